From an optimization exercise on the open Yosys and OpenROAD flow, aimed at a short achievable clock period and few clock cycles; shortcuts taken in it are not production practice. Function was checked by simulation only, so behaviour that the tests miss may differ from the original. Order is by start time. A run may have started before the one above it ended, and the first run may already hold edits. Some runs may be left out. An edit can pass the tests and still lose a function that they never use. The clock cells of run 10 come from the design's own scripts or RTL, not from TritonCTS. The flow treats the clock pin as an ideal source. Dropping or thinning the clock tree relies on that and would not hold on a real chip. Power figures rest on the tool's default switching activity, not on a simulated workload.

<file path="flow/config.mk">
export PLATFORM = sky130hd
export DESIGN_NAME = cpu
export DESIGN_NICKNAME = cpu
export VERILOG_FILES = /design/flow/design.v
export SDC_FILE = /design/flow/constraint.sdc
export NUM_CORES = 4
export LEC_CHECK = 0
export CAP_MARGIN = 20
export CORE_MARGIN = 2
export CORE_UTILIZATION = 40
export SLEW_MARGIN = 20
</file>
<file path="flow/constraint.sdc">
create_clock -name core_clock -period 7.0 [get_ports {clk}]
set_input_delay 1.4000 -clock core_clock [delete_from_list [all_inputs] [get_ports {clk}]]
set_output_delay 1.4000 -clock core_clock [all_outputs]
set_load 0.01 [all_outputs]
</file>
<file path="flow/design.v">
module cpu(clk,reset,s,load,in,out,N,V,Z,w);
  input clk, reset, s, load;
  input [15:0] in;
  output [15:0] out;
  output N, V, Z, w;
  wire [15:0] instruction_out;
  wire loada,loadb,loads,loadc,write,asel,bsel;
  wire [2:0] status;
  wire [1:0] op, ALUop, shift, vsel;
  wire [2:0] opcode, readnum, writenum, nsel;  
  wire [15:0] sximm5, sximm8; 
  wire [15:0] mdata = 16'b0;
  wire [7:0] PC = 8'b0;
  vDFFE #(16) instruct_reg(clk, load , in, instruction_out);  
  instruct_decoder decoder(   .instruction_out(instruction_out),
			        .nsel(nsel),
				.opcode(opcode),
				.op(op),
				.ALUop(ALUop),
				.sximm5(sximm5),
				.sximm8(sximm8),
				.shift(shift),
				.readnum(readnum),
				.writenum(writenum)
  );
  FSM state_machine(    .clk(clk),
			.reset(reset),
			.s(s),
			.w(w),
			.opcode(opcode),
			.op(op),
			.nsel(nsel),
			.loada(loada),
			.loadb(loadb),
			.loadc(loadc),
			.loads(loads),
			.vsel(vsel),
			.write(write),
			.asel(asel),
			.bsel(bsel)
  );
  datapath DP(          .clk(clk),
			.readnum(readnum),
			.writenum(writenum),
			.write(write),
			.vsel(vsel),
			.loada(loada),
			.loadb(loadb),
			.loadc(loadc),
			.loads(loads),
			.shift(shift),
			.ALUop(ALUop),
			.asel(asel),
			.bsel(bsel),
			.mdata(mdata),
			.status(status),
			.C(out),
			.sximm8(sximm8),
			.sximm5(sximm5),
			.PC(PC)
  );	
  assign N = status[0];
  assign V = status[1]; 
  assign Z = status[2];  
endmodule
module instruct_decoder( instruction_out, 
			 nsel, 
			 opcode,
			 op,
			 ALUop, 
			 sximm5, 
			 sximm8, 
			 shift,
			 readnum,
			 writenum );
  input [15:0] instruction_out;
  input [2:0] nsel;
  output [2:0] opcode;
  output reg [2:0] readnum, writenum;
  output [1:0] shift, ALUop, op;
  output [15:0] sximm5, sximm8;
  wire [2:0] Rn, Rd, Rm;
  wire [4:0] imm5;
  wire [7:0] imm8;
  setval retval(instruction_out,opcode,op,ALUop,imm5,imm8,shift,Rn,Rd,Rm);
  assign sximm5 = imm5[4] ? {11'b11111111111,imm5}:{11'b00000000000,imm5}; 
  assign sximm8 = imm8[7] ? {8'b11111111,imm8}:{8'b00000000,imm8};
  always @(*) 
    case(nsel)
      3'b001: {readnum,writenum} = {Rn,Rn};  
      3'b010: {readnum,writenum} = {Rd,Rd};  
      3'b100: {readnum,writenum} = {Rm,Rm};  
      default: {readnum,writenum} = 6'bx;  
    endcase
endmodule
module setval(instruction_out,opcode,op,ALUop,imm5,imm8,shift,Rn,Rd,Rm);
  input [15:0] instruction_out;
  output reg [2:0] opcode,Rn,Rd,Rm;
  output reg [1:0] op, ALUop, shift;
  output reg [4:0] imm5;
  output reg [7:0] imm8;
  always @(*) begin 
    casex(instruction_out)
	{5'b11010,11'bx}: {opcode,op,ALUop,Rn,imm8,imm5,Rd,shift,Rm} = {instruction_out[15:13],2'b10,2'b0,instruction_out[10:8],instruction_out[7:0],
						5'b0,3'b0,2'b0,3'b0}; 
	{8'b11000000,8'bx}: {opcode,op,ALUop,Rn,imm8,imm5,Rd,shift,Rm} = {instruction_out[15:13],2'b0,2'b0,3'b0,8'b0,5'b0, instruction_out[7:5],
						instruction_out[4:3],instruction_out[2:0]}; 
	{5'b10100,11'bx}: {opcode,op,ALUop,Rn,imm8,imm5,Rd,shift,Rm} = {instruction_out[15:13],2'b0,2'b0,instruction_out[10:8],
						8'b0,5'b0,instruction_out[7:5],instruction_out[4:3],instruction_out[2:0]}; 
	{5'b10101,11'bx}: {opcode,op,ALUop,Rn,imm8,imm5,Rd,shift,Rm} = {instruction_out[15:13],2'b01,2'b01,instruction_out[10:8],
						8'b0,5'b0,3'b0, instruction_out[4:3], instruction_out[2:0]}; 
 	{5'b10110,11'bx}: {opcode,op,ALUop,Rn,imm8,imm5,Rd,shift,Rm} = {instruction_out[15:13],2'b10,2'b10,instruction_out[10:8],
						8'b0,5'b0,instruction_out[7:5],instruction_out[4:3],instruction_out[2:0]}; 
	{5'b10111,11'bx}: {opcode,op,ALUop,Rn,imm8,imm5,Rd,shift,Rm} = {instruction_out[15:13],2'b11,2'b11,3'b0,
						8'b0,5'b0,instruction_out[7:5],instruction_out[4:3],instruction_out[2:0]}; 
	default: {opcode,op,ALUop,Rn,imm8,imm5,Rd,shift,Rm} = {3'bx,2'bx,2'bx,3'bx,8'bx,5'bx,3'bx,2'bx,3'bx};  
    endcase
end
endmodule
module datapath(clk, readnum, vsel, loada, loadb, shift, asel, bsel,
		ALUop, loadc, loads, writenum, write, mdata, 
		status, C, sximm8, PC, sximm5);
  input clk, loada, loadb, loadc, loads, asel, bsel, write;
  input [1:0] vsel;
  input [1:0] shift, ALUop; 
  input [2:0] writenum, readnum;  
  input [15:0] mdata, sximm8, sximm5;
  input [7:0] PC;
  output wire [2:0] status;
  output wire [15:0] C;
  reg [15:0] data_in;
  wire [15:0] muxa, muxb, aout, bout, bout_shift, data_out, ALUout;
  wire [2:0] status_out;
  always @(*)
    case(vsel)
      2'b00: data_in = C;
      2'b01: data_in = {8'b0,PC};
      2'b10: data_in = sximm8;
      2'b11: data_in = mdata;
    endcase
  regfile REGFILE( .clk(clk), 
           		.write(write),
			.writenum(writenum),
			.readnum(readnum),
			.data_in(data_in),
			.data_out(data_out)
  );
  vDFFE #(16) reg_a(clk, loada, data_out, aout);
  vDFFE #(16) reg_b(clk, loadb, data_out, bout); 
  vDFFE #(16) reg_c(clk, loadc, ALUout, C);
  vDFFE #(3) status_block(.clk(clk), .en(loads), .in(status_out), .out(status));
  shifter shift_b(shift, bout, bout_shift);
  assign muxa = asel ? 16'b0:aout;
  assign muxb = bsel ? sximm5:bout_shift;
  alu ALU( .ALUop(ALUop), .Ain(muxa), .Bin(muxb), .out(ALUout), .status(status_out));
endmodule 
module regfile(clk,write,writenum,readnum,data_in,data_out);
  input clk,write;
  input [2:0] writenum, readnum;
  input [15:0] data_in;
  output [15:0] data_out;
  wire [7:0] readout, writeout;
  wire [15:0] R7, R6, R5, R4, R3, R2, R1, R0;
  dec #(3,8) read_num(readnum, readout);
  dec #(3,8) write_num(writenum, writeout);
  vDFFE #(16) write_reg0(clk, (write & writeout[0]), data_in, R0);
  vDFFE #(16) write_reg1(clk, (write & writeout[1]), data_in, R1);
  vDFFE #(16) write_reg2(clk, (write & writeout[2]), data_in, R2);
  vDFFE #(16) write_reg3(clk, (write & writeout[3]), data_in, R3);
  vDFFE #(16) write_reg4(clk, (write & writeout[4]), data_in, R4);
  vDFFE #(16) write_reg5(clk, (write & writeout[5]), data_in, R5);
  vDFFE #(16) write_reg6(clk, (write & writeout[6]), data_in, R6);
  vDFFE #(16) write_reg7(clk, (write & writeout[7]), data_in, R7);
  mux8 #(16) read_mux(R7, R6, R5, R4, R3, R2, R1, R0, readout, data_out);
endmodule
module dec(a,b);
  parameter n = 2;
  parameter m = 4;
  input [n-1:0] a;
  output [m-1:0] b;
  wire[m-1:0] b = 1<<a;
endmodule 
module vDFFE(clk,en,in,out);
  parameter n = 3;
  input clk, en;
  input [n-1:0] in;
  output reg [n-1:0] out;
  wire [n-1:0] nextout;
  assign nextout = en ? in:out;
  always @(posedge clk)
    out <= nextout;
  endmodule 
module mux8(r7, r6, r5, r4, r3, r2, r1, r0, s, b);
  parameter k = 1;
  input [k-1:0] r7, r6, r5, r4, r3, r2, r1, r0;
  input [7:0] s;
  output [k-1:0] b;
  wire [k-1:0] b = ({k{s[0]}} & r0) |
		   ({k{s[1]}} & r1) |    
		   ({k{s[2]}} & r2) |
		   ({k{s[3]}} & r3) | 
		   ({k{s[4]}} & r4) |
		   ({k{s[5]}} & r5) |
		   ({k{s[6]}} & r6) |
		   ({k{s[7]}} & r7) ;
endmodule
module shifter(shift,bin,out);
input [15:0] bin;
input [1:0] shift;
output reg [15:0] out;  
  always @(*) begin
    case(shift) 
      2'b01: out = bin << 1;  
      2'b10: out = bin >> 1;  
      2'b11: out = $signed(bin) >>> 1;  
      default: out = bin;  
    endcase 
  end 
endmodule 
module alu(ALUop,Ain,Bin,out,status);
  input [1:0] ALUop; 
  input [15:0] Ain, Bin;
  output reg [15:0] out;
  output [2:0] status;
  wire ovf;
  wire [15:0] sout;
  Addsub #(16) a(Ain, Bin, 1'b1, sout, ovf);
  assign status[2] = ((out == 16'b0) ? 1'b1:1'b0);  
  assign status[1] = ovf;  
  assign status[0] = out[15];  
  always @(*) begin
    case (ALUop)
      2'b00: out = Ain + Bin;
      2'b01: out = Ain - Bin; 
      2'b10: out = Ain & Bin;
      2'b11: out = ~Bin;
      default: out = 16'bx;
    endcase	
  end
endmodule
module Addsub(a,b,sub,s,ovf);
  parameter n = 8;
  input [n-1:0] a, b;  
  input sub ;  
  output [n-1:0] s;
  output ovf;   
  wire c1, c2;
  assign ovf = c1 ^ c2;  
  Adder1 #(n-1) ai(a[n-2:0],b[n-2:0]^{n-1{sub}},sub,c1,s[n-2:0]);
  Adder1 #(1) as(a[n-1],b[n-1]^sub,c1,c2,s[n-1]);
endmodule 
module Adder1(a,b,cin,cout,s);
  parameter n = 8;
  input [n-1:0] a, b;
  input cin ;
  output [n-1:0] s;
  output cout;
  assign {cout, s} = a + b + cin;
endmodule
module FSM(clk, reset, s, w, opcode, op, nsel,loada,loadb,loadc,vsel,write,loads,asel,bsel);
  input clk, reset, s;
  input [2:0] opcode;
  input [1:0] op;
  output w;
  output reg [2:0] nsel;
  output reg loada,loadb,loadc,loads,write,asel,bsel;
  output reg [1:0] vsel;
  wire [2:0] state;
  reg load_s;
  reg [2:0] next_state;
  assign w = load_s ? 1'b0:1'b1;  
  assign state =  reset ? 3'b000:next_state;
  always @(posedge clk) begin
    casex({reset,w,s,opcode,op,state})
	11'b1xxxxxxxxxx: {load_s, nsel, next_state,loada,loadb,loadc,vsel,write,loads,asel,bsel} 
				<= {1'b0,3'b000,3'b000,1'b0,1'b0,1'b0,2'b00,1'b0,1'b0,1'b0,1'b0};  
	{8'bx10xxxxx,3'b000}: {load_s,nsel,next_state,loada,loadb,loadc,vsel,write,loads,asel,bsel}
				<= {1'b0,3'b000,3'b000,1'b0,1'b0,1'b0,2'b00,1'b0,1'b0,1'b0,1'b0};  
	{8'bx1111010,3'b000}: {load_s, nsel, next_state,loada,loadb,loadc,vsel,write,loads,asel,bsel} 
				<= {1'b1,3'b001,3'b001,1'b0,1'b0,1'b0,2'b10,1'b1,1'b0,1'b0,1'b0};  
	{8'b00x11010,3'b001}: {load_s, nsel, next_state,loada,loadb,loadc,vsel,write,loads,asel,bsel} 
				<= {1'b0,3'b000,3'b000,1'b0,1'b0,1'b0,2'b00,1'b0,1'b0,1'b0,1'b0};  
        {8'b01111000,3'b000}: {load_s, nsel, next_state,loada,loadb,loadc,vsel,write,loads,asel,bsel} 
				<= {1'b1,3'b100,3'b001,1'b0,1'b1,1'b0,2'b10,1'b0,1'b0,1'b0,1'b0};  
	{8'b00x11000,3'b001}: {load_s,nsel,next_state,loada,loadb,loadc,vsel,write,loads,asel,bsel}
				<= {1'b1,3'b000,3'b010,1'b0,1'b0,1'b1,2'b00,1'b0,1'b0,1'b1,1'b0};  
	{8'b00x11000,3'b010}: {load_s,nsel,next_state,loada,loadb,loadc,vsel,write,loads,asel,bsel}
				<= {1'b1,3'b010,3'b011,1'b0,1'b0,1'b0,2'b00,1'b1,1'b0,1'b0,1'b0};  
	{8'b00x11000,3'b011}: {load_s,nsel,next_state,loada,loadb,loadc,vsel,write,loads,asel,bsel}
				<= {1'b0,3'b000,3'b000,1'b0,1'b0,1'b0,2'b00,1'b0,1'b0,1'b0,1'b0};  
	{8'b01110100,3'b000}: {load_s,nsel,next_state,loada,loadb,loadc,vsel,write,loads,asel,bsel}
				<= {1'b1,3'b001,3'b001,1'b1,1'b0,1'b0,2'b10,1'b0,1'b0,1'b0,1'b0};  
	{8'b00x10100,3'b001}: {load_s,nsel,next_state,loada,loadb,loadc,vsel,write,loads,asel,bsel}
				<= {1'b1,3'b100,3'b010,1'b0,1'b1,1'b0,2'b10,1'b0,1'b0,1'b0,1'b0};  
	{8'b00x10100,3'b010}: {load_s,nsel,next_state,loada,loadb,loadc,vsel,write,loads,asel,bsel}
				<= {1'b1,3'b000,3'b011,1'b0,1'b0,1'b1,2'b00,1'b0,1'b0,1'b0,1'b0};  
	{8'b00x10100,3'b011}: {load_s,nsel,next_state,loada,loadb,loadc,vsel,write,loads,asel,bsel}
				<= {1'b1,3'b010,3'b100,1'b0,1'b0,1'b0,2'b00,1'b1,1'b0,1'b0,1'b0};  
	{8'b00x10100,3'b100}: {load_s,nsel,next_state,loada,loadb,loadc,vsel,write,loads,asel,bsel}
				<= {1'b0,3'b000,3'b000,1'b0,1'b0,1'b0,2'b00,1'b0,1'b0,1'b0,1'b0};  
	{8'b01110101,3'b000}: {load_s,nsel,next_state,loada,loadb,loadc,vsel,write,loads,asel,bsel}
				<= {1'b1,3'b001,3'b001,1'b1,1'b0,1'b0,2'b10,1'b0,1'b0,1'b0,1'b0};  
	{8'b00x10101,3'b001}: {load_s,nsel,next_state,loada,loadb,loadc,vsel,write,loads,asel,bsel}
				<= {1'b1,3'b100,3'b010,1'b0,1'b1,1'b0,2'b10,1'b0,1'b0,1'b0,1'b0};  
	{8'b00x10101,3'b010}: {load_s,nsel,next_state,loada,loadb,loadc,vsel,write,loads,asel,bsel}
				<= {1'b1,3'b000,3'b011,1'b0,1'b0,1'b0,2'b00,1'b0,1'b1,1'b0,1'b0};  
   	{8'b00x10101,3'b011}: {load_s,nsel,next_state,loada,loadb,loadc,vsel,write,loads,asel,bsel}
				<= {1'b0,3'b000,3'b000,1'b0,1'b0,1'b0,2'b00,1'b0,1'b0,1'b0,1'b0};  
	{8'b01110110,3'b000}: {load_s,nsel,next_state,loada,loadb,loadc,vsel,write,loads,asel,bsel}
				<= {1'b1,3'b001,3'b001,1'b1,1'b0,1'b0,2'b10,1'b0,1'b0,1'b0,1'b0};  
	{8'b00x10110,3'b001}: {load_s,nsel,next_state,loada,loadb,loadc,vsel,write,loads,asel,bsel}
				<= {1'b1,3'b100,3'b010,1'b0,1'b1,1'b0,2'b10,1'b0,1'b0,1'b0,1'b0};  
	{8'b00x10110,3'b010}: {load_s,nsel,next_state,loada,loadb,loadc,vsel,write,loads,asel,bsel}
				<= {1'b1,3'b000,3'b011,1'b0,1'b0,1'b1,2'b00,1'b0,1'b0,1'b0,1'b0};  
	{8'b00x10110,3'b011}: {load_s,nsel,next_state,loada,loadb,loadc,vsel,write,loads,asel,bsel}
				<= {1'b1,3'b010,3'b100,1'b0,1'b0,1'b0,2'b00,1'b1,1'b0,1'b0,1'b0};  
	{8'b00x10110,3'b100}: {load_s,nsel,next_state,loada,loadb,loadc,vsel,write,loads,asel,bsel}
				<= {1'b0,3'b000,3'b000,1'b0,1'b0,1'b0,2'b00,1'b0,1'b0,1'b0,1'b0};  
	{8'b01110111,3'b000}: {load_s,nsel,next_state,loada,loadb,loadc,vsel,write,loads,asel,bsel}
				<= {1'b1,3'b100,3'b001,1'b0,1'b1,1'b0,2'b10,1'b0,1'b0,1'b1,1'b0};  
	{8'b00x10111,3'b001}: {load_s,nsel,next_state,loada,loadb,loadc,vsel,write,loads,asel,bsel}
				<= {1'b1,3'b000,3'b010,1'b0,1'b0,1'b1,2'b00,1'b0,1'b0,1'b1,1'b0};  
	{8'b00x10111,3'b010}: {load_s,nsel,next_state,loada,loadb,loadc,vsel,write,loads,asel,bsel}
				<= {1'b1,3'b010,3'b011,1'b0,1'b0,1'b0,2'b00,1'b1,1'b0,1'b0,1'b0};  
	{8'b00x10111,3'b011}: {load_s,nsel,next_state,loada,loadb,loadc,vsel,write,loads,asel,bsel}
				<= {1'b0,3'b000,3'b000,1'b0,1'b0,1'b0,2'b00,1'b0,1'b0,1'b0,1'b0};  
	default: {load_s,nsel,next_state,loada,loadb,loadc,vsel,write,loads,asel,bsel}
				<= {1'b0,3'b000,3'b000,1'b0,1'b0,1'b0,2'b00,1'b0,1'b0,1'b0,1'b0};  
   endcase
  end
endmodule 
</file>
<file path="flow/run.sh">
#!/bin/bash
# synth_recipe.tcl (not shown) runs the flow's synth.tcl, then flattens the netlist and writes it again
# the make line also repeats each setting of config.mk as NAME=value (left out here)
make -C /OpenROAD-flow-scripts/flow DESIGN_CONFIG=/design/flow/config.mk WORK_HOME=/design/flow/orfs CLKGATE_MAP_FILE= SYNTH_SCRIPT=/design/flow/synth_recipe.tcl finish
</file>
==> results.yml, run 1 <==
run_status:
  status: "complete, no violations"
power_and_ir_drop:
  power.leakage_uw: 0.00428
  power.total_uw: 2950
  swShare: 0.238
  netSwitchingPower_uw: 703
  internal_power_uw: 2250
  irDropWorstVdd_uv: 211
  p_per_area_mw_per_mm2: 246
  seqPwrFrac: 0.472
  clkPwrFrac: 0.421
  pwr-share-comb: 0.107
floorplan:
  initial_core_util: 0.406
  io_pins: 40
  die_w_um: 166
  core_area_mm2: 0.0259
  std_cell_rows: 59
  die_y_um: 166
  dieArea_mm2: 0.0276
worst_setup_path:
  cp-startpoint: "instruct_reg.out[4]"
  crit_required_ns: 7.34
  setup.worst_path.end_class: "register"
  r2r_setup_slack_ns: 1.42
  reg2reg_to: "DP.status_block.out[2]"
  crit_arrival_ns: 5.92
  start_kind: "register"
  r2r-start: "instruct_reg.out[4]"
  criticalPathCategory: "register to register"
  rr_worst_depth: 17
  crit_path_end: "DP.status_block.out[2]"
  critPathMaxFanout: 34
global_route:
  grt_start_max_net_pins: 35
  antenna_found_initial: 0
  grt_first_pass_wirelength_um: 42000
  grt_pass1_vias: 7068
  grt_usage: 0.197
  grt-ovfl-total: 0
timing:
  slew_violations: 0
  slew_headroom: 0.291
  setup_violations: 0
  tightestPinTransition_ns: 1.05
  layout_min_cycle_time_ns: 5.58
  setup_ws_ns: 1.42
  skew_ns: 0.0100
  rsz0062_at_grt: "false"
  timing.fmax_ghz: 0.179
  tns_ns: 0
  period_share: 0.798
  hold_violations: 0
yosys:
  synth_area_leaders: "edfxtp_1, ha_1, o21ai_0, dfxtp_1, a22oi_1"
  avgSynthCellArea_um2: 11.9
  ys.flop_type: "edfxtp_1"
  yosys.area.top_type: "edfxtp_1"
  yosys_warnings: 8
  yosys.cell_types.count: 76
  postSynthCellCount: 881
  postSynth.asyncResetShare: 0
  synth_top_area_share: 0.557
  ys_ff_latch: 208
  synth_edf_count: 195
  synth_area_mm2: 0.0105
  ys_seq_area_frac: 0.582
cells_and_area:
  areaGrowthSynthToFinish_pct: 14.4
  drive_gt1_frac: 0.0795
  antenna_cells: 0
  n_fill_cell: 2375
  final-instance-count-excl-fill: 1266
  nNetsFinal: 981
placed_design:
  dp_cells: 1224
  place.gp.congestion: 0.865
  post-place-ws_ns: 1.51
  dp_hpwl_um: 19600
  io_buffers: 39
cts:
  cts_buffers: 23
  cts-htree-levels: 1
  cts_sinks: 208
  cts_resized: 0
  post_cts_buffers: 0
  root_buffer: "clkbuf_16"
  clk_latency_ns: 0.52
  clk_pin_slew_ns: 0.06
  cts_max_path_buffers: 3
  cts_tree: "built"
  hold_buffers: 0
drt:
  drt-total-wl_um: 27400
  drtIter0Drc: 695
  vias: 7198
  drtPass1Iterations: 5
  route.detailed.drc: 0
  antenna_left: 0
  wl_per_cell_um: 21.7
  viasPerCell: 5.69
flow_run:
  maxCapViolations: 0
hold_path:
  hold_path_startpoint: "state_machine.next_state[0]"
  min-delay-path-class: "register to register"
  hold_path_depth: 2
-- cells in the mapped netlist (all sizes together), types with 20 or more instances --
library cell / number
inv: 49
nand3: 28
nor2: 51
ha: 46
xnor2: 20
o21ai: 58
a21oi: 46
nor2b: 29
edfxtp: 195
a22oi: 31
clkbuf: 26
nand2: 54
-- layout by cell type, fill, tap and decap left out, types with 13 or more instances in the layout --
cell	netlist	final
edfxtp_1	195	195
clkdlybuf4s50_1	0	39
mux2i_1	18	18
nor2b_1	29	29
nand3_1	28	28
inv_1	49	49
nand2_1	54	54
xnor2_1	19	19
nor2_1	51	51
ha_1	46	46
dfxtp_1	13	13
clkbuf_16	0	23
and3_1	14	14
a22oi_1	31	31
a21oi_1	46	46
o21ai_0	55	55
-- worst min path at each step --
stage,end,slack [ns]
after floorplan,state_machine.next_state[2],0.45
after detailed placement,state_machine.next_state[2],0.49
after global routing,DP.status_block.out[1],0.54
after global placement,state_machine.next_state[2],0.49
final,state_machine.next_state[2],0.51
after CTS,state_machine.next_state[2],0.50
-- final cells by class --
class,instances,area [µm²],area share
Clock buffer,23,576,0.0479
Clock inverter,19,208,0.0173
Inverter,49,184,0.0153
Multi-Input combinational cell,585,4070,0.338
Sequential cell,208,6120,0.509
Tap cell,335,419,0.0349
Timing Repair Buffer,47,450,0.0375
-- critical path, stage by stage (launching register included) --
cell	delay [ns]
edfxtp_1	1.04
inv_1	0.32
nor2_1	0.42
a22oi_1	0.20
ha_1	0.33
nand2_1	0.06
o21ai_0	0.17
fa_1	0.49
nor2b_1	0.14
o21ai_0	0.13
nor2b_1	0.18
xnor2_1	0.15
a2111oi_0	0.41
o221ai_1	0.20
nand4bb_1	0.27
nor4_1	0.47
nand4b_1	0.16
a211oi_1	0.26
-- through the flow --
step | cell area [µm²] | hold slack (ns) | utilization
after global routing | 12000 | 0.536 | 0.464
after detailed placement | 11200 | 0.489 | 0.434
final | 12000 | 0.510 | 0.464
after global placement | 11200 | 0.486 | 0.434
after CTS | 12000 | 0.498 | 0.464
after floorplan | 10500 | 0.453 | -
-- metal layers --
metal  track usage  wire (µm)  vias to the layer above
met2         0.323      12800                      202
met4        0.0522        728                        0
met1         0.277      12500                     3538
met3        0.0245       1300                       47
li1              -          -                     3411
met5             0          0                        -
-- registers in the layout (all words and copies together), names as in the netlist, 2 cells and up --
signal,cells
DP.REGFILE.write_reg4.out,16
DP.status_block.out,3
instruct_reg.out,16
DP.reg_b.out,16
DP.REGFILE.write_reg3.out,16
DP.reg_c.out,16
DP.REGFILE.write_reg2.out,16
DP.REGFILE.write_reg1.out,16
state_machine.next_state,3
state_machine.nsel,2
DP.REGFILE.write_reg5.out,16
DP.REGFILE.write_reg0.out,16
DP.REGFILE.write_reg6.out,16
DP.REGFILE.write_reg7.out,16
DP.reg_a.out,16
-- power groups by stage --
stage / clock network [µW] / registers (µW) / logic (µW)
finish: 1240 / 1390 / 317
CTS: 1260 / 1390 / 316
global route: 1310 / 1390 / 350
global placement: 0 / 1420 / 312
detailed placement: 0 / 1420 / 315
floorplan: 0 / 1410 / 227
-- logic make-up after synthesis --
group | synth area share
compound gates | 0.160
xor+xnor | 0.0216
fa+ha+maj | 0.0567
buf+inv | 0.0323
flops | 0.582
mux | 0.0236
simple gates | 0.124
Testbench counts, summed over its fixed seeds: cycles 61,093.
==> run 2: changes to the inputs <==
==> flow/design.v (replaced) <==
module cpu(clk,reset,s,load,in,out,N,V,Z,w);
  input clk, reset, s, load;
  input [15:0] in;
  output [15:0] out;
  output N, V, Z, w;
  reg [7:0] asel;    
  reg [7:0] bsel0;   
  reg [7:0] bsel1;   
  reg [7:0] bselr;   
  reg [7:0] bsel15;  
  reg [7:0] wsel;    
  reg       o_movi, o_mov, o_add, o_cmp, o_and, o_mvn, o_wc;
  reg [7:0] imm;
  reg [127:0] R;     
  reg [15:0] C;
  reg        Nr, Vr, Zr, wr;
  wire [4:0] opc = in[15:11];
  wire [2:0] rn = in[10:8], rd = in[7:5], rm = in[2:0];
  wire [1:0] sh = in[4:3];
  wire d_movi = opc == 5'b11010;
  wire d_mov  = opc == 5'b11000;
  wire d_add  = opc == 5'b10100;
  wire d_cmp  = opc == 5'b10101;
  wire d_and  = opc == 5'b10110;
  wire d_mvn  = opc == 5'b10111;
  wire d_wrd  = d_mov | d_add | d_and | d_mvn;
  integer j;
  always @(posedge clk) begin
    if (load) begin
      for (j = 0; j < 8; j = j + 1) begin
        asel[j]   <= rn == j;
        bsel0[j]  <= rm == j && sh == 2'b00;
        bsel1[j]  <= rm == j && sh == 2'b01;
        bselr[j]  <= rm == j && sh[1];
        bsel15[j] <= rm == j && (sh == 2'b00 || sh == 2'b11);
        wsel[j]   <= (d_movi && rn == j) || (d_wrd && rd == j);
      end
      o_movi <= d_movi;
      o_mov  <= d_mov;
      o_add  <= d_add;
      o_cmp  <= d_cmp;
      o_and  <= d_and;
      o_mvn  <= d_mvn;
      o_wc   <= d_wrd;
      imm    <= in[7:0];
    end
  end
  reg [15:0] A, B;
  integer k;
  always @(*) begin
    A = 16'b0;
    B = 16'b0;
    for (k = 0; k < 8; k = k + 1) begin
      A = A | ({16{asel[k]}} & R[16*k +: 16]);
      B = B | ({16{bsel1[k]}} & {R[16*k +: 15], 1'b0})
            | ({16{bselr[k]}} & {1'b0, R[16*k+1 +: 15]})
            | ({bsel15[k], {15{bsel0[k]}}} & R[16*k +: 16]);
    end
  end
  wire [15:0] sum  = A + B;
  wire [15:0] diff = A - B;
  wire [15:0] res  = ({16{o_add}} & sum)
                   | ({16{o_and}} & (A & B))
                   | ({16{o_mov}} & B)
                   | ({16{o_mvn}} & ~B)
                   | ({16{o_movi}} & {{8{imm[7]}}, imm});
  integer i;
  always @(posedge clk) begin
    for (i = 0; i < 8; i = i + 1)
      if (s && wsel[i]) R[16*i +: 16] <= res;
    if (s && o_wc) C <= res;
    if (s && o_cmp) begin
      Nr <= diff[15];
      Vr <= (A[15] ^ B[15]) & (diff[15] ^ A[15]);
      Zr <= A == B;
    end
    if (reset) wr <= 1'b1;
  end
  assign out = C;
  assign N = Nr;
  assign V = Vr;
  assign Z = Zr;
  assign w = wr;
endmodule
==> results.yml, run 2 <==
run_status:
  status: "complete, no violations"
cells_and_area:
  final_common_cell: "a22oi_1"
  n_fill_cell: 2468
  reg_top3: "R: 128 flops, C: 16 flops"
  largest_register_ffs: 128
  regMostFlops: "R"
  antenna_cells: 0
  areaGrowthSynthToFinish_pct: 13.8
  nNetsFinal: 987
  final_cell_mix: "a22oi_1, edfxtp_1, nand4_1"
  multi_input_area_mm2: 0.00433
  drive_gt1_frac: 0.0683
  seqCellArea_mm2: 0.00631
yosys:
  synth_edf_count: 210
  postSynthCellCount: 906
  ys_seq_area_frac: 0.576
  yosys_warnings: 1
  yosys.area.top_type: "edfxtp_1"
  postSynth.asyncResetShare: 0
  ys.flop_type: "edfxtp_1"
  synth_area_mm2: 0.0109
  ys_ff_latch: 210
  synth.most_common_cell: "a22oi_1"
  synthTopCellsByCount: "a22oi_1, edfxtp_1, nand4_1"
  yosys.cell_types.count: 53
  synth_top_area_share: 0.576
  synth_area_leaders: "edfxtp_1, a22oi_1, ha_1, nand4_1, clkbuf_1"
  avgSynthCellArea_um2: 12.1
drt:
  drtPass1Iterations: 12
  viasPerCell: 7.19
  vias: 9286
  drt-total-wl_um: 39300
  wl_per_cell_um: 30.4
  route.detailed.drc: 0
  antenna_left: 0
  drtIter0Drc: 1931
worst_setup_path:
  start_kind: "register"
  criticalPathCategory: "register to register"
  crit_path_max_incr_delay_ns: 0.75
  critPathMaxFanout: 15
  crit_chain: "a22o_1, a221oi_1, nand4_1, ha_1, fa_1, a21o_1, nand4_1, nand3_1, o21ai_0, nor3_1, or4_1"
  cpMostUsedCell: "nand4_1"
  setup.worst_path.end_class: "register"
  crit_required_ns: 7.21
  crit_arrival_ns: 4.99
  cp_slowest_cell: "edfxtp_1"
cts:
  cts_buffers: 24
  clk_pin_slew_ns: 0.06
  post_cts_buffers: 0
  cts_max_path_buffers: 3
  cts-htree-levels: 1
  hold_buffers: 0
  cts_sinks: 210
  cts_tree: "built"
  cts_resized: 0
  root_buffer: "clkbuf_16"
  clk_latency_ns: 0.54
power_and_ir_drop:
  seqPwrFrac: 0.506
  power.leakage_uw: 0.00389
  pwr-share-comb: 0.088
  netSwitchingPower_uw: 799
  clkPwrFrac: 0.406
  internal_power_uw: 2260
  swShare: 0.261
  irDropWorstVdd_uv: 162
  p_per_area_mw_per_mm2: 246
timing:
  slew_violations: 0
  tns_ns: 0
  rsz0062_at_grt: "false"
  skew_ns: 0.0136
  slew_headroom: 0.225
  timing.fmax_ghz: 0.209
  holdWs_ns: 0.700
  setup_violations: 0
  layout_min_cycle_time_ns: 4.78
  tightestPinTransition_ns: 1.16
  hold_violations: 0
  period_share: 0.683
floorplan:
  initial_core_util: 0.407
  dieArea_mm2: 0.0287
  core_area_mm2: 0.0269
  std_cell_rows: 60
  die_w_um: 169
  die_y_um: 169
  io_pins: 40
placed_design:
  dp_hpwl_um: 24500
  place.gp.congestion: 0.941
  io_buffers: 37
hold_path:
  min-delay-path-class: "register to register"
global_route:
  grt_usage: 0.270
  grt_pass1_vias: 9067
  grt_start_max_net_pins: 64
  grt_first_pass_wirelength_um: 58100
  grt-ovfl-total: 0
  antenna_found_initial: 0
flow_run:
  maxCapViolations: 0
## run 2: path summary, 6_finish.rpt
kind,from,endpoint,slack [ns],cells after the start
setup / recovery,bselr[7],R[78],2.22,11
hold / removal,o_cmp,Vr,0.70,1
setup reg to reg,bselr[7],R[78],2.22,11
hold reg to reg,o_cmp,Vr,0.70,1
## run 2: power by group through the flow
stage                     sequential [µW]  clock [µW]  combinational, µW
final                                1550        1240                270
after global routing                 1540        1300                289
after CTS                            1540        1250                261
after detailed placement             1560           0                260
after global placement               1570           0                257
after floorplan                      1500           0                178
## run 2: kinds of logic (layout without fill, tap and decap cells)
kind of cell,after synthesis,count (layout),share of synthesized area
other,1,1,0.000343
adders and majority gates,34,34,0.0396
and+or+nand+nor,233,233,0.114
DFF,210,210,0.576
xor gates and xnor gates,13,13,0.0104
muxes,13,13,0.0120
AOI/OAI and AO/OA,321,321,0.219
buffers and inverters,81,126,0.0283
## run 2: routing by layer
metal  routed length [µm]  GRT usage  vias up
met1                14500      0.357     4364
met4                 2880      0.148        0
met2                16800      0.407      828
met3                 5070     0.0714      296
li1                     -          -     3798
met5                    0          0        -
## run 2: critical path: cells and delay by family, from the launching register on
kind                       cells  cell delay [ns]
and+or+nand+nor                5             1.48
AOI/OAI and AO/OA              4             1.35
adders and majority gates      2             0.88
DFF                            1             0.75
## run 2: area by class of cell
type,instances,area share
Inverter,24,0.00724
Sequential cell,210,0.507
Clock inverter,15,0.0123
Tap cell,341,0.0343
Timing Repair Buffer,58,0.0420
Multi-Input combinational cell,615,0.348
Clock buffer,29,0.0498
## run 2: stage by stage
| stage | setup slack, ns | area [µm²] | std cells | total power, µW | util |
|---|---|---|---|---|---|
| after floorplan | 3.17 | 10900 | 906 | 1680 | - |
| final | 2.22 | 12400 | 1292 | 3060 | 0.463 |
| after CTS | 2.35 | 12400 | 1292 | 3050 | 0.463 |
| after global routing | 1.97 | 12400 | 1292 | 3130 | 0.463 |
| after detailed placement | 2.38 | 11700 | 1248 | 1820 | 0.434 |
| after global placement | 2.35 | 11700 | 1248 | 1820 | 0.434 |
Testbench counts for the RTL of run 2, summed over its fixed seeds: cycles 24,128.
==> run 3: changes to the inputs <==
==> flow/design.v (replaced) <==
module cpu(clk,reset,s,load,in,out,N,V,Z,w);
  input clk, reset, s, load;
  input [15:0] in;
  output [15:0] out;
  output N, V, Z, w;
  reg [7:0] ir_a;    
  reg [7:0] ir_b0;   
  reg [7:0] ir_b1;   
  reg [7:0] ir_br;   
  reg [7:0] ir_b15;  
  reg [7:0] wsel;    
  reg       o_movi, o_mov, o_add, o_cmp, o_and, o_mvn, o_wc;
  reg [7:0] imm;
  reg [127:0] R;     
  reg [15:0] A, B;   
  reg [15:0] C;
  reg        Nr, Vr, Zr;
  reg        wr, fresh, pend;
  wire [4:0] opc = in[15:11];
  wire [2:0] rn = in[10:8], rd = in[7:5], rm = in[2:0];
  wire [1:0] sh = in[4:3];
  wire d_movi = opc == 5'b11010;
  wire d_mov  = opc == 5'b11000;
  wire d_add  = opc == 5'b10100;
  wire d_cmp  = opc == 5'b10101;
  wire d_and  = opc == 5'b10110;
  wire d_mvn  = opc == 5'b10111;
  wire d_wrd  = d_mov | d_add | d_and | d_mvn;
  reg [7:0] d_a, d_b0, d_b1, d_br, d_b15;
  integer j;
  always @(*)
    for (j = 0; j < 8; j = j + 1) begin
      d_a[j]   = rn == j;
      d_b0[j]  = rm == j && sh == 2'b00;
      d_b1[j]  = rm == j && sh == 2'b01;
      d_br[j]  = rm == j && sh[1];
      d_b15[j] = rm == j && (sh == 2'b00 || sh == 2'b11);
    end
  always @(posedge clk)
    if (load) begin
      ir_a   <= d_a;
      ir_b0  <= d_b0;
      ir_b1  <= d_b1;
      ir_br  <= d_br;
      ir_b15 <= d_b15;
      for (j = 0; j < 8; j = j + 1)
        wsel[j] <= (d_movi && rn == j) || (d_wrd && rd == j);
      o_movi <= d_movi;
      o_mov  <= d_mov;
      o_add  <= d_add;
      o_cmp  <= d_cmp;
      o_and  <= d_and;
      o_mvn  <= d_mvn;
      o_wc   <= d_wrd;
      imm    <= in[7:0];
    end
  wire [7:0] sa   = load ? d_a   : ir_a;
  wire [7:0] sb0  = load ? d_b0  : ir_b0;
  wire [7:0] sb1  = load ? d_b1  : ir_b1;
  wire [7:0] sbr  = load ? d_br  : ir_br;
  wire [7:0] sb15 = load ? d_b15 : ir_b15;
  reg [15:0] An, Bn;
  integer k;
  always @(*) begin
    An = 16'b0;
    Bn = 16'b0;
    for (k = 0; k < 8; k = k + 1) begin
      An = An | ({16{sa[k]}} & R[16*k +: 16]);
      Bn = Bn | ({16{sb1[k]}} & {R[16*k +: 15], 1'b0})
              | ({16{sbr[k]}} & {1'b0, R[16*k+1 +: 15]})
              | ({sb15[k], {15{sb0[k]}}} & R[16*k +: 16]);
    end
  end
  always @(posedge clk) begin
    A <= An;
    B <= Bn;
  end
  wire [15:0] sum;
  wire        c15d;
  wire [15:0] cy;
  ks_add ADD(.a(A), .b(B), .cin(1'b0), .s(sum), .c15(), .c(cy));
  ks_add SUB(.a(A), .b(~B), .cin(1'b1), .s(), .c15(c15d), .c());
  wire        d15  = A[15] ^ ~B[15] ^ c15d;
  wire [15:0] other = ({16{o_and}} & (A & B))
                    | ({16{o_mov}} & B)
                    | ({16{o_mvn}} & ~B)
                    | ({16{o_movi}} & {{8{imm[7]}}, imm});
  wire [15:0] pab = A ^ B;
  wire [15:0] r0  = o_add ? pab : other;
  wire [15:0] r1  = o_add ? ~pab : other;
  wire [15:0] res = (cy & r1) | (~cy & r0);
  wire exec = (s & fresh) | pend;
  integer i;
  always @(posedge clk) begin
    for (i = 0; i < 8; i = i + 1)
      if (exec && wsel[i]) R[16*i +: 16] <= res;
    if (exec && o_wc) C <= res;
    if (exec && o_cmp) begin
      Nr <= d15;
      Vr <= (A[15] ^ B[15]) & (d15 ^ A[15]);
      Zr <= A == B;
    end
    fresh <= !exec;
    if (reset) begin
      pend <= 1'b0;
      wr   <= 1'b1;
    end else begin
      pend <= s & !fresh;
      wr   <= !(s & !fresh);
    end
  end
  assign out = C;
  assign N = Nr;
  assign V = Vr;
  assign Z = Zr;
  assign w = wr;
endmodule
module ks_add(a, b, cin, s, c15, c);
  input [15:0] a, b;
  input cin;
  output [15:0] s;
  output c15;
  output [15:0] c;
  wire [15:0] p = a ^ b;
  wire [15:0] g0 = a & b;
  wire [15:0] p0 = p;
  wire [15:0] g1, p1, g2, p2, g3, p3, g4, p4;
  wire [15:0] gi = {g0[15:1], g0[0] | (p0[0] & cin)};
  genvar i;
  generate
    for (i = 0; i < 16; i = i + 1) begin : L1
      if (i >= 1) begin
        assign g1[i] = gi[i] | (p0[i] & gi[i-1]);
        assign p1[i] = p0[i] & p0[i-1];
      end else begin
        assign g1[i] = gi[i];
        assign p1[i] = p0[i];
      end
    end
    for (i = 0; i < 16; i = i + 1) begin : L2
      if (i >= 2) begin
        assign g2[i] = g1[i] | (p1[i] & g1[i-2]);
        assign p2[i] = p1[i] & p1[i-2];
      end else begin
        assign g2[i] = g1[i];
        assign p2[i] = p1[i];
      end
    end
    for (i = 0; i < 16; i = i + 1) begin : L3
      if (i >= 4) begin
        assign g3[i] = g2[i] | (p2[i] & g2[i-4]);
        assign p3[i] = p2[i] & p2[i-4];
      end else begin
        assign g3[i] = g2[i];
        assign p3[i] = p2[i];
      end
    end
    for (i = 0; i < 16; i = i + 1) begin : L4
      if (i >= 8) begin
        assign g4[i] = g3[i] | (p3[i] & g3[i-8]);
        assign p4[i] = p3[i] & p3[i-8];
      end else begin
        assign g4[i] = g3[i];
        assign p4[i] = p3[i];
      end
    end
  endgenerate
  assign c = {g4[14:0], cin};
  assign s = p ^ c;
  assign c15 = c[15];
endmodule
--- a/flow/config.mk
+++ b/flow/config.mk
@@ -10,2 +10,3 @@
 export CORE_UTILIZATION = 40
+export SETUP_SLACK_MARGIN = 5
 export SLEW_MARGIN = 20
==> results.yml, run 3 <==
run_status:
  status: "complete, no violations"
worst_setup_path:
  timing.critical_path.buf_inv: 1
  crit_chain: "buf_16, or3b_4, nor2_4, a21o_4, a22o_1, a221o_1, or4_4"
  criticalPathCategory: "input port to register"
  crit_path_max_incr_delay_ns: 0.53
  start_kind: "input port"
  cp_slowest_cell: "or4_4"
  crit_arrival_ns: 3.17
  critPathMaxFanout: 5
  critPathTopFamily: "simple AND/OR/NAND/NOR gates"
  crit_required_ns: 7.43
  setup.worst_path.end_class: "register"
cts:
  root_buffer: "clkbuf_16"
  clk_latency_ns: 0.57
  clk_pin_slew_ns: 0.06
  hold_buffers: 0
  cts_max_path_buffers: 3
  cts_sinks: 245
  cts_buffers: 27
  cts-htree-levels: 1
  cts_tree: "built"
timing:
  hold_violations: 0
  layout_min_cycle_time_ns: 2.74
  period_share: 0.391
  tns_ns: 0
  rsz0062_at_grt: "true"
  slew_violations: 0
  setup_violations: 0
  slew_headroom: 0.170
  tightestPinTransition_ns: 1.24
  skew_ns: 0.0244
  timing.fmax_ghz: 0.365
global_route:
  grt_usage: 0.427
  antenna_found_initial: 3
  grt_pass1_vias: 14700
  grt_first_pass_wirelength_um: 108000
  grt-ovfl-total: 0
  grt_start_max_net_pins: 30
yosys:
  postSynthCellCount: 1265
  ys_seq_area_frac: 0.490
  synth_area_mm2: 0.0135
  synth_edf_count: 170
  ys.flop_type: "edfxtp_1"
  postSynth.asyncResetShare: 0
  synth_top_area_share: 0.378
  yosys.area.top_type: "edfxtp_1"
  synthTopCellsByCount: "a22oi_1, edfxtp_1, dfxtp_1"
  yosys_warnings: 1
  ys_ff_latch: 245
  synth_area_leaders: "edfxtp_1, a22oi_1, dfxtp_1, ha_1, nand4_1"
  yosys.cell_types.count: 69
  synth.most_common_cell: "a22oi_1"
  avgSynthCellArea_um2: 10.7
cells_and_area:
  areaGrowthSynthToFinish_pct: 50.4
  largest_register_ffs: 128
  drive_gt1_frac: 0.418
  final_cell_mix: "a22oi_1, edfxtp_1, buf_4"
  final_area_mm2: 0.0203
  final_common_cell: "a22oi_1"
  regMostFlops: "R"
  nNetsFinal: 1592
  n_fill_cell: 2615
  finish.utilization: 0.608
power_and_ir_drop:
  clkPwrFrac: 0.267
  power.leakage_uw: 0.00732
  p_per_area_mw_per_mm2: 279
  pwr-share-comb: 0.325
  internal_power_uw: 3640
  swShare: 0.356
  irDropWorstVdd_uv: 224
  netSwitchingPower_uw: 2010
  seqPwrFrac: 0.407
floorplan:
  std_cell_rows: 67
  dieArea_mm2: 0.0352
  die_w_um: 188
  die_y_um: 188
  io_pins: 40
  initial_core_util: 0.404
  core_area_mm2: 0.0334
placed_design:
  placed_area_mm2: 0.0152
  place.gp.congestion: 1.03
  dp_hpwl_um: 44000
  io_buffers: 39
drt:
  drt-total-wl_um: 78100
  vias: 15400
  route.detailed.drc: 0
  viasPerCell: 7.64
  antenna_left: 0
  drtPass1Iterations: 10
  wl_per_cell_um: 38.9
  drtIter0Drc: 3221
flow_run:
  maxCapViolations: 0
hold_path:
  min-delay-path-class: "register to register"
-- run 3: timing repair --
item                       CTS  global route
buffers inserted           184            68
pin swaps                  112            84
setup endpoints to repair  400           225
cloned                      12             2
resized for setup          364            98
-- run 3: path summary, 6_finish.rpt --
| path | from | endpoint | slack [ns] | depth (start not counted) |
|---|---|---|---|---|
| hold reg to reg | ir_b15[6] | ir_b15[6] | 0.46 | 2 |
| hold / removal | ir_b15[6] | ir_b15[6] | 0.46 | 2 |
| setup / recovery | load | B[0] | 4.26 | 7 |
| setup reg to reg | A[1] | R[78] | 4.49 | 10 |
-- run 3: cells by family (layout without fill, tap and decap cells) --
kind of cell	count (synthesis)	after routing	synth area share
flops	245	245	0.490
mux	24	24	0.0180
other cells	0	3	0
fa+ha+maj	33	33	0.0306
buf+inv	117	411	0.0359
compound gates	530	531	0.297
xor+xnor	13	13	0.00844
simple gates	303	303	0.120
-- run 3: metrics by stage --
stage | power [µW] | setup slack, ns | hold WS [ns] | cells
floorplan | 2870 | 3.96 | 0.425 | 1265
global placement | 3400 | 2.46 | 0.440 | 1692
detailed placement | 3400 | 2.42 | 0.449 | 1692
CTS | 5300 | 4.27 | 0.459 | 1938
global route | 5770 | 4.24 | 0.487 | 2008
finish | 5650 | 4.26 | 0.464 | 2011
-- run 3: layout make-up --
type | count | area, µm² | area share
Antenna cell | 3 | 7.51 | 0.000370
Clock buffer | 30 | 697 | 0.0343
Inverter | 36 | 170 | 0.00838
Sequential cell | 245 | 6660 | 0.328
Multi-Input combinational cell | 904 | 8350 | 0.412
Clock inverter | 20 | 218 | 0.0107
Tap cell | 448 | 561 | 0.0276
Timing Repair inverter | 1 | 20.0 | 0.000986
Timing Repair Buffer | 324 | 3610 | 0.178
-- run 3: power by group through the flow --
stage	Sequential, µW	Combinational (µW)	Clock [µW]
detailed placement	2280	1120	0
global route	2290	1910	1570
CTS	2260	1520	1520
global placement	2300	1110	0
finish	2300	1840	1510
floorplan	2090	785	0
-- run 3: routing by layer --
| layer | wire [µm] | track usage | share of wire |
|---|---|---|---|
| met5 | 0 | 0.00687 | 0 |
| met2 | 31500 | 0.615 | 0.40 |
| met4 | 7230 | 0.270 | 0.093 |
| met1 | 27500 | 0.527 | 0.35 |
| met3 | 11900 | 0.178 | 0.15 |
-- run 3: worst min-delay path: stages, from the launching register on --
cell and delay (ns):
dfxtp_1 0.30, inv_1 0.05, o21ai_1 0.07
Testbench counts for the RTL of run 3, summed over its fixed seeds: cycles 24,128.
==> run 4: changes to the inputs <==
==> flow/design.v (replaced) <==
module cpu(clk,reset,s,load,in,out,N,V,Z,w);
  input clk, reset, s, load;
  input [15:0] in;
  output [15:0] out;
  output N, V, Z, w;
  reg [7:0] ir_a;    
  reg [7:0] ir_b0;   
  reg [7:0] ir_b1;   
  reg [7:0] ir_br;   
  reg [7:0] ir_b15;  
  reg [7:0] wsel;    
  reg [5:0] op;      
  reg       o_wc;    
  reg [7:0] imm;
  reg [127:0] R;     
  reg [15:0] A, B;   
  reg [15:0] P, G, GS;  
  reg [15:0] C;
  reg        Nr, Vr, Zr;
  reg        wr, fresh, pend;
  wire [7:0] d_a, d_b0, d_b1, d_br, d_b15, d_wsel;
  wire [5:0] d_op;
  wire       d_wc;
  decode DEC(.in(in), .a(d_a), .b0(d_b0), .b1(d_b1), .br(d_br), .b15(d_b15),
             .wsel(d_wsel), .op(d_op), .wc(d_wc));
  always @(posedge clk)
    if (load) begin
      ir_a   <= d_a;
      ir_b0  <= d_b0;
      ir_b1  <= d_b1;
      ir_br  <= d_br;
      ir_b15 <= d_b15;
      wsel   <= d_wsel;
      op     <= d_op;
      o_wc   <= d_wc;
      imm    <= in[7:0];
    end
  wire [15:0] An, Bn, Pn, Gn, GSn;
  opread RD(.rn(in[10:8]), .rm(in[2:0]), .sh(in[4:3]), .load(load),
            .ir_a(ir_a), .ir_b0(ir_b0), .ir_b1(ir_b1), .ir_br(ir_br),
            .ir_b15(ir_b15), .R(R), .A(An), .B(Bn), .P(Pn), .G(Gn), .GS(GSn));
  always @(posedge clk) begin
    A  <= An;
    B  <= Bn;
    P  <= Pn;
    G  <= Gn;
    GS <= GSn;
  end
  wire [15:0] res;
  wire        n, v, z;
  alu ALU(.A(A), .B(B), .P(P), .G(G), .GS(GS), .op(op), .imm(imm), .res(res), .n(n), .v(v), .z(z));
  wire exec = (s & fresh) | pend;
  integer i;
  always @(posedge clk) begin
    for (i = 0; i < 8; i = i + 1)
      if (exec && wsel[i]) R[16*i +: 16] <= res;
    if (exec && o_wc) C <= res;
    if (exec && op[3]) begin
      Nr <= n;
      Vr <= v;
      Zr <= z;
    end
    fresh <= !exec;
    if (reset) begin
      pend <= 1'b0;
      wr   <= 1'b1;
    end else begin
      pend <= s & !fresh;
      wr   <= !(s & !fresh);
    end
  end
  assign out = C;
  assign N = Nr;
  assign V = Vr;
  assign Z = Zr;
  assign w = wr;
endmodule
module decode(in, a, b0, b1, br, b15, wsel, op, wc);
  input [15:0] in;
  output reg [7:0] a, b0, b1, br, b15, wsel;
  output [5:0] op;
  output wc;
  wire [4:0] opc = in[15:11];
  wire [2:0] rn = in[10:8], rd = in[7:5], rm = in[2:0];
  wire [1:0] sh = in[4:3];
  wire d_movi = opc == 5'b11010;
  wire d_mov  = opc == 5'b11000;
  wire d_add  = opc == 5'b10100;
  wire d_cmp  = opc == 5'b10101;
  wire d_and  = opc == 5'b10110;
  wire d_mvn  = opc == 5'b10111;
  assign wc = d_mov | d_add | d_and | d_mvn;
  assign op = {d_mvn, d_and, d_cmp, d_add, d_mov, d_movi};
  integer j;
  always @(*)
    for (j = 0; j < 8; j = j + 1) begin
      a[j]    = rn == j;
      b0[j]   = rm == j && sh == 2'b00;
      b1[j]   = rm == j && sh == 2'b01;
      br[j]   = rm == j && sh[1];
      b15[j]  = rm == j && (sh == 2'b00 || sh == 2'b11);
      wsel[j] = (d_movi && rn == j) || (wc && rd == j);
    end
endmodule
module opread(rn, rm, sh, load, ir_a, ir_b0, ir_b1, ir_br, ir_b15, R, A, B,
              P, G, GS);
  input [2:0] rn, rm;
  input [1:0] sh;
  input load;
  input [7:0] ir_a, ir_b0, ir_b1, ir_br, ir_b15;
  input [127:0] R;
  output [15:0] A, B;
  output [15:0] P, G, GS;   
  wire [15:0] xa = R[16*rn +: 16];
  wire [15:0] xb = R[16*rm +: 16];
  reg  [15:0] ain, bin, air, bir;
  integer k;
  always @(*) begin
    ain = xa;
    case (sh)
      2'b00: bin = xb;
      2'b01: bin = {xb[14:0], 1'b0};
      2'b10: bin = {1'b0, xb[15:1]};
      default: bin = {xb[15], xb[15:1]};
    endcase
    air = 16'b0;
    bir = 16'b0;
    for (k = 0; k < 8; k = k + 1) begin
      air = air | ({16{ir_a[k]}} & R[16*k +: 16]);
      bir = bir | ({16{ir_b1[k]}} & {R[16*k +: 15], 1'b0})
                | ({16{ir_br[k]}} & {1'b0, R[16*k+1 +: 15]})
                | ({ir_b15[k], {15{ir_b0[k]}}} & R[16*k +: 16]);
    end
  end
  assign A = load ? ain : air;
  assign B = load ? bin : bir;
  assign P  = A ^ B;
  assign G  = A & B;
  assign GS = A & ~B;
endmodule
module alu(A, B, P, G, GS, op, imm, res, n, v, z);
  input [15:0] A, B, P, G, GS;
  input [5:0] op;    
  input [7:0] imm;
  output [15:0] res;
  output n, v, z;
  wire [15:0] cy;    
  wire [15:0] cd;    
  ks_carries ADD(.p(P), .g(G), .cin(1'b0), .c(cy));
  ks_carries SUB(.p(~P), .g(GS), .cin(1'b1), .c(cd));
  wire o_movi = op[0], o_mov = op[1], o_add = op[2], o_and = op[4], o_mvn = op[5];
  wire [15:0] other = ({16{o_and}} & G)
                    | ({16{o_mov}} & B)
                    | ({16{o_mvn}} & ~B)
                    | ({16{o_movi}} & {{8{imm[7]}}, imm});
  wire [15:0] r0 = o_add ? P : other;
  wire [15:0] r1 = o_add ? ~P : other;
  assign res = (cy & r1) | (~cy & r0);
  wire d15 = ~P[15] ^ cd[15];
  assign n = d15;
  assign v = (A[15] ^ B[15]) & (d15 ^ A[15]);
  assign z = ~|P;
endmodule
module ks_carries(p, g, cin, c);
  input [15:0] p, g;
  input cin;
  output [15:0] c;
  wire [15:0] g0 = {g[15:1], g[0] | (p[0] & cin)};
  wire [15:0] g1, p1, g2, p2, g3, p3, g4, p4;
  genvar i;
  generate
    for (i = 0; i < 16; i = i + 1) begin : L1
      if (i >= 1) begin
        assign g1[i] = g0[i] | (p[i] & g0[i-1]);
        assign p1[i] = p[i] & p[i-1];
      end else begin
        assign g1[i] = g0[i];
        assign p1[i] = p[i];
      end
    end
    for (i = 0; i < 16; i = i + 1) begin : L2
      if (i >= 2) begin
        assign g2[i] = g1[i] | (p1[i] & g1[i-2]);
        assign p2[i] = p1[i] & p1[i-2];
      end else begin
        assign g2[i] = g1[i];
        assign p2[i] = p1[i];
      end
    end
    for (i = 0; i < 16; i = i + 1) begin : L3
      if (i >= 4) begin
        assign g3[i] = g2[i] | (p2[i] & g2[i-4]);
        assign p3[i] = p2[i] & p2[i-4];
      end else begin
        assign g3[i] = g2[i];
        assign p3[i] = p2[i];
      end
    end
    for (i = 0; i < 16; i = i + 1) begin : L4
      if (i >= 8) begin
        assign g4[i] = g3[i] | (p3[i] & g3[i-8]);
        assign p4[i] = p3[i] & p3[i-8];
      end else begin
        assign g4[i] = g3[i];
        assign p4[i] = p3[i];
      end
    end
  endgenerate
  assign c = {g4[14:0], cin};
endmodule
--- a/flow/config.mk
+++ b/flow/config.mk
@@ -12 +12,2 @@
 export SLEW_MARGIN = 20
+export SYNTH_HIERARCHICAL = 1
==> results.yml, run 4 <==
timing:
  hold_violations: 0
  timing.fmax_ghz: 0.374
  skew_ns: 0.0181
  slew_violations: 0
  holdWs_ns: 0.525
  tightestPinTransition_ns: 1.20
  setup_violations: 0
  slew_headroom: 0.200
  setup_ws_ns: 4.33
  tns_ns: 0
  rsz0062_at_grt: "true"
  period_share: 0.382
  layout_min_cycle_time_ns: 2.67
global_route:
  grt_start_max_net_pins: 45
  grt_pass1_vias: 13500
  grt-ovfl-total: 0
  grt_first_pass_wirelength_um: 91000
  antenna_found_initial: 0
  grt_usage: 0.300
worst_setup_path:
  crit_required_ns: 7.47
  crit_chain: "buf_16, buf_12, buf_16, mux2i_4, a22oi_2, nand2_2, o22a_1, a32o_2, ha_1, inv_1"
  criticalPathCategory: "input port to register"
  critPathTopFamily: "compound AO/OA/AOI/OAI gates"
  cp_slowest_cell: "a32o_2"
  setup.worst_path.end_class: "register"
  critPathMaxFanout: 6
  crit_path_max_incr_delay_ns: 0.27
  crit_arrival_ns: 3.14
  cpMostUsedCell: "buf_16"
  start_kind: "input port"
  timing.critical_path.buf_inv: 4
placed_design:
  post-place-ws_ns: 2.71
  place.gp.congestion: 0.955
  io_buffers: 39
  dp_hpwl_um: 35900
cells_and_area:
  final_common_cell: "edfxtp_1"
  nNetsFinal: 1488
  largest_register_ffs: 128
  regMostFlops: "R"
  areaGrowthSynthToFinish_pct: 31.6
  finish.utilization: 0.536
  final_cell_mix: "edfxtp_1, a22oi_1, buf_4"
  drive_gt1_frac: 0.360
  n_fill_cell: 3095
cts:
  cts_buffers: 30
  cts_tree: "built"
  cts-htree-levels: 1
  clk_pin_slew_ns: 0.06
  cts_sinks: 277
  cts_max_path_buffers: 3
  root_buffer: "clkbuf_16"
  clk_latency_ns: 0.58
yosys:
  avgSynthCellArea_um2: 11.9
  postSynthCellCount: 1298
  synth_area_mm2: 0.0154
  yosys_warnings: 9
floorplan:
  core_area_mm2: 0.0378
  std_cell_rows: 71
  initial_core_util: 0.407
  die_w_um: 200
  io_pins: 40
  dieArea_mm2: 0.0400
  die_y_um: 200
drt:
  drtPass1Iterations: 12
  wl_per_cell_um: 31.9
  route.detailed.drc: 0
  vias: 14000
  viasPerCell: 7.10
  antenna_left: 0
  drtIter0Drc: 2603
  drt-total-wl_um: 62800
flow_run:
  maxCapViolations: 0
power_and_ir_drop:
  pwr-share-comb: 0.262
  internal_power_uw: 3580
  netSwitchingPower_uw: 1710
  irDropWorstVdd_uv: 183
  seqPwrFrac: 0.446
  swShare: 0.323
  clkPwrFrac: 0.292
  p_per_area_mw_per_mm2: 261
  power.total_uw: 5290
  power.leakage_uw: 0.00740
hold_path:
  min-delay-path-class: "register to register"
run_status:
  status: "complete, no violations"
[run 4: cell types whose count changed in the layout (fill, tap and decap cells not counted), sizes merged, moves of 11 or more]
cell	delta
a222oi	+11
a21oi	+19
edfxtp	+40
buf	-130
a2111oi	+17
nand4	-16
a221oi	-13
o21ai	-15
o2bb2ai	-15
mux4	+32
clkbuf	+14
mux2i	+58
a22oi	-94
[run 4: path summary, 6_finish.rpt]
path	start	to	slack, ns	cells past startpoint
max reg2reg	ir_b0[6]	P[13]	4.42	6
min reg2reg	fresh	wr	0.53	2
max	in[0]	P[5]	4.33	10
min	fresh	wr	0.53	2
[run 4: worst register-to-register path, cell delays in order (launching register included)]
cell,delay [ns]
edfxtp_1,0.79
a22oi_1,0.34
nand3_1,0.12
a2111oi_2,0.76
a32o_2,0.24
ha_1,0.23
inv_1,0.05
[run 4: area by class of cell]
| class | count | area (µm²) | share of cell area |
|---|---|---|---|
| Multi-Input combinational cell | 890 | 8410 | 0.416 |
| Sequential cell | 277 | 7670 | 0.379 |
| Timing Repair Buffer | 194 | 2380 | 0.118 |
| Clock buffer | 43 | 891 | 0.0440 |
| Tap cell | 511 | 639 | 0.0316 |
| Inverter | 41 | 178 | 0.00878 |
| Clock inverter | 13 | 70.1 | 0.00346 |
| Antenna cell | 1 | 2.50 | 0.000124 |
[run 4: per-layer routing]
metal	vias up	track usage	share of wire
met5	-	0.00357	0.00070
met4	4	0.166	0.080
met3	427	0.132	0.15
met2	1255	0.434	0.41
met1	6718	0.376	0.36
li1	5580	-	-
[run 4: timing repair]
action | 4_1_cts | 5_1_grt
pin swaps | 63 | 59
resized for setup | 378 | 104
setup endpoints to repair | 461 | 240
setup buffers | 98 | 18
gates cloned | 19 | 2
hold buffers | 0 | 0
[run 4: power groups by stage]
stage / combinational, µW / clock (µW) / sequential (µW)
4_1_cts: 1220 / 1560 / 2330
3_3_place_gp: 878 / 0 / 2360
5_1_grt: 1460 / 1630 / 2370
3_5_place_dp: 891 / 0 / 2360
2_1_floorplan: 646 / 0 / 2210
6_report: 1390 / 1540 / 2360
[run 4: metrics by stage]
step	area, µm²	std cells
after detailed placement	16200	1776
after floorplan	15700	1299
after CTS	19600	1949
final	20200	1970
after global placement	16200	1775
after global routing	20200	1969
Testbench counts for the RTL of run 4, summed over its fixed seeds: cycles 24,128.
==> run 5: changes to the inputs <==
--- a/flow/design.v
+++ b/flow/design.v
@@ -6,6 +6,4 @@
   reg [7:0] ir_a;    
-  reg [7:0] ir_b0;   
-  reg [7:0] ir_b1;   
-  reg [7:0] ir_br;   
-  reg [7:0] ir_b15;  
+  reg [7:0] ir_m;    
+  reg [3:0] ir_sh;   
   reg [7:0] wsel;    
@@ -20,6 +18,7 @@
   reg        wr, fresh, pend;
-  wire [7:0] d_a, d_b0, d_b1, d_br, d_b15, d_wsel;
+  wire [7:0] d_a, d_m, d_wsel;
+  wire [3:0] d_sh;
   wire [5:0] d_op;
   wire       d_wc;
-  decode DEC(.in(in), .a(d_a), .b0(d_b0), .b1(d_b1), .br(d_br), .b15(d_b15),
+  decode DEC(.in(in), .a(d_a), .m(d_m), .sh(d_sh),
              .wsel(d_wsel), .op(d_op), .wc(d_wc));
@@ -28,6 +27,4 @@
       ir_a   <= d_a;
-      ir_b0  <= d_b0;
-      ir_b1  <= d_b1;
-      ir_br  <= d_br;
-      ir_b15 <= d_b15;
+      ir_m   <= d_m;
+      ir_sh  <= d_sh;
       wsel   <= d_wsel;
@@ -39,4 +36,3 @@
   opread RD(.rn(in[10:8]), .rm(in[2:0]), .sh(in[4:3]), .load(load),
-            .ir_a(ir_a), .ir_b0(ir_b0), .ir_b1(ir_b1), .ir_br(ir_br),
-            .ir_b15(ir_b15), .R(R), .A(An), .B(Bn), .P(Pn), .G(Gn), .GS(GSn));
+            .ir_a(ir_a), .ir_m(ir_m), .ir_sh(ir_sh), .R(R), .A(An), .B(Bn), .P(Pn), .G(Gn), .GS(GSn));
   always @(posedge clk) begin
@@ -77,5 +73,6 @@
 endmodule
-module decode(in, a, b0, b1, br, b15, wsel, op, wc);
+module decode(in, a, m, sh, wsel, op, wc);
   input [15:0] in;
-  output reg [7:0] a, b0, b1, br, b15, wsel;
+  output reg [7:0] a, m, wsel;
+  output reg [3:0] sh;
   output [5:0] op;
@@ -84,3 +81,2 @@
   wire [2:0] rn = in[10:8], rd = in[7:5], rm = in[2:0];
-  wire [1:0] sh = in[4:3];
   wire d_movi = opc == 5'b11010;
@@ -97,6 +93,4 @@
       a[j]    = rn == j;
-      b0[j]   = rm == j && sh == 2'b00;
-      b1[j]   = rm == j && sh == 2'b01;
-      br[j]   = rm == j && sh[1];
-      b15[j]  = rm == j && (sh == 2'b00 || sh == 2'b11);
+      m[j]    = rm == j;
+      if (j < 4) sh[j] = in[4:3] == j;
       wsel[j] = (d_movi && rn == j) || (wc && rd == j);
@@ -104,4 +98,3 @@
 endmodule
-module opread(rn, rm, sh, load, ir_a, ir_b0, ir_b1, ir_br, ir_b15, R, A, B,
-              P, G, GS);
+module opread(rn, rm, sh, load, ir_a, ir_m, ir_sh, R, A, B, P, G, GS);
   input [2:0] rn, rm;
@@ -109,3 +102,4 @@
   input load;
-  input [7:0] ir_a, ir_b0, ir_b1, ir_br, ir_b15;
+  input [7:0] ir_a, ir_m;
+  input [3:0] ir_sh;        
   input [127:0] R;
@@ -113,28 +107,76 @@
   output [15:0] P, G, GS;   
-  wire [15:0] xa = R[16*rn +: 16];
-  wire [15:0] xb = R[16*rm +: 16];
-  reg  [15:0] ain, bin, air, bir;
+  wire [15:0] X;            
+  genvar q;
+  generate
+    for (q = 0; q < 4; q = q + 1) begin : NIB
+      wire [7:0] sa, sm;
+      wire [3:0] ss;
+      seldec SD(.rn(rn), .rm(rm), .sh(sh), .load(load), .ir_a(ir_a),
+                .ir_m(ir_m), .ir_sh(ir_sh), .sa(sa), .sm(sm), .ss(ss));
+      rdmux #(q) MX(.sa(sa), .sm(sm), .R(R), .A(A[4*q +: 4]), .X(X[4*q +: 4]));
+      shmux #(q) SM(.ss(ss), .X(X), .B(B[4*q +: 4]));
+    end
+  endgenerate
+  pxor PX(.a(A), .b(B), .p(P));
+  pand PA(.a(A), .b(B), .g(G));
+  pand PS(.a(A), .b(~B), .g(GS));
+endmodule
+module seldec(rn, rm, sh, load, ir_a, ir_m, ir_sh, sa, sm, ss);
+  input [2:0] rn, rm;
+  input [1:0] sh;
+  input load;
+  input [7:0] ir_a, ir_m;
+  input [3:0] ir_sh;
+  output reg [7:0] sa, sm;
+  output reg [3:0] ss;
   integer k;
   always @(*) begin
-    ain = xa;
-    case (sh)
-      2'b00: bin = xb;
-      2'b01: bin = {xb[14:0], 1'b0};
-      2'b10: bin = {1'b0, xb[15:1]};
-      default: bin = {xb[15], xb[15:1]};
-    endcase
-    air = 16'b0;
-    bir = 16'b0;
     for (k = 0; k < 8; k = k + 1) begin
-      air = air | ({16{ir_a[k]}} & R[16*k +: 16]);
-      bir = bir | ({16{ir_b1[k]}} & {R[16*k +: 15], 1'b0})
-                | ({16{ir_br[k]}} & {1'b0, R[16*k+1 +: 15]})
-                | ({ir_b15[k], {15{ir_b0[k]}}} & R[16*k +: 16]);
-    end
-  end
-  assign A = load ? ain : air;
-  assign B = load ? bin : bir;
-  assign P  = A ^ B;
-  assign G  = A & B;
-  assign GS = A & ~B;
+      sa[k] = load ? rn == k : ir_a[k];
+      sm[k] = load ? rm == k : ir_m[k];
+    end
+    for (k = 0; k < 4; k = k + 1)
+      ss[k] = load ? sh == k : ir_sh[k];
+  end
+endmodule
+module rdmux(sa, sm, R, A, X);
+  parameter Q = 0;
+  input [7:0] sa, sm;
+  input [127:0] R;
+  output reg [3:0] A, X;
+  integer k, i;
+  always @(*) begin
+    A = 4'b0;
+    X = 4'b0;
+    for (i = 0; i < 4; i = i + 1)
+      for (k = 0; k < 8; k = k + 1) begin
+        A[i] = A[i] | (sa[k] & R[16*k + 4*Q + i]);
+        X[i] = X[i] | (sm[k] & R[16*k + 4*Q + i]);
+      end
+  end
+endmodule
+module shmux(ss, X, B);
+  parameter Q = 0;
+  input [3:0] ss;    
+  input [15:0] X;
+  output reg [3:0] B;
+  integer i, b;
+  always @(*)
+    for (i = 0; i < 4; i = i + 1) begin
+      b = 4*Q + i;
+      B[i] = (ss[0] & X[b])
+           | (ss[1] & (b > 0 ? X[b > 0 ? b - 1 : 0] : 1'b0))
+           | ((ss[2] | ss[3]) & (b < 15 ? X[b < 15 ? b + 1 : 15] : 1'b0))
+           | (ss[3] & (b == 15 ? X[15] : 1'b0));
+    end
+endmodule
+module pxor(a, b, p);
+  input [15:0] a, b;
+  output [15:0] p;
+  assign p = a ^ b;
+endmodule
+module pand(a, b, g);
+  input [15:0] a, b;
+  output [15:0] g;
+  assign g = a & b;
 endmodule
==> results.yml, run 5 <==
placed_design:
  place.gp.congestion: 0.901
  io_buffers: 39
  dp_cells: 1431
  dp_hpwl_um: 23600
worst_setup_path:
  criticalPathCategory: "input port to register"
  setup.worst_path.end_class: "register"
  rr_worst_depth: 8
  crit_arrival_ns: 2.99
  cp_slowest_cell: "nand4_1"
  crit_required_ns: 7.42
  start_kind: "input port"
  critPathMaxFanout: 6
  crit_chain: "buf_16, buf_8, nand2b_4, buf_6, o22ai_4, a22oi_2, nand4_1, a22oi_1, nand2_2, xor2_1"
  crit_path_max_incr_delay_ns: 0.30
global_route:
  grt_first_pass_wirelength_um: 57100
  antenna_found_initial: 0
  grt_pass1_vias: 9145
  grt_start_max_net_pins: 50
  grt-ovfl-total: 0
  grt_usage: 0.242
timing:
  period_share: 0.366
  timing.fmax_ghz: 0.390
  slew_violations: 0
  tightestPinTransition_ns: 0.651
  tns_ns: 0
  setup_violations: 0
  rsz0062_at_grt: "true"
  hold_violations: 0
  layout_min_cycle_time_ns: 2.56
  skew_ns: 0.0182
  slew_headroom: 0.565
cells_and_area:
  finish.utilization: 0.563
  antenna_cells: 0
  final_cell_mix: "edfxtp_1, inv_1, a22oi_1"
  areaGrowthSynthToFinish_pct: 38.4
  largest_register_ffs: 128
  n_fill_cell: 2292
  regMostFlops: "R"
  drive_gt1_frac: 0.366
  nNetsFinal: 1182
  final-instance-count-excl-fill: 1572
  final_common_cell: "edfxtp_1"
power_and_ir_drop:
  seqPwrFrac: 0.433
  p_per_area_mw_per_mm2: 311
  clkPwrFrac: 0.287
  swShare: 0.312
  internal_power_uw: 3580
  power.leakage_uw: 0.00619
  pwr-share-comb: 0.280
  irDropWorstVdd_uv: 198
  netSwitchingPower_uw: 1620
floorplan:
  initial_core_util: 0.406
  io_pins: 40
  dieArea_mm2: 0.0316
  core_area_mm2: 0.0297
  std_cell_rows: 63
  die_w_um: 178
  die_y_um: 178
yosys:
  postSynthCellCount: 1023
  avgSynthCellArea_um2: 11.8
  synth_area_mm2: 0.0121
  yosys_warnings: 17
flow_run:
  maxCapViolations: 0
hold_path:
  hold_path_depth: 2
  min-delay-path-class: "register to register"
run_status:
  status: "complete, no violations"
cts:
  cts-htree-levels: 1
  hold_buffers: 0
  clk_pin_slew_ns: 0.07
  cts_sinks: 257
  clk_latency_ns: 0.55
  cts_max_path_buffers: 3
  cts_tree: "built"
  root_buffer: "clkbuf_16"
  cts_buffers: 27
drt:
  route.detailed.drc: 0
  vias: 9519
  dr_wl_met3_um: 3180
  met1Wirelength_um: 16500
  viasPerCell: 6.06
  drtPass1Iterations: 6
  drt-total-wl_um: 38500
  antenna_left: 0
  wl_per_cell_um: 24.5
  met2_length_um: 17600
  highest_layer: "met4"
  drtIter0Drc: 1144
[run 5: final timing paths]
kind                            slack (ns)  startpoint     to
worst min-delay path                  0.51       fresh     wr
worst max-delay path                  4.44        load   P[9]
worst min register to register        0.51       fresh     wr
worst max register to register        4.80        P[2]  C[15]
[run 5: power groups by stage]
stage / Sequential [µW] / Clock [µW] / Combinational (µW)
final: 2250 / 1490 / 1460
after global routing: 2280 / 1570 / 1550
after CTS: 2230 / 1510 / 1270
after detailed placement: 2260 / 0 / 971
after global placement: 2260 / 0 / 962
after floorplan: 2180 / 0 / 672
[run 5: final cells by class]
type | instances | area [µm²] | share of cell area
clock buffers | 41 | 898 | 0.0537
clock inverters | 8 | 47.5 | 0.00284
inverters | 109 | 413 | 0.0247
multi-input cells | 629 | 5890 | 0.352
flip-flops and latches | 257 | 7070 | 0.423
well taps | 390 | 488 | 0.0292
repair buffers | 138 | 1910 | 0.114
[run 5: timing repair]
| action | in CTS | in global routing |
|---|---|---|
| resized for setup | 381 | 83 |
| endpoints found under the setup margin | 447 | 237 |
| hold endpoints to repair | 0 | 0 |
| pin swaps | 95 | 63 |
| gates cloned | 17 | 1 |
| buffers inserted | 53 | 21 |
[run 5: per-stage QoR]
| step | hold WS [ns] | worst slack (ns) | power, µW | instance area [µm²] |
|---|---|---|---|---|
| floorplan | 0.489 | 4.42 | 2850 | 12700 |
| global placement | 0.505 | 2.81 | 3220 | 13300 |
| detailed placement | 0.505 | 2.73 | 3230 | 13300 |
| CTS | 0.506 | 4.51 | 5010 | 16200 |
| global route | 0.544 | 4.43 | 5400 | 16700 |
| finish | 0.514 | 4.44 | 5200 | 16700 |
[run 5: per-layer routing]
layer	global-route usage	vias to the layer above
met4	0.0792	0
met3	0.0454	88
li1	-	4243
met5	0	-
met2	0.374	478
met1	0.342	4710
[run 5: critical path, delay by kind of cell]
family	cells	cell delay [ns]
xor gates and xnor gates	1	0.15
AOI/OAI and AO/OA	3	0.53
and+or+nand+nor	3	0.51
buffers and inverters	3	0.37
Testbench counts for the RTL of run 5, summed over its fixed seeds: cycles 24,128.
==> run 6: changes to the inputs <==
--- a/flow/design.v
+++ b/flow/design.v
@@ -14,3 +14,2 @@
   reg [15:0] A, B;   
-  reg [15:0] P, G, GS;  
   reg [15:0] C;
@@ -34,11 +33,8 @@
     end
-  wire [15:0] An, Bn, Pn, Gn, GSn;
+  wire [15:0] An, Bn;
   opread RD(.rn(in[10:8]), .rm(in[2:0]), .sh(in[4:3]), .load(load),
-            .ir_a(ir_a), .ir_m(ir_m), .ir_sh(ir_sh), .R(R), .A(An), .B(Bn), .P(Pn), .G(Gn), .GS(GSn));
+            .ir_a(ir_a), .ir_m(ir_m), .ir_sh(ir_sh), .R(R), .A(An), .B(Bn));
   always @(posedge clk) begin
-    A  <= An;
-    B  <= Bn;
-    P  <= Pn;
-    G  <= Gn;
-    GS <= GSn;
+    A <= An;
+    B <= Bn;
   end
@@ -46,3 +42,3 @@
   wire        n, v, z;
-  alu ALU(.A(A), .B(B), .P(P), .G(G), .GS(GS), .op(op), .imm(imm), .res(res), .n(n), .v(v), .z(z));
+  alu ALU(.A(A), .B(B), .op(op), .imm(imm), .res(res), .n(n), .v(v), .z(z));
   wire exec = (s & fresh) | pend;
@@ -98,3 +94,3 @@
 endmodule
-module opread(rn, rm, sh, load, ir_a, ir_m, ir_sh, R, A, B, P, G, GS);
+module opread(rn, rm, sh, load, ir_a, ir_m, ir_sh, R, A, B);
   input [2:0] rn, rm;
@@ -106,3 +102,2 @@
   output [15:0] A, B;
-  output [15:0] P, G, GS;   
   wire [15:0] X;            
@@ -119,5 +114,2 @@
   endgenerate
-  pxor PX(.a(A), .b(B), .p(P));
-  pand PA(.a(A), .b(B), .g(G));
-  pand PS(.a(A), .b(~B), .g(GS));
 endmodule
@@ -182,4 +174,4 @@
 endmodule
-module alu(A, B, P, G, GS, op, imm, res, n, v, z);
-  input [15:0] A, B, P, G, GS;
+module alu(A, B, op, imm, res, n, v, z);
+  input [15:0] A, B;
   input [5:0] op;    
@@ -188,2 +180,6 @@
   output n, v, z;
+  wire [15:0] P, G, GS;     
+  pxor PX(.a(A), .b(B), .p(P));
+  pand PA(.a(A), .b(B), .g(G));
+  pand PS(.a(A), .b(~B), .g(GS));
   wire [15:0] cy;    
==> results.yml, run 6 <==
timing:
  period_share: 0.352
  timing.fmax_ghz: 0.406
  slew_violations: 0
  tns_ns: 0
  rsz0062_at_grt: "true"
  hold_violations: 0
  holdWs_ns: 0.531
  setup_ws_ns: 4.54
  tightestPinTransition_ns: 0.744
  skew_ns: 0.0102
  layout_min_cycle_time_ns: 2.46
  setup_violations: 0
  slew_headroom: 0.503
cells_and_area:
  drive_gt1_frac: 0.445
  finish.utilization: 0.609
  antenna_cells: 0
  final_common_cell: "edfxtp_1"
  regMostFlops: "R"
  areaGrowthSynthToFinish_pct: 48.7
  nNetsFinal: 1179
  largest_register_ffs: 128
  final_cell_mix: "edfxtp_1, inv_1, a22oi_1"
global_route:
  grt_first_pass_wirelength_um: 59400
  grt_pass1_vias: 9491
  grt-ovfl-total: 0
  grt_start_max_net_pins: 57
  grt_usage: 0.261
  antenna_found_initial: 1
placed_design:
  dp_hpwl_um: 23300
  io_buffers: 39
  post-place-ws_ns: 3.05
  place.gp.congestion: 0.943
drt:
  drtIter0Drc: 1294
  wl_per_cell_um: 26.8
  drtPass1Iterations: 5
  viasPerCell: 6.35
  antenna_left: 0
  drt-total-wl_um: 41600
  route.detailed.drc: 0
  vias: 9868
flow_run:
  maxCapViolations: 0
cts:
  cts_tree: "built"
  cts-htree-levels: 1
  cts_sinks: 225
  hold_buffers: 0
  cts_buffers: 24
  root_buffer: "clkbuf_16"
  cts_max_path_buffers: 3
  clk_pin_slew_ns: 0.06
  clk_latency_ns: 0.53
worst_setup_path:
  rr_worst_depth: 9
  critPathTopFamily: "compound AO/OA/AOI/OAI gates"
  criticalPathCategory: "register to register"
  crit_path_max_incr_delay_ns: 0.42
  r2r_setup_slack_ns: 4.54
  crit_arrival_ns: 2.74
  crit_chain: "xor2_4, a21o_1, a21oi_2, nand2_2, a41o_1, o41a_1, xnor2_2, a21oi_4, buf_12"
  cp_slowest_cell: "o41a_1"
  reg2reg_to: "R[61]"
  r2r-start: "B[2]"
  setup.worst_path.end_class: "register"
  crit_required_ns: 7.28
  critPathMaxFanout: 5
  timing.critical_path.buf_inv: 1
  start_kind: "register"
floorplan:
  die_w_um: 173
  die_y_um: 173
  initial_core_util: 0.409
  dieArea_mm2: 0.0300
  io_pins: 40
  core_area_mm2: 0.0280
  std_cell_rows: 61
power_and_ir_drop:
  p_per_area_mw_per_mm2: 301
  seqPwrFrac: 0.382
  irDropWorstVdd_uv: 207
  power.total_uw: 5140
  internal_power_uw: 3400
  clkPwrFrac: 0.245
  power.leakage_uw: 0.00621
  netSwitchingPower_uw: 1730
  pwr-share-comb: 0.373
  swShare: 0.337
hold_path:
  hold_path_depth: 2
  worstHoldEndpoint: "wr"
  hold_path_startpoint: "fresh"
  min-delay-path-class: "register to register"
yosys:
  postSynthCellCount: 993
  synth_area_mm2: 0.0115
  avgSynthCellArea_um2: 11.5
  yosys_warnings: 17
run_status:
  status: "complete, no violations"
[run 6: through the flow]
stage | instance area [µm²] | instances
after floorplan | 12100 | 994
after CTS | 16300 | 1533
after detailed placement | 12700 | 1387
after global routing | 17000 | 1555
final | 17000 | 1555
after global placement | 12700 | 1387
[run 6: power by group through the flow]
stage	combinational, µW	clock [µW]	sequential, µW
2_1_floorplan	741	0	1880
3_3_place_gp	1050	0	1950
3_5_place_dp	1050	0	1950
4_1_cts	1640	1280	1940
5_1_grt	2000	1320	1970
6_report	1920	1260	1960
[run 6: area by class of cell]
class | count | area [µm²]
clock buffers | 27 | 633
fillers | 2057 | 11000
inverters | 110 | 417
clock inverters | 17 | 140
multi-input cells | 630 | 6630
well taps | 378 | 473
flip-flops and latches | 225 | 6450
repair buffers | 168 | 2300
[run 6: what timing repair did]
action	in CTS	in global routing
gates cloned	24	2
setup buffers	78	20
gates resized for setup	480	100
endpoints found under the setup margin	394	215
pin swaps	128	101
[run 6: how the worst max path moves through the flow]
| stage | start | end | slack, ns | cells after the start |
|---|---|---|---|---|
| floorplan | load | B[10] | 4.63 | 7 |
| global placement | in[1] | B[12] | 3.06 | 7 |
| detailed placement | in[1] | B[12] | 3.05 | 7 |
| CTS | C[10] | out[10] | 4.55 | 1 |
| global route | B[2] | R[10] | 4.47 | 11 |
| finish | B[2] | R[61] | 4.54 | 9 |
[run 6: metal layers]
layer / track usage / part of all wire
met1: 0.355 / 0.41
met5: 0 / 0
met2: 0.400 / 0.45
met3: 0.0564 / 0.091
met4: 0.125 / 0.052
[run 6: worst min-delay path, stage by stage (launching register included)]
cell and delay [ns]:
dfxtp_1 0.38, nor2_1 0.07, nand2_1 0.05
Testbench counts for the RTL of run 6, summed over its fixed seeds: cycles 24,128.
==> run 7: changes to the inputs <==
--- a/flow/design.v
+++ b/flow/design.v
@@ -206,43 +206,42 @@
   wire [15:0] g0 = {g[15:1], g[0] | (p[0] & cin)};
-  wire [15:0] g1, p1, g2, p2, g3, p3, g4, p4;
+  wire [15:0] g1n, p1n, g2, p2, g3n, p3n, g4, p4;
+  ks_level_n #(1) L1(.g(g0), .p(p), .gn(g1n), .pn(p1n));
+  ks_level_p #(2) L2(.gn(g1n), .pn(p1n), .g(g2), .p(p2));
+  ks_level_n #(4) L3(.g(g2), .p(p2), .gn(g3n), .pn(p3n));
+  ks_level_p #(8) L4(.gn(g3n), .pn(p3n), .g(g4), .p(p4));
+  assign c = {g4[14:0], cin};
+endmodule
+module ks_level_n(g, p, gn, pn);
+  parameter D = 1;
+  input [15:0] g, p;
+  output [15:0] gn, pn;
   genvar i;
   generate
-    for (i = 0; i < 16; i = i + 1) begin : L1
-      if (i >= 1) begin
-        assign g1[i] = g0[i] | (p[i] & g0[i-1]);
-        assign p1[i] = p[i] & p[i-1];
+    for (i = 0; i < 16; i = i + 1) begin : B
+      if (i >= D) begin
+        assign gn[i] = ~(g[i] | (p[i] & g[i-D]));
+        assign pn[i] = ~(p[i] & p[i-D]);
       end else begin
-        assign g1[i] = g0[i];
-        assign p1[i] = p[i];
+        assign gn[i] = ~g[i];
+        assign pn[i] = ~p[i];
       end
     end
-    for (i = 0; i < 16; i = i + 1) begin : L2
-      if (i >= 2) begin
-        assign g2[i] = g1[i] | (p1[i] & g1[i-2]);
-        assign p2[i] = p1[i] & p1[i-2];
+  endgenerate
+endmodule
+module ks_level_p(gn, pn, g, p);
+  parameter D = 2;
+  input [15:0] gn, pn;
+  output [15:0] g, p;
+  genvar i;
+  generate
+    for (i = 0; i < 16; i = i + 1) begin : B
+      if (i >= D) begin
+        assign g[i] = ~(gn[i] & (pn[i] | gn[i-D]));
+        assign p[i] = ~(pn[i] | pn[i-D]);
       end else begin
-        assign g2[i] = g1[i];
-        assign p2[i] = p1[i];
+        assign g[i] = ~gn[i];
+        assign p[i] = ~pn[i];
       end
     end
-    for (i = 0; i < 16; i = i + 1) begin : L3
-      if (i >= 4) begin
-        assign g3[i] = g2[i] | (p2[i] & g2[i-4]);
-        assign p3[i] = p2[i] & p2[i-4];
-      end else begin
-        assign g3[i] = g2[i];
-        assign p3[i] = p2[i];
-      end
-    end
-    for (i = 0; i < 16; i = i + 1) begin : L4
-      if (i >= 8) begin
-        assign g4[i] = g3[i] | (p3[i] & g3[i-8]);
-        assign p4[i] = p3[i] & p3[i-8];
-      end else begin
-        assign g4[i] = g3[i];
-        assign p4[i] = p3[i];
-      end
-    end
   endgenerate
-  assign c = {g4[14:0], cin};
-endmodule
+endmodule
==> results.yml, run 7 <==
run_status:
  status: "complete, no violations"
worst_setup_path:
  crit_arrival_ns: 1.04
  criticalPathCategory: "register to output pin"
  timing.critical_path.buf_inv: 1
  crit_required_ns: 5.60
  start_kind: "register"
  crit_chain: "buf_2"
  critPathMaxFanout: 1
  r2r-start: "A[8]"
  cp_slowest_cell: "edfxtp_1"
  cp-startpoint: "C[8]"
  critPathTopFamily: "flip-flops"
  setup.worst_path.end_class: "output pin"
  crit_path_max_incr_delay_ns: 0.36
timing:
  setup_violations: 0
  slew_headroom: 0.440
  slew_violations: 0
  timing.fmax_ghz: 0.410
  tightestPinTransition_ns: 0.831
  holdWs_ns: 0.527
  layout_min_cycle_time_ns: 2.44
  hold_violations: 0
  skew_ns: 0.0250
  period_share: 0.349
  tns_ns: 0
  rsz0062_at_grt: "true"
floorplan:
  die_y_um: 174
  io_pins: 40
  core_area_mm2: 0.0285
  std_cell_rows: 62
  initial_core_util: 0.403
  die_w_um: 174
  dieArea_mm2: 0.0302
placed_design:
  placed_area_mm2: 0.0126
  place.gp.congestion: 0.954
  dp_hpwl_um: 24500
  io_buffers: 39
cells_and_area:
  finish.utilization: 0.610
  nNetsFinal: 1221
  areaGrowthSynthToFinish_pct: 51.2
  largest_register_ffs: 128
  regMostFlops: "R"
  antenna_cells: 0
  drive_gt1_frac: 0.470
  final_cell_mix: "edfxtp_1, inv_1, a22oi_2"
  final_common_cell: "edfxtp_1"
  final_area_mm2: 0.0174
  n_fill_cell: 2116
cts:
  cts_max_path_buffers: 3
  clk_pin_slew_ns: 0.07
  cts_tree: "built"
  cts_buffers: 25
  root_buffer: "clkbuf_16"
  clk_latency_ns: 0.54
  hold_buffers: 0
  cts_sinks: 225
  cts-htree-levels: 1
drt:
  route.detailed.drc: 0
  viasPerCell: 6.20
  antenna_left: 0
  wl_per_cell_um: 26.6
  drt-total-wl_um: 42500
  drtIter0Drc: 1330
  drtPass1Iterations: 5
  vias: 9936
yosys:
  synth_area_mm2: 0.0115
  avgSynthCellArea_um2: 11.1
  yosys_warnings: 17
  postSynthCellCount: 1041
hold_path:
  hold_path_startpoint: "R[91]"
  min-delay-path-class: "register to register"
power_and_ir_drop:
  power.leakage_uw: 0.00618
  irDropWorstVdd_uv: 185
  p_per_area_mw_per_mm2: 305
global_route:
  grt_usage: 0.258
  grt_start_max_net_pins: 52
  grt_pass1_vias: 9422
  grt-ovfl-total: 0
  antenna_found_initial: 0
  grt_first_pass_wirelength_um: 58800
flow_run:
  maxCapViolations: 0
run 7: cell type report:
type	instances	area [µm²]	area share
multi-input combinational	665	6920	0.397
sequential	225	6490	0.373
timing repair buffer	159	2140	0.123
clock buffer	28	637	0.0366
tap	384	480	0.0276
inverter	125	469	0.0269
clock inverter	16	282	0.0162
run 7: routing by layer:
layer / vias up / part of all wire / GRT usage
met3: 155 / 0.098 / 0.0349
met4: 0 / 0.054 / 0.119
met1: 4904 / 0.39 / 0.364
li1: 4306 / - / -
met5: - / 0 / 0
met2: 571 / 0.45 / 0.396
run 7: worst paths after layout:
check / endpoint / depth (start not counted) / slack, ns
worst max-delay path: out[8] / 1 / 4.56
worst min-delay path: A[11] / 2 / 0.53
worst max register to register: R[123] / 9 / 4.99
worst min register to register: A[11] / 2 / 0.53
run 7: per-stage QoR:
| stage | worst slack [ns] | cells | power [µW] |
|---|---|---|---|
| 2_1_floorplan | 4.63 | 1042 | 2600 |
| 3_3_place_gp | 3.16 | 1443 | 2990 |
| 3_5_place_dp | 3.19 | 1443 | 2990 |
| 4_1_cts | 4.54 | 1568 | 4830 |
| 5_1_grt | 4.52 | 1602 | 5490 |
| 6_report | 4.56 | 1602 | 5300 |
run 7: repair_timing:
action | CTS | global route
setup endpoints to repair | 420 | 218
buffers inserted | 65 | 27
gates cloned | 16 | 7
gates resized for setup | 419 | 236
pin swaps | 82 | 114
run 7: power by group:
part | total (µW) | switching [µW] | internal (µW)
Combinational | 1840 | 1040 | 790
Sequential | 1980 | 205 | 1780
Clock | 1490 | 543 | 946
Total | 5300 | 1790 | 3510
Testbench counts for the RTL of run 7, summed over its fixed seeds: cycles 24,128.
==> run 8: changes to the inputs <==
--- a/flow/design.v
+++ b/flow/design.v
@@ -102,2 +102,10 @@
   output [15:0] A, B;
+  wire [7:0] dan, dmn;      
+  wire [3:0] dsn;
+  wire [7:0] fl;            
+  invs #(8) IV(.a({sh, rm, rn}), .y(fl));
+  decn DN(.t({sh, rm, rn}), .f(fl), .an(dan), .mn(dmn), .sn(dsn));
+  wire [7:0] iran = ~ir_a, irmn = ~ir_m;
+  wire [3:0] irsn = ~ir_sh;
+  wire loadn = ~load;
   wire [15:0] X;            
@@ -108,4 +116,4 @@
       wire [3:0] ss;
-      seldec SD(.rn(rn), .rm(rm), .sh(sh), .load(load), .ir_a(ir_a),
-                .ir_m(ir_m), .ir_sh(ir_sh), .sa(sa), .sm(sm), .ss(ss));
+      selmx SD(.load(load), .loadn(loadn), .dan(dan), .dmn(dmn), .dsn(dsn),
+               .iran(iran), .irmn(irmn), .irsn(irsn), .sa(sa), .sm(sm), .ss(ss));
       rdmux #(q) MX(.sa(sa), .sm(sm), .R(R), .A(A[4*q +: 4]), .X(X[4*q +: 4]));
@@ -115,10 +123,12 @@
 endmodule
-module seldec(rn, rm, sh, load, ir_a, ir_m, ir_sh, sa, sm, ss);
-  input [2:0] rn, rm;
-  input [1:0] sh;
-  input load;
-  input [7:0] ir_a, ir_m;
-  input [3:0] ir_sh;
-  output reg [7:0] sa, sm;
-  output reg [3:0] ss;
+module invs(a, y);
+  parameter W = 1;
+  input [W-1:0] a;
+  output [W-1:0] y;
+  assign y = ~a;
+endmodule
+module decn(t, f, an, mn, sn);
+  input [7:0] t, f;
+  output reg [7:0] an, mn;
+  output reg [3:0] sn;
   integer k;
@@ -126,8 +136,18 @@
     for (k = 0; k < 8; k = k + 1) begin
-      sa[k] = load ? rn == k : ir_a[k];
-      sm[k] = load ? rm == k : ir_m[k];
+      an[k] = ~((k & 1 ? t[0] : f[0]) & (k & 2 ? t[1] : f[1]) & (k & 4 ? t[2] : f[2]));
+      mn[k] = ~((k & 1 ? t[3] : f[3]) & (k & 2 ? t[4] : f[4]) & (k & 4 ? t[5] : f[5]));
     end
     for (k = 0; k < 4; k = k + 1)
-      ss[k] = load ? sh == k : ir_sh[k];
-  end
+      sn[k] = ~((k & 1 ? t[6] : f[6]) & (k & 2 ? t[7] : f[7]));
+  end
+endmodule
+module selmx(load, loadn, dan, dmn, dsn, iran, irmn, irsn, sa, sm, ss);
+  input load, loadn;
+  input [7:0] dan, dmn, iran, irmn;
+  input [3:0] dsn, irsn;
+  output [7:0] sa, sm;
+  output [3:0] ss;
+  assign sa = ~(({8{load}} & dan) | ({8{loadn}} & iran));
+  assign sm = ~(({8{load}} & dmn) | ({8{loadn}} & irmn));
+  assign ss = ~(({4{load}} & dsn) | ({4{loadn}} & irsn));
 endmodule
==> results.yml, run 8 <==
run_status:
  status: "complete, no violations"
floorplan:
  die_w_um: 170
  io_pins: 40
  die_y_um: 170
  std_cell_rows: 60
  core_area_mm2: 0.0270
  dieArea_mm2: 0.0290
  initial_core_util: 0.409
cells_and_area:
  seqCellArea_mm2: 0.00647
  n_fill_cell: 2007
  final_common_cell: "edfxtp_1"
  final_area_mm2: 0.0161
  nNetsFinal: 1124
  largest_register_ffs: 128
  final_cell_mix: "edfxtp_1, a22oi_2, a22oi_1"
  multi_input_area_mm2: 0.00599
  regMostFlops: "R"
  drive_gt1_frac: 0.474
  areaGrowthSynthToFinish_pct: 45.7
worst_setup_path:
  critPathMaxFanout: 4
  crit_required_ns: 7.42
  cpMostUsedCell: "a22oi_1"
  rr_worst_depth: 8
  start_kind: "input port"
  reg2reg_to: "R[9]"
  crit_arrival_ns: 2.95
  r2r-start: "B[2]"
  cp-startpoint: "in[1]"
  crit_path_end: "B[3]"
  setup.worst_path.end_class: "register"
  cp_slowest_cell: "nand4_1"
  r2r_setup_slack_ns: 4.89
  crit_chain: "buf_12, clkinvlp_4, nand3_4, buf_6, a22oi_2, a22oi_1, nand4_1, a22oi_1, nand2_1"
  crit_path_max_incr_delay_ns: 0.27
  criticalPathCategory: "input port to register"
cts:
  root_buffer: "clkbuf_16"
  clk_latency_ns: 0.54
  cts_sinks: 225
  cts-htree-levels: 1
  cts_max_path_buffers: 3
  cts_buffers: 25
  hold_buffers: 0
  clk_pin_slew_ns: 0.07
  cts_tree: "built"
power_and_ir_drop:
  irDropWorstVdd_uv: 197
  p_per_area_mw_per_mm2: 264
  power.leakage_uw: 0.00554
hold_path:
  min-delay-path-class: "register to register"
yosys:
  avgSynthCellArea_um2: 11.7
  synth_area_mm2: 0.0110
  postSynthCellCount: 946
  yosys_warnings: 17
global_route:
  use_met1: 0.361
  grt_first_pass_wirelength_um: 55600
  grt_usage: 0.256
  grt_pass1_vias: 8850
  global_route.usage.met3: 0.0409
  grt_start_max_net_pins: 33
  grt-ovfl-total: 0
  grt_use_met2: 0.395
  grt_busiest_layer: "met2"
  antenna_found_initial: 1
timing:
  rsz0062_at_grt: "true"
  setup_ws_ns: 4.47
  timing.fmax_ghz: 0.395
  period_share: 0.362
  tns_ns: 0
  setup_violations: 0
  layout_min_cycle_time_ns: 2.53
  slew_headroom: 0.454
  slew_violations: 0
  tightestPinTransition_ns: 0.818
  skew_ns: 0.0320
  hold_violations: 0
placed_design:
  io_buffers: 39
  placed_area_mm2: 0.0120
  place.gp.congestion: 0.942
  dp_hpwl_um: 23800
  post-place-ws_ns: 2.58
drt:
  drtPass1Iterations: 6
  vias: 9406
  viasPerCell: 6.42
  drt-total-wl_um: 39800
  drtIter0Drc: 1245
  antenna_left: 0
  wl_per_cell_um: 27.2
  route.detailed.drc: 0
flow_run:
  maxCapViolations: 0
[run 8: changes by cell type in the layout (fill, tap and decap cells not counted), sizes merged, moves of 11 or more]
cell / change
a22oi: +80
o22ai: -52
inv: -49
nand2b: -32
nand2: -24
o32ai: -16
nand3: +12
clkinvlp: +11
[run 8: final cells by class]
type | instances | share of cell area
Multi-Input combinational cell | 611 | 0.372
Tap cell | 341 | 0.0265
Antenna cell | 1 | 0.000155
Timing Repair inverter | 3 | 0.00140
Sequential cell | 225 | 0.402
Clock buffer | 27 | 0.0393
Clock inverter | 18 | 0.0117
Timing Repair Buffer | 160 | 0.127
Inverter | 78 | 0.0199
[run 8: power by group]
group	switching (µW)	total [µW]	internal, µW	leakage, µW
Clock	546	1320	770	0.000394
Combinational	675	1180	507	0.00316
Sequential	101	1750	1650	0.00199
[run 8: routing by layer]
layer / up-vias / routed length [µm]
met5: - / 0
li1: 4049 / -
met2: 547 / 18200
met3: 122 / 3270
met1: 4688 / 16500
met4: 0 / 1820
[run 8: worst min-delay path by stage]
stage	start	depth (start not counted)	slack [ns]	endpoint
floorplan	R[48]	2	0.47	A[0]
global placement	fresh	2	0.51	wr
detailed placement	fresh	2	0.52	wr
CTS	fresh	2	0.53	wr
global route	fresh	2	0.56	wr
finish	fresh	2	0.52	wr
[run 8: timing repair]
action,CTS,global route
buffers inserted,68,36
gates cloned,14,4
setup endpoints to repair,379,296
hold endpoints to repair,0,0
resized for setup,381,176
pin swaps,135,122
[run 8: critical path, delay by kind of cell]
kind	cells	cell delay (ns)
compound gates	3	0.58
simple gates	3	0.58
buf+inv	3	0.40
[run 8: through the flow]
step	util	std cells	hold slack (ns)	total power [µW]
floorplan	-	947	0.468	2200
global placement	0.445	1296	0.513	2460
detailed placement	0.445	1296	0.519	2460
CTS	0.550	1423	0.527	3990
global route	0.596	1463	0.558	4380
finish	0.596	1464	0.520	4250
Testbench counts for the RTL of run 8, summed over its fixed seeds: cycles 24,128.
==> run 9: changes to the inputs <==
--- a/flow/design.v
+++ b/flow/design.v
@@ -13,3 +13,3 @@
   reg [127:0] R;     
-  reg [15:0] A, B;   
+  reg [15:0] Ax, Bx, Ay, By;
   reg [15:0] C;
@@ -33,8 +33,11 @@
     end
-  wire [15:0] An, Bn;
+  wire [15:0] Axn, Bxn, Ayn, Byn;
   opread RD(.rn(in[10:8]), .rm(in[2:0]), .sh(in[4:3]), .load(load),
-            .ir_a(ir_a), .ir_m(ir_m), .ir_sh(ir_sh), .R(R), .A(An), .B(Bn));
+            .ir_a(ir_a), .ir_m(ir_m), .ir_sh(ir_sh), .R(R),
+            .Ax(Axn), .Bx(Bxn), .Ay(Ayn), .By(Byn));
   always @(posedge clk) begin
-    A <= An;
-    B <= Bn;
+    Ax <= Axn;
+    Bx <= Bxn;
+    Ay <= Ayn;
+    By <= Byn;
   end
@@ -42,3 +45,3 @@
   wire        n, v, z;
-  alu ALU(.A(A), .B(B), .op(op), .imm(imm), .res(res), .n(n), .v(v), .z(z));
+  alu ALU(.Ax(Ax), .Bx(Bx), .Ay(Ay), .By(By), .op(op), .imm(imm), .res(res), .n(n), .v(v), .z(z));
   wire exec = (s & fresh) | pend;
@@ -94,3 +97,3 @@
 endmodule
-module opread(rn, rm, sh, load, ir_a, ir_m, ir_sh, R, A, B);
+module opread(rn, rm, sh, load, ir_a, ir_m, ir_sh, R, Ax, Bx, Ay, By);
   input [2:0] rn, rm;
@@ -101,12 +104,13 @@
   input [127:0] R;
-  output [15:0] A, B;
-  wire [7:0] dan, dmn;      
-  wire [3:0] dsn;
+  output [15:0] Ax, Bx, Ay, By;
+  wire [7:0] sax, smx;      
+  wire [3:0] ssx;
   wire [7:0] fl;            
   invs #(8) IV(.a({sh, rm, rn}), .y(fl));
-  decn DN(.t({sh, rm, rn}), .f(fl), .an(dan), .mn(dmn), .sn(dsn));
-  wire [7:0] iran = ~ir_a, irmn = ~ir_m;
-  wire [3:0] irsn = ~ir_sh;
-  wire loadn = ~load;
-  wire [15:0] X;            
+  decl DL(.load(load), .t({sh, rm, rn}), .f(fl), .a(sax), .m(smx), .s(ssx));
+  wire [7:0] say, smy;      
+  wire [3:0] ssy;           
+  irsel IS(.load(load), .ir_a(ir_a), .ir_m(ir_m), .ir_sh(ir_sh), .a(say),
+           .m(smy), .s(ssy));
+  wire [15:0] Xx, Xy;       
   genvar q;
@@ -114,8 +118,6 @@
     for (q = 0; q < 4; q = q + 1) begin : NIB
-      wire [7:0] sa, sm;
-      wire [3:0] ss;
-      selmx SD(.load(load), .loadn(loadn), .dan(dan), .dmn(dmn), .dsn(dsn),
-               .iran(iran), .irmn(irmn), .irsn(irsn), .sa(sa), .sm(sm), .ss(ss));
-      rdmux #(q) MX(.sa(sa), .sm(sm), .R(R), .A(A[4*q +: 4]), .X(X[4*q +: 4]));
-      shmux #(q) SM(.ss(ss), .X(X), .B(B[4*q +: 4]));
+      rdmux #(q) MXX(.sa(sax), .sm(smx), .R(R), .A(Ax[4*q +: 4]), .X(Xx[4*q +: 4]));
+      shmux #(q) SMX(.ss(ssx), .X(Xx), .B(Bx[4*q +: 4]));
+      rdmux #(q) MXY(.sa(say), .sm(smy), .R(R), .A(Ay[4*q +: 4]), .X(Xy[4*q +: 4]));
+      shmux #(q) SMY(.ss(ssy), .X(Xy), .B(By[4*q +: 4]));
     end
@@ -129,6 +131,7 @@
 endmodule
-module decn(t, f, an, mn, sn);
+module decl(load, t, f, a, m, s);
+  input load;
   input [7:0] t, f;
-  output reg [7:0] an, mn;
-  output reg [3:0] sn;
+  output reg [7:0] a, m;
+  output reg [3:0] s;
   integer k;
@@ -136,18 +139,18 @@
     for (k = 0; k < 8; k = k + 1) begin
-      an[k] = ~((k & 1 ? t[0] : f[0]) & (k & 2 ? t[1] : f[1]) & (k & 4 ? t[2] : f[2]));
-      mn[k] = ~((k & 1 ? t[3] : f[3]) & (k & 2 ? t[4] : f[4]) & (k & 4 ? t[5] : f[5]));
+      a[k] = load & (k & 1 ? t[0] : f[0]) & (k & 2 ? t[1] : f[1]) & (k & 4 ? t[2] : f[2]);
+      m[k] = load & (k & 1 ? t[3] : f[3]) & (k & 2 ? t[4] : f[4]) & (k & 4 ? t[5] : f[5]);
     end
     for (k = 0; k < 4; k = k + 1)
-      sn[k] = ~((k & 1 ? t[6] : f[6]) & (k & 2 ? t[7] : f[7]));
-  end
-endmodule
-module selmx(load, loadn, dan, dmn, dsn, iran, irmn, irsn, sa, sm, ss);
-  input load, loadn;
-  input [7:0] dan, dmn, iran, irmn;
-  input [3:0] dsn, irsn;
-  output [7:0] sa, sm;
-  output [3:0] ss;
-  assign sa = ~(({8{load}} & dan) | ({8{loadn}} & iran));
-  assign sm = ~(({8{load}} & dmn) | ({8{loadn}} & irmn));
-  assign ss = ~(({4{load}} & dsn) | ({4{loadn}} & irsn));
+      s[k] = (k & 1 ? t[6] : f[6]) & (k & 2 ? t[7] : f[7]);
+  end
+endmodule
+module irsel(load, ir_a, ir_m, ir_sh, a, m, s);
+  input load;
+  input [7:0] ir_a, ir_m;
+  input [3:0] ir_sh;
+  output [7:0] a, m;
+  output [3:0] s;
+  assign a = {8{~load}} & ir_a;
+  assign m = {8{~load}} & ir_m;
+  assign s = ir_sh;
 endmodule
@@ -184,14 +187,24 @@
 endmodule
-module pxor(a, b, p);
+module pxor(ax, ay, bx, by, p);
+  input [15:0] ax, ay, bx, by;
+  output [15:0] p;
+  assign p = (ax | ay) ^ (bx | by);
+endmodule
+module pand(ax, ay, bx, by, g);
+  input [15:0] ax, ay, bx, by;
+  output [15:0] g;
+  assign g = (ax | ay) & (bx | by);
+endmodule
+module pandn(ax, ay, bx, by, g);
+  input [15:0] ax, ay, bx, by;
+  output [15:0] g;
+  assign g = (ax | ay) & ~(bx | by);
+endmodule
+module por2(a, b, y);
   input [15:0] a, b;
-  output [15:0] p;
-  assign p = a ^ b;
-endmodule
-module pand(a, b, g);
-  input [15:0] a, b;
-  output [15:0] g;
-  assign g = a & b;
-endmodule
-module alu(A, B, op, imm, res, n, v, z);
-  input [15:0] A, B;
+  output [15:0] y;
+  assign y = a | b;
+endmodule
+module alu(Ax, Bx, Ay, By, op, imm, res, n, v, z);
+  input [15:0] Ax, Bx, Ay, By;
   input [5:0] op;    
@@ -200,6 +213,8 @@
   output n, v, z;
-  wire [15:0] P, G, GS;     
-  pxor PX(.a(A), .b(B), .p(P));
-  pand PA(.a(A), .b(B), .g(G));
-  pand PS(.a(A), .b(~B), .g(GS));
+  wire [15:0] A, B, P, G, GS;     
+  por2 OA(.a(Ax), .b(Ay), .y(A));
+  por2 OB(.a(Bx), .b(By), .y(B));
+  pxor PX(.ax(Ax), .ay(Ay), .bx(Bx), .by(By), .p(P));
+  pand PA(.ax(Ax), .ay(Ay), .bx(Bx), .by(By), .g(G));
+  pandn PS(.ax(Ax), .ay(Ay), .bx(Bx), .by(By), .g(GS));
   wire [15:0] cy;    
==> results.yml, run 9 <==
run_status:
  status: "complete, no violations"
drt:
  drt-total-wl_um: 53600
  drtPass1Iterations: 8
  wl_per_cell_um: 30.2
  vias: 12400
  met2_length_um: 23100
  antenna_left: 0
  viasPerCell: 6.97
  dr_wl_met3_um: 6610
  drtIter0Drc: 2074
  highest_layer: "met5"
  met1Wirelength_um: 19900
  route.detailed.drc: 0
worst_setup_path:
  start_kind: "register"
  crit_arrival_ns: 1.07
  timing.critical_path.buf_inv: 1
  critPathMaxFanout: 1
  r2r_setup_slack_ns: 4.72
  cp_slowest_cell: "edfxtp_1"
  criticalPathCategory: "register to output pin"
  path_depth: 1
  crit_path_max_incr_delay_ns: 0.37
  critPathTopFamily: "flip-flops"
  crit_required_ns: 5.60
  rr_worst_depth: 12
  setup.worst_path.end_class: "output pin"
  r2r-start: "Bx[4]"
  reg2reg_to: "C[9]"
  crit_chain: "buf_2"
yosys:
  avgSynthCellArea_um2: 11.3
  postSynthCellCount: 1138
  yosys_warnings: 17
  synth_area_mm2: 0.0129
timing:
  slew_headroom: 0.507
  period_share: 0.353
  slew_violations: 0
  layout_min_cycle_time_ns: 2.47
  skew_ns: 0.0242
  tightestPinTransition_ns: 0.740
  holdWs_ns: 0.463
  tns_ns: 0
  setup_violations: 0
  hold_violations: 0
  setup_ws_ns: 4.53
  rsz0062_at_grt: "true"
  timing.fmax_ghz: 0.405
placed_design:
  io_buffers: 39
  post-place-ws_ns: 3.42
  dp_hpwl_um: 28800
  place.gp.congestion: 0.952
power_and_ir_drop:
  clkPwrFrac: 0.258
  power.total_uw: 5530
  pwr-share-comb: 0.347
  power.leakage_uw: 0.00634
  seqPwrFrac: 0.396
  irDropWorstVdd_uv: 213
  internal_power_uw: 3620
  netSwitchingPower_uw: 1900
  swShare: 0.344
  p_per_area_mw_per_mm2: 293
hold_path:
  hold_path_startpoint: "pend"
  worstHoldEndpoint: "fresh"
  hold_path_depth: 1
  min-delay-path-class: "register to register"
cells_and_area:
  drive_gt1_frac: 0.503
  regMostFlops: "R"
  n_fill_cell: 2288
  antenna_cells: 0
  nNetsFinal: 1375
  final_cell_mix: "edfxtp_1, a22oi_2, a22oi_1"
  areaGrowthSynthToFinish_pct: 46.7
  largest_register_ffs: 128
  final_common_cell: "edfxtp_1"
cts:
  cts_sinks: 257
  cts_buffers: 27
  clk_pin_slew_ns: 0.06
  cts-htree-levels: 1
  cts_tree: "built"
  clk_latency_ns: 0.55
  cts_max_path_buffers: 3
  root_buffer: "clkbuf_16"
floorplan:
  die_w_um: 183
  io_pins: 40
  initial_core_util: 0.407
  dieArea_mm2: 0.0336
  core_area_mm2: 0.0316
  std_cell_rows: 65
  die_y_um: 183
global_route:
  grt_usage: 0.294
  antenna_found_initial: 2
  grt_first_pass_wirelength_um: 73200
  grt_start_max_net_pins: 41
  grt-ovfl-total: 0
  grt_pass1_vias: 11500
flow_run:
  maxCapViolations: 0
## run 9: routing by layer
metal  GRT usage  up-vias
met3      0.0778      313
met4       0.167        2
met1       0.382     5988
met2       0.446      984
met5           0        -
li1            -     5083
## run 9: worst max path at each step
stage	slack (ns)	to	start
after floorplan	4.64	Bx[10]	load
after global placement	3.45	Bx[12]	in[0]
after detailed placement	3.42	Bx[12]	in[0]
after CTS	4.52	out[9]	C[9]
after global routing	4.50	out[9]	C[9]
final	4.53	out[9]	C[9]
## run 9: cell type report
class	count	area, µm²	share of cell area
clock inverters	16	175	0.00928
inverters	41	180	0.00954
multi-input cells	835	7800	0.413
clock buffers	31	691	0.0366
flip-flops and latches	257	7120	0.377
well taps	402	503	0.0266
repair buffers	193	2410	0.128
## run 9: power groups by stage
| stage | Combinational (µW) | Clock, µW | Sequential [µW] |
|---|---|---|---|
| floorplan | 659 | 0 | 2090 |
| global placement | 975 | 0 | 2160 |
| detailed placement | 981 | 0 | 2160 |
| CTS | 1540 | 1430 | 2150 |
| global route | 1990 | 1490 | 2210 |
| finish | 1920 | 1420 | 2190 |
## run 9: repair_timing
item                                    in CTS  in global routing
pin swaps                                  156                155
resized for setup                          498                195
buffers inserted                            99                 42
hold buffers                                 0                  0
cloned                                      21                  8
endpoints found under the setup margin     407                364
## run 9: through the flow
step,utilization,instances,instance area [µm²]
floorplan,-,1139,13100
global placement,0.437,1558,13800
detailed placement,0.437,1558,13800
CTS,0.553,1725,17500
global route,0.597,1775,18900
finish,0.597,1775,18900
Testbench counts for the RTL of run 9, summed over its fixed seeds: cycles 24,128.
==> run 10: changes to the inputs <==
==> flow/flow/run.sh (new file) <==
#!/bin/bash
# The standard layout, except for the clock tree: standard.sh runs
# synthesis, floorplan and placement; flow/cts.tcl then builds a two-level
# tree of clkbuf_16 buffers (the clock port drives a few top buffers, each of
# which drives leaf buffers placed among the registers) and repairs timing as
# ORFS's cts step does; standard.sh then routes and finishes the layout.
# Each step's output goes to a log of its own in this folder.
set -euo pipefail
here=$(pwd)
bash standard.sh synth floorplan place > 1_3_synth_floorplan_place.log 2>&1
bash standard.sh run RUN_SCRIPT="$here/flow/cts.tcl" RUN_LOG_NAME_STEM=4_1_cts > 4_cts.log 2>&1
bash standard.sh finish > 5_6_route_finish.log 2>&1
==> flow/flow/cts.tcl (new file) <==
# Clock tree of two levels: the clock port drives NTOP clkbuf_16 buffers, each
# of which drives some of NLEAF clkbuf_16 buffers, each of which drives the
# clock pins of the registers nearest to it.
utl::set_metrics_stage "cts__{}"
source $::env(SCRIPTS_DIR)/load.tcl
erase_non_stage_variables cts
load_design 3_place.odb 3_place.sdc

set nleaf 12
set ntop 3
set db [ord::get_db]
set block [ord::get_db_block]
set clk [$block findNet clk]
$clk setSigType CLOCK
set master [$db findMaster sky130_fd_sc_hd__clkbuf_16]

# k-means of points {obj x y} into k groups: returns {assign cx cy}
proc kmeans {pts k} {
  set sorted [lsort -integer -index 1 $pts]
  set n [llength $sorted]
  set cx {}; set cy {}
  for {set j 0} {$j < $k} {incr j} {
    set p [lindex $sorted [expr {int(($j + 0.5) * $n / $k)}]]
    lappend cx [lindex $p 1]; lappend cy [lindex $p 2]
  }
  for {set iter 0} {$iter < 100} {incr iter} {
    set sx [lrepeat $k 0.0]; set sy [lrepeat $k 0.0]; set sn [lrepeat $k 0]
    set assign {}
    foreach p $pts {
      set best 0; set bd 1e30
      for {set j 0} {$j < $k} {incr j} {
        set d [expr {abs([lindex $p 1] - [lindex $cx $j]) + abs([lindex $p 2] - [lindex $cy $j])}]
        if {$d < $bd} { set bd $d; set best $j }
      }
      lappend assign $best
      lset sx $best [expr {[lindex $sx $best] + [lindex $p 1]}]
      lset sy $best [expr {[lindex $sy $best] + [lindex $p 2]}]
      lset sn $best [expr {[lindex $sn $best] + 1}]
    }
    for {set j 0} {$j < $k} {incr j} {
      if {[lindex $sn $j] > 0} {
        lset cx $j [expr {int([lindex $sx $j] / [lindex $sn $j])}]
        lset cy $j [expr {int([lindex $sy $j] / [lindex $sn $j])}]
      }
    }
  }
  return [list $assign $cx $cy]
}

# buffer named NAME at x y driving a new net NAME_net; returns {inst net}
proc add_buf {block master name x y} {
  set inst [odb::dbInst_create $block $master $name]
  $inst setLocation $x $y
  $inst setPlacementStatus PLACED
  set net [odb::dbNet_create $block "${name}_net"]
  $net setSigType CLOCK
  [$inst findITerm X] connect $net
  return [list $inst $net]
}

set pts {}
foreach it [$clk getITerms] {
  set bb [[$it getInst] getBBox]
  lappend pts [list $it [expr {([$bb xMin] + [$bb xMax]) / 2}] [expr {([$bb yMin] + [$bb yMax]) / 2}]]
}
puts "mycts: [llength $pts] sinks, $nleaf leaf and $ntop top buffers"

lassign [kmeans $pts $nleaf] lassign_ lcx lcy
set leaves {}
set lpts {}
for {set j 0} {$j < $nleaf} {incr j} {
  set b [add_buf $block $master "clkbuf_leaf_my_$j" [lindex $lcx $j] [lindex $lcy $j]]
  lappend leaves $b
  lappend lpts [list [lindex $b 0] [lindex $lcx $j] [lindex $lcy $j]]
}
set i 0
foreach p $pts {
  set it [lindex $p 0]
  $it disconnect
  $it connect [lindex [lindex $leaves [lindex $lassign_ $i]] 1]
  incr i
}
lassign [kmeans $lpts $ntop] tassign tcx tcy
set tops {}
for {set j 0} {$j < $ntop} {incr j} {
  set b [add_buf $block $master "clkbuf_top_my_$j" [lindex $tcx $j] [lindex $tcy $j]]
  [[lindex $b 0] findITerm A] connect $clk
  lappend tops $b
}
for {set j 0} {$j < $nleaf} {incr j} {
  set leaf [lindex [lindex $leaves $j] 0]
  [$leaf findITerm A] connect [lindex [lindex $tops [lindex $tassign $j]] 1]
}
foreach b [concat $tops $leaves] {
  puts "mycts: [[lindex $b 0] getName] drives [llength [[lindex $b 1] getITerms]] pins"
}

set_propagated_clock [all_clocks]
set_dont_use $::env(DONT_USE_CELLS)
set_placement_padding -global \
  -left $::env(CELL_PAD_IN_SITES_DETAIL_PLACEMENT) \
  -right $::env(CELL_PAD_IN_SITES_DETAIL_PLACEMENT)
detailed_placement
estimate_parasitics -placement
report_clock_skew
repair_timing_helper
detailed_placement
check_placement -verbose
report_metrics 4 "cts final"
orfs_write_db $::env(RESULTS_DIR)/4_1_cts.odb
orfs_write_sdc $::env(RESULTS_DIR)/4_cts.sdc
==> flow/standard.sh (new file) <==
#!/bin/bash
# synth_recipe.tcl (not shown) runs the flow's synth.tcl, then flattens the netlist and writes it again
# the make line also repeats each setting of config.mk as NAME=value (left out here)
make -C /OpenROAD-flow-scripts/flow DESIGN_CONFIG=/design/flow/config.mk WORK_HOME=/design/flow/orfs CLKGATE_MAP_FILE= SYNTH_SCRIPT=/design/flow/synth_recipe.tcl "${@:-finish}"
removed: flow/run.sh
==> results.yml, run 10 <==
run_status:
  status: "complete, no violations"
drt:
  wl_per_cell_um: 30.5
  vias: 12300
  route.detailed.drc: 0
  met1Wirelength_um: 19900
  highest_layer: "met5"
  dr_wl_met3_um: 6820
  drtPass1Iterations: 7
  met2_length_um: 22900
  viasPerCell: 6.97
  drtIter0Drc: 1854
  drt-total-wl_um: 53800
  antenna_left: 0
cts:
  clk_pin_slew_ns: 0.09
  clk_latency_ns: 0.35
  hold_buffers: 0
hold_path:
  hold_path_startpoint: "pend"
  worstHoldEndpoint: "fresh"
  min-delay-path-class: "register to register"
  hold_path_depth: 1
worst_setup_path:
  crit_chain: "buf_12, inv_6, and4_4, buf_8, a22oi_2, nand4_1, a22oi_2, nand2_1"
  crit_arrival_ns: 2.65
  setup.worst_path.end_class: "register"
  critPathMaxFanout: 8
  reg2reg_to: "R[122]"
  cp_slowest_cell: "a22oi_2"
  r2r-start: "Bx[2]"
  start_kind: "input port"
  r2r_setup_slack_ns: 4.71
  cpMostUsedCell: "a22oi_2"
  rr_worst_depth: 11
  critPathTopFamily: "simple AND/OR/NAND/NOR gates"
  criticalPathCategory: "input port to register"
  timing.critical_path.buf_inv: 3
  crit_required_ns: 7.22
  crit_path_max_incr_delay_ns: 0.24
global_route:
  grt_pass1_vias: 11700
  grt-ovfl-total: 0
  grt_usage: 0.308
  grt_start_max_net_pins: 38
  grt_first_pass_wirelength_um: 76800
  antenna_found_initial: 2
cells_and_area:
  drive_gt1_frac: 0.499
  nNetsFinal: 1384
  final_cell_mix: "edfxtp_1, a22oi_2, a22oi_1"
  final_common_cell: "edfxtp_1"
  largest_register_ffs: 128
  regMostFlops: "R"
  antenna_cells: 0
  areaGrowthSynthToFinish_pct: 44.8
timing:
  timing.fmax_ghz: 0.411
  setup_ws_ns: 4.56
  holdWs_ns: 0.471
  rsz0062_at_grt: "true"
  slew_violations: 0
  setup_violations: 0
  slew_headroom: 0.506
  hold_violations: 0
  skew_ns: 0.0665
  tns_ns: 0
  layout_min_cycle_time_ns: 2.44
  period_share: 0.348
  tightestPinTransition_ns: 0.741
power_and_ir_drop:
  power.leakage_uw: 0.00623
  p_per_area_mw_per_mm2: 261
  irDropWorstVdd_uv: 140
floorplan:
  core_area_mm2: 0.0316
  initial_core_util: 0.407
  io_pins: 40
  dieArea_mm2: 0.0336
  std_cell_rows: 65
  die_y_um: 183
  die_w_um: 183
placed_design:
  io_buffers: 39
  place.gp.congestion: 0.952
  post-place-ws_ns: 3.42
  dp_hpwl_um: 28800
yosys:
  postSynthCellCount: 1138
  yosys_warnings: 17
  avgSynthCellArea_um2: 11.3
  synth_area_mm2: 0.0129
flow_run:
  maxCapViolations: 0
-- run 10: layer usage --
metal  up-vias  global-route usage
li1       5062                   -
met1      5935               0.397
met2       975               0.471
met3       319              0.0925
met4         2               0.158
met5         -                   0
-- run 10: cell type report --
class | instances | area (µm²)
Tap cell | 402 | 503
Timing Repair Buffer | 217 | 2730
Fill cell | 2347 | 13000
Multi-Input combinational cell | 832 | 7740
Inverter | 41 | 176
Buffer | 15 | 375
Sequential cell | 257 | 7100
-- run 10: what timing repair did --
action | in CTS | in global routing
pin swaps | 200 | 103
cloned | 26 | 1
resized for setup | 607 | 90
setup buffers | 133 | 31
setup endpoints to repair | 461 | 383
-- run 10: worst max-delay path by stage --
stage	start	end	cells past startpoint
4_1_cts	in[2]	Bx[8]	8
6_report	in[2]	Bx[11]	8
5_1_grt	in[2]	Bx[13]	7
2_1_floorplan	load	Bx[10]	6
3_3_place_gp	in[0]	Bx[12]	7
3_5_place_dp	in[0]	Bx[12]	7
-- run 10: metrics by stage --
| step | power (µW) | cell area [µm²] | utilization | cells |
|---|---|---|---|---|
| 5_1_grt | 5020 | 18600 | 0.589 | 1764 |
| 2_1_floorplan | 2740 | 13100 | - | 1139 |
| 3_3_place_gp | 3130 | 13800 | 0.437 | 1558 |
| 3_5_place_dp | 3140 | 13800 | 0.437 | 1558 |
| 6_report | 4870 | 18600 | 0.589 | 1764 |
-- run 10: worst reg2reg max path, stage by stage, from the launching register on --
cell and delay [ns]:
dfxtp_2 0.37, nor2_4 0.14, xor2_4 0.29, buf_6 0.15, nand2_2 0.07, buf_4 0.16
nor2_4 0.11, nand2_1 0.07, o21ai_2 0.26, xnor2_2 0.18, a21oi_4 0.08, buf_12 0.16
-- run 10: power by group --
part           total [µW]  internal, µW  switching (µW)
logic                1850           832            1010
registers            2180          1940             248
clock network         840           386             455
total                4870          3150            1720

==> static timing again, ports no longer ideal <==
Ports are ideal in the flow. The routed layouts listed here were re-timed in OpenROAD. Step 1 (the two cells are an assumption about what drives the block):
set clk [get_ports {clk}]
set_driving_cell -lib_cell sky130_fd_sc_hd__clkbuf_16 $clk
set_driving_cell -lib_cell sky130_fd_sc_hd__buf_2 [delete_from_list [all_inputs] $clk]
Step 2 times the ports against the registers' clock, not the clock port: input delays grow and output delays shrink by t, the midpoint of the rising clock arrivals with the driver on. a / b / c = ideal ports / drivers / drivers and shift; a / b = the first two.
run | t, ns | slack for setup (ns) | clock arrival spread, ns
run 1 | 0.566 | 1.417 / 1.417 / 1.417 | 0.010 / 0.010
run 2 | 0.579 | 2.221 / 2.221 / 2.221 | 0.014 / 0.013
run 3 | 0.615 | 4.263 / 4.158 / 3.543 | 0.025 / 0.025
run 4 | 0.623 | 4.329 / 4.271 / 3.647 | 0.019 / 0.019
run 5 | 0.587 | 4.439 / 4.161 / 3.574 | 0.019 / 0.019
run 6 | 0.571 | 4.536 / 4.287 / 3.716 | 0.011 / 0.010
run 7 | 0.577 | 4.558 / 4.349 / 3.773 | 0.025 / 0.025
run 8 | 0.570 | 4.466 / 4.440 / 3.871 | 0.032 / 0.033
run 9 | 0.596 | 4.532 / 4.453 / 3.857 | 0.024 / 0.024
run 10 | 0.416 | 4.564 / 4.282 / 3.866 | 0.067 / 0.066
After both steps every run listed still meets setup and hold. The setup slack of run 5, which loses most, moves by -0.278 ns with the drivers and by -0.865 ns with both steps.
